This design comes from an exercise in tuning for small area and few clock cycles on the open sky130 flow, not from production work. Only simulation tests tie the RTL to the original design; equivalence was not proved. The runs stand in the order in which they began. Some may have run side by side, so a run need not build on the results above it, and the first need not be the original design. The series may have gaps, and a smaller design here may also do less where the tests do not look. Power and IR drop assume default switching activity.

`flow/config.mk`:
```
export PLATFORM = sky130hd
export DESIGN_NAME = apb_register_top
export DESIGN_NICKNAME = apb_register_top
export VERILOG_FILES = /design/flow/design.v
export SDC_FILE = /design/flow/constraint.sdc
export NUM_CORES = 4
export LEC_CHECK = 0
export CAP_MARGIN = 20
export CORE_MARGIN = 2
export CORE_UTILIZATION = 40
export PLACE_DENSITY = 0.6
export SLEW_MARGIN = 20
```
`flow/constraint.sdc`:
```
create_clock -name core_clock -period 5.0 [get_ports {clk}]
set_input_delay 1.0000 -clock core_clock [delete_from_list [all_inputs] [get_ports {clk}]]
set_output_delay 1.0000 -clock core_clock [all_outputs]
set_load 0.01 [all_outputs]
```
`flow/design.v`:
```
module apb_slave (
    input               psel,
    input               pwrite,
    input  logic [31:0] paddr,
    output logic [31:0] prdata,
    output logic        pready,
    output logic        pslverr,
    output logic        wr_tx,
    output logic        wr_cfg,
    output logic        wr_ctrl,
    output logic [2:0]  rsel,
    input  logic [31:0] rdata
);
    logic       aligned;
    logic [2:0] a;
    assign aligned = ~|paddr[31:5] & ~|paddr[1:0];
    assign a       = paddr[4:2];
    logic wvalid, rvalid;
    assign wvalid = aligned & ~a[2] & (a[1] | ~a[0]);
    assign rvalid = aligned & (~a[2] | (a[1:0] == 2'b00));
    assign pready  = 1'b1;
    assign pslverr = pwrite ? ~wvalid : ~rvalid;
    assign wr_tx   = psel & pwrite & aligned & (a == 3'd0);
    assign wr_cfg  = psel & pwrite & aligned & (a == 3'd2);
    assign wr_ctrl = psel & pwrite & aligned & (a == 3'd3);
    assign rsel   = a;
    assign prdata = rdata;
endmodule
module register_block (
    input               clk,
    input               reset,
    input  logic [31:0] wdata,
    input  logic        wr_tx,
    input  logic        wr_cfg,
    input  logic        wr_ctrl,
    input  logic [2:0]  rsel,
    output logic [31:0] rdata,
    output logic [31:0] tx_data,
    output logic        ctrl_cpol,
    output logic        ctrl_cpha,
    output logic        ctrl_order,
    output logic [3:0]  ctrl_slave_en,
    output logic        ctrl_rd,
    output logic [1:0]  ctrl_scks,
    output logic        start_op,
    input  logic [31:0] rx_data,
    input               busy
);
    logic [9:0] cfg_data;
    logic       ctrl_data;
    assign ctrl_cpol     = cfg_data[0];
    assign ctrl_cpha     = cfg_data[1];
    assign ctrl_order    = cfg_data[2];
    assign ctrl_slave_en = cfg_data[6:3];
    assign ctrl_rd       = cfg_data[7];
    assign ctrl_scks     = cfg_data[9:8];
    assign start_op      = ctrl_data;
    always_ff @(posedge clk or negedge reset) begin
        if (!reset) begin
            tx_data   <= 32'd0;
            cfg_data  <= 10'd0;
            ctrl_data <= 1'b0;
        end else begin
            if (wr_tx)   tx_data   <= wdata;
            if (wr_cfg)  cfg_data  <= wdata[9:0];
            if (wr_ctrl) ctrl_data <= wdata[0];
        end
    end
    logic sel_tx, sel_rx, sel_cfg, sel_ctrl, sel_stt;
    assign sel_tx   = ~rsel[2] & ~rsel[1] & ~rsel[0];
    assign sel_rx   = ~rsel[2] & ~rsel[1] &  rsel[0];
    assign sel_cfg  = ~rsel[2] &  rsel[1] & ~rsel[0];
    assign sel_ctrl = ~rsel[2] &  rsel[1] &  rsel[0];
    assign sel_stt  =  rsel[2];
    assign rdata = ({32{sel_tx}}   & tx_data)
                 | ({32{sel_rx}}   & rx_data)
                 | ({32{sel_cfg}}  & {22'd0, cfg_data})
                 | ({32{sel_ctrl}} & {31'd0, ctrl_data})
                 | ({32{sel_stt}}  & {31'd0, busy});
endmodule
module apb_register_top (
    input          clk,           
    input          rst,           
    input          psel,          
    input          penable,       
    input          pwrite,        
    input  logic [31:0] paddr,    
    input  logic [31:0] pwdata,   
    output logic [31:0] prdata,   
    output logic        pready,    
    output logic        pslverr,   
    output logic [31:0] tx_data,           
    output logic        ctrl_cpol,         
    output logic        ctrl_cpha,         
    output logic        ctrl_order,        
    output logic [3:0]  ctrl_slave_en,     
    output logic        ctrl_rd,           
    output logic [1:0]  ctrl_scks,         
    output logic        start_op,          
    input  logic [31:0] rx_data,           
    input  logic        busy               
);
    logic [31:0] rdata;
    logic [2:0]  rsel;
    logic        wr_tx, wr_cfg, wr_ctrl;
    apb_slave u_apb_slave (
        .psel, .pwrite, .paddr,
        .prdata, .pready, .pslverr,
        .wr_tx, .wr_cfg, .wr_ctrl, .rsel, .rdata
    );
    register_block u_register_block (
        .clk, .reset(rst), .wdata(pwdata),
        .wr_tx, .wr_cfg, .wr_ctrl, .rsel, .rdata,
        .tx_data, .ctrl_cpol, .ctrl_cpha, .ctrl_order,
        .ctrl_slave_en, .ctrl_rd, .ctrl_scks, .start_op,
        .rx_data, .busy
    );
endmodule
```
`flow/run.sh`:
```
#!/bin/bash
# synth_recipe.tcl (not shown) runs the flow's synth.tcl, then flattens the netlist and writes it again
# the make line also repeats each setting of config.mk as NAME=value (left out here)
make -C /OpenROAD-flow-scripts/flow DESIGN_CONFIG=/design/flow/config.mk WORK_HOME=/design/flow/orfs CLKGATE_MAP_FILE= SYNTH_SCRIPT=/design/flow/synth_recipe.tcl finish
```
==> results of run 1 <==
cell usage after synthesis, drive strengths merged:
| cell | n | share of area |
|---|---|---|
| or3 | 1 | 0.0033 |
| a31oi | 1 | 0.0028 |
| a22o | 22 | 0.086 |
| o21ai | 1 | 0.0022 |
| mux2i | 9 | 0.040 |
| nand2 | 2 | 0.0033 |
| nand4 | 3 | 0.0083 |
| nand3 | 1 | 0.0022 |
| nor4bb | 1 | 0.0044 |
| a221o | 1 | 0.0044 |
| conb | 1 | 0.0017 |
| inv | 3 | 0.0050 |
| a21oi | 11 | 0.024 |
| buf | 5 | 0.018 |
| dfrtp | 43 | 0.48 |
| nor4 | 9 | 0.038 |
| nor3 | 3 | 0.0089 |
| mux2 | 44 | 0.22 |
| clkbuf | 7 | 0.012 |
| or2b | 1 | 0.0033 |
| nor2 | 20 | 0.033 |
registers in the layout (all words and copies together) (netlist names):
name,count
u_register_block.cfg_data,10
u_register_block.ctrl_data,1
u_register_block.tx_data,32
placed cells by master (no fill, tap or decap), types with 5 or more instances in the layout:
| cell | instances |
|---|---|
| a21oi_1 | 11 |
| a22o_1 | 22 |
| buf_4 | 5 |
| clkbuf_8 | 5 |
| clkdlybuf4s50_1 | 175 |
| dfrtp_1 | 43 |
| mux2_2 | 43 |
| mux2i_1 | 9 |
| nor2_1 | 20 |
| nor4_1 | 7 |
power by group through the flow:
stage | logic [uW] | clock network (uW) | registers (uW)
after floorplan | 29.4 | 0 | 354
after global placement | 134 | 0 | 354
after detailed placement | 137 | 0 | 354
after CTS | 137 | 224 | 347
after global routing | 146 | 239 | 347
final | 136 | 218 | 347
layer usage:
metal,share of wire,track usage
met5,0,0
met4,0.0083,0.0534
met3,0.089,0.0773
met2,0.53,0.439
met1,0.37,0.252
cell type report:
cell class	instances	area, um^2
timing repair buffer	181	1790
fill	436	1310
multi-input combinational	131	1110
sequential	43	1080
tap	72	90.1
clock buffer	5	68.8
clock inverter	3	20.0
inverter	3	11.3
final timing paths:
check / endpoint / start / depth (start not counted)
max in group asynchronous: u_register_block.tx_data[24] / rst / 1
worst min-delay path: u_register_block.tx_data[28] / u_register_block.tx_data[28] / 1
worst min register to register: u_register_block.tx_data[28] / u_register_block.tx_data[28] / 1
min in group asynchronous: u_register_block.tx_data[9] / rst / 1
worst max-delay path: prdata[4] / paddr[3] / 6
worst max register to register: u_register_block.tx_data[22] / u_register_block.tx_data[22] / 1
kinds of logic after synthesis:
logic type / Yosys count / synth area share
AO/OA/AOI/OAI: 36 / 0.120
other: 1 / 0.00167
buffers and inverters: 15 / 0.0350
flip-flops: 43 / 0.478
multiplexers: 53 / 0.260
AND/OR/NAND/NOR: 41 / 0.106
worst max-delay path: cells and delay by family:
family                 cells  cell delay (ns)
AO/OA/AOI/OAI              1             0.13
buffers and inverters      3             1.65
AND/OR/NAND/NOR            2             0.51
metrics by stage:
stage               hold WS (ns)  total power (uW)  area [um^2]  utilization  setup slack, ns
floorplan                  0.549               384         2250            -             1.97
global placement           0.507               489         4080        0.745            0.704
detailed placement         0.510               491         4080        0.745            0.690
CTS                        0.529               708         4170        0.762            0.697
global route               0.553               733         4170        0.762            0.508
finish                     0.527               701         4170        0.762            0.703
==> impl_metrics.ini, run 1 <==
[worst_setup_path]
crit_fanout = 12
cp_data_required_time_ns = 4.00
worstPathCellList = clkdlybuf4s50_1, buf_4, nor2_1, a21oi_1, nor2_1, clkdlybuf4s50_1
slowest_delay_ns = 0.73
startpoint_type = primary input
cp.arrival_ns = 3.30
slowest_stage = clkdlybuf4s50_1
worst-r2r-setup-slack_ns = 4.20
cp-end-kind = output port
path_class = in2out

[power]
p_comb_frac = 0.193
p_seq_frac = 0.495
p_leak_uw = 0.00178
p_int_uw = 536
p_sw_uw = 166
p_sw_frac = 0.236
max-vdd-ir-drop_uv = 156
cellPowerDensity_nw_per_um2 = 168
clkPwrFrac = 0.311

[clock_network]
path_clk_slew_ns = 0.08
cts_hold_buf = 0
cts_buffers = 5
cts_tree = yes
ctsRootBufferMaster = clkbuf_8
cts_setup_buffers = 0
post_cts_resized = 0
clock_sinks = 43
clkLatencyLatePin_ns = 0.30
clock_path_buffers = 2
h-tree-depth = 2

[synth]
postSynthCellCount = 189
netlist_area_um2 = 2250
synth_seq_cells = 43
yosysSeqAreaShare = 0.478
yosysWarnings = 1
ys_types = 25
syn-mean-instance-area_um2 = 11.9

[layout]
nets = 467
drive_gt1_frac = 0.169
area_delta_synth_final_pct = 85.2
stdcell_count = 438
diodes = 0

[timing]
finalSetupViolCount = 0
slew_violations = 0
skew_ns = 0
slew_headroom = 0.373
rsz0062_at_grt = no
fin_crit_sh = 0.859
totalNegativeSetupSlack_ns = 0
max_freq_ghz = 0.233
tightest_slew_ns = 0.940
fin_crit_ns = 4.30
hold_viol = 0

[floorplan]
fp.dieH_um = 79.0
core_um2 = 5470
die_area_um2 = 6240
num_rows = 27
pin_count = 179
start_util = 0.411
die_w_um = 79.0

[detailed_routing]
drt-initial-drc-count = 60
drtPass1Iterations = 4
vias = 2267
via_per_inst = 5.18
antenna_left = 0
wire_per_inst_um = 16.8
routed_wl_um = 7340
remaining_drc_errors = 0

[grt]
antenna_found_initial = 0
grt_remaining_overflow = 0
grt_pass1_wl_um = 11400
grt_pass1_vias = 2321
grt_usage = 0.234
grt_max_degree = 44

[place]
hpwl_um = 5650
portBuffers = 176
dp_cells = 430
place_congestion = 0.765

[outcome]
status = no timing/DRC/antenna violations

[worst_hold_path]
min_path_type = reg2reg

[flow_run]
drv_cap = 0
Testbench counts, summed over its fixed seeds: cycles 48,000.
==> inputs of run 2 (changes only) <==
--- a/flow/config.mk
+++ b/flow/config.mk
@@ -6,4 +6,5 @@
 export NUM_CORES = 4
 export LEC_CHECK = 0
+export ABC_AREA = 1
 export CAP_MARGIN = 20
 export CORE_MARGIN = 2
==> impl_metrics.ini, run 2 <==
[clock_network]
cts_tree = yes
h-tree-depth = 2
path_clk_slew_ns = 0.08
cts_setup_buffers = 0
clkLatencyLatePin_ns = 0.30
post_cts_resized = 0
ctsRootBufferMaster = clkbuf_8
cts_buffers = 5
clock_sinks = 43
cts_hold_buf = 0
clock_path_buffers = 2

[floorplan]
num_rows = 28
fp.dieH_um = 81.4
die_area_um2 = 6630
pin_count = 179
start_util = 0.410
core_um2 = 5850
die_w_um = 81.4

[layout]
area_delta_synth_final_pct = 78.3
final_area_um2 = 4280
drive_gt1_frac = 0.0462
top_register = u_register_block.tx_data
final_common_cell = clkdlybuf4s50_1
nets = 577
largest_register_ffs = 32
fill_cells = 484
multiInputGateArea_um2 = 1150
regArea_um2 = 1080
diodes = 0
most-common-layout-cells = clkdlybuf4s50_1, nand2_1, nand4_1, dfrtp_1, a22o_1
top_regs = u_register_block.tx_data (32), u_register_block.cfg_data (10), u_register_block.ctrl_data (1)

[synth]
ys.flop_type = dfrtp_1
synth_commonest_cells = nand2_1, dfrtp_1, nand4_1
synth_compound_area_frac = 0.0877
synth.top_cell.area_share = 0.449
synthArstFlopShare = 1.00
synth_top_family_by_area = simple AND/OR/NAND/NOR gates
synth-adder-area-share = 0
ys_types = 21
synth.area.mux_share = 0
postSynthCellCount = 309
yosys.area_share.xor_xnor = 0
synth.area.top_cells = dfrtp_1, nand2_1, nand4_1
synth_seq_cells = 43
yosysSeqAreaShare = 0.449
synth-edff-count = 0
yosysWarnings = 1
netlist_area_um2 = 2400
yosys.area.top_type = dfrtp_1
synth_most_common_cell = nand2_1
syn-mean-instance-area_um2 = 7.76
yosys.area_share.simple = 0.390

[timing]
hold_viol = 0
slew_headroom = 0.376
max_freq_ghz = 0.240
rsz0062_at_grt = no
finalSetupViolCount = 0
skew_ns = 0
tightest_slew_ns = 0.937
whs_ns = 0.505
fin_crit_ns = 4.17
totalNegativeSetupSlack_ns = 0
slew_violations = 0
setup_ws_ns = 0.826
fin_crit_sh = 0.835

[worst_setup_path]
cp_top_family = buffers and inverters
worstPathCellList = clkdlybuf4s50_1, nor2_1, nand2_1, inv_1, buf_4, nand2_1, nand3_1, clkdlybuf4s50_1
rr_endpoint = u_register_block.tx_data[19]
cp_data_required_time_ns = 4.00
cp.arrival_ns = 3.17
cp_num_buf_inv = 4
r2r-start = u_register_block.tx_data[19]
slowest_delay_ns = 0.56
cp-end-kind = output port
path_class = in2out
r2r_cells = 2
startpoint_type = primary input
worst-r2r-setup-slack_ns = 4.34
crit_fanout = 20
slowest_stage = clkdlybuf4s50_1

[grt]
grt_max_degree = 47
grt_pass1_wl_um = 13200
grt_pass1_vias = 2623
grt_remaining_overflow = 0
grt_usage = 0.257
antenna_found_initial = 0

[power]
p_seq_frac = 0.457
max-vdd-ir-drop_uv = 157
p_comb_frac = 0.183
p_leak_uw = 0.00195
cellPowerDensity_nw_per_um2 = 178
clkPwrFrac = 0.361
p_int_uw = 585
p_sw_frac = 0.231
p_sw_uw = 175

[detailed_routing]
drt-initial-drc-count = 93
wire_per_inst_um = 15.0
antenna_left = 0
drtPass1Iterations = 4
via_per_inst = 5.04
remaining_drc_errors = 0
vias = 2775
routed_wl_um = 8280

[place]
hpwl_um = 6160
preCtsSetupSlack_ns = 0.829
portBuffers = 176
place_congestion = 0.795
post_dp_cell_area_um2 = 4160

[worst_hold_path]
holdPathEnd = u_register_block.tx_data[16]
hp-start = u_register_block.tx_data[16]
min_delay_path_depth = 2
min_path_type = reg2reg

[outcome]
status = no timing/DRC/antenna violations

[flow_run]
drv_cap = 0
## run 2: logic make-up (layout without fill, tap and decap cells)
logic type | count (synthesis) | after routing
buffers and inverters | 31 | 198
other | 1 | 1
DFF | 43 | 43
and+or+nand+nor | 209 | 209
AOI/OAI and AO/OA | 25 | 25
## run 2: worst max path at each step
stage	from	to	slack [ns]	cells after the start
finish	paddr[4]	prdata[8]	0.83	8
floorplan	paddr[7]	pslverr	2.12	7
CTS	paddr[4]	prdata[17]	0.82	7
detailed placement	paddr[4]	prdata[17]	0.83	7
global placement	paddr[4]	prdata[17]	0.85	7
global route	paddr[4]	prdata[17]	0.65	7
## run 2: worst register-to-register path, cell delays in order (launching register included)
cell and delay, ns:
dfrtp_1 0.40, nand2_1 0.09, nand2_1 0.06
## run 2: area by class of cell
type | instances | share of cell area
timing repair buffer | 184 | 0.425
tap | 75 | 0.0219
sequential | 43 | 0.252
clock inverter | 3 | 0.0102
inverter | 6 | 0.00527
clock buffer | 5 | 0.0161
multi-input combinational | 235 | 0.270
## run 2: through the flow
| step | utilization | total power [uW] | std cells |
|---|---|---|---|
| 5_1_grt | 0.731 | 790 | 551 |
| 3_5_place_dp | 0.712 | 494 | 543 |
| 4_1_cts | 0.731 | 765 | 551 |
| 3_3_place_gp | 0.712 | 492 | 543 |
| 2_1_floorplan | - | 387 | 309 |
| 6_report | 0.731 | 761 | 551 |
## run 2: routing by layer
layer / part of all wire / global-route usage
met1: 0.41 / 0.332
met3: 0.074 / 0.0571
met4: 0.022 / 0.0746
met5: 0 / 0
met2: 0.50 / 0.433
## run 2: power groups by stage
stage	Combinational (uW)	Clock, uW	Sequential, uW
6_report	139	274	347
5_1_grt	150	292	347
4_1_cts	140	278	347
3_5_place_dp	139	0	354
3_3_place_gp	138	0	354
2_1_floorplan	33.0	0	354
==> inputs of run 3 (changes only) <==
==> flow/flow/run.sh (new file) <==
#!/bin/bash
# Standard layout, but with the smallest buffer on every input and output port.
set -euo pipefail
cd "$(dirname "$0")/.."
bash standard.sh "BUFFER_PORTS_ARGS=-buffer_cell sky130_fd_sc_hd__buf_1" finish > make_finish.log 2>&1
==> flow/standard.sh (new file) <==
#!/bin/bash
# synth_recipe.tcl (not shown) runs the flow's synth.tcl, then flattens the netlist and writes it again
# the make line also repeats each setting of config.mk as NAME=value (left out here)
make -C /OpenROAD-flow-scripts/flow DESIGN_CONFIG=/design/flow/config.mk WORK_HOME=/design/flow/orfs CLKGATE_MAP_FILE= SYNTH_SCRIPT=/design/flow/synth_recipe.tcl "${@:-finish}"
--- a/flow/config.mk
+++ b/flow/config.mk
@@ -6,5 +6,4 @@
 export NUM_CORES = 4
 export LEC_CHECK = 0
-export ABC_AREA = 1
 export CAP_MARGIN = 20
 export CORE_MARGIN = 2
removed: flow/run.sh
==> impl_metrics.ini, run 3 <==
[outcome]
status = no timing/DRC/antenna violations

[worst_setup_path]
worst-r2r-setup-slack_ns = 4.20
cp-end-kind = output port
startpoint_type = primary input
r2r_cells = 1
worstPathCellList = buf_1, inv_1, nor2_1, a21oi_1, nor2_1, buf_1
cp.arrival_ns = 2.83
crit_fanout = 14
path_class = in2out
rr_endpoint = u_register_block.tx_data[10]
slowest_delay_ns = 0.60
cp_data_required_time_ns = 4.00
cp-endpoint = prdata[2]
cp-startpoint = paddr[2]
slowest_stage = buf_1
r2r-start = u_register_block.tx_data[10]

[worst_hold_path]
min_path_type = reg2reg
min_delay_path_depth = 1

[synth]
netlist_area_um2 = 2250
ys.flop_type = dfrtp_1
synthArstFlopShare = 1.00
synth.top_cell.area_share = 0.478
yosys.area.top_type = dfrtp_1
synth-edff-count = 0
synth.area.top_cells = dfrtp_1, mux2_2, a22o_1
ys_types = 25
synth_seq_cells = 43
synth_commonest_cells = dfrtp_1, mux2_2, a22o_1
syn-mean-instance-area_um2 = 11.9
yosysWarnings = 1
postSynthCellCount = 189
yosysSeqAreaShare = 0.478

[power]
cellPowerDensity_nw_per_um2 = 203
finalPower_uw = 621
p_leak_uw = 0.00134
max-vdd-ir-drop_uv = 163

[timing]
tightest_slew_ns = 0.946
skew_ns = 0
max_freq_ghz = 0.261
slew_headroom = 0.369
whs_ns = 0.527
hold_viol = 0
totalNegativeSetupSlack_ns = 0
finalSetupViolCount = 0
fin_crit_sh = 0.765
fin_crit_ns = 3.83
rsz0062_at_grt = no
slew_violations = 0

[place]
place_congestion = 0.709
portBuffers = 176
hpwl_um = 4810
post_dp_cell_area_um2 = 2980

[layout]
drive_gt1_frac = 0.162
final_area_um2 = 3060
diodes = 0
final_common_cell = buf_1
area_delta_synth_final_pct = 35.8
nets = 467
top_register = u_register_block.tx_data
largest_register_ffs = 32
top_regs = u_register_block.tx_data (32), u_register_block.cfg_data (10), u_register_block.ctrl_data (1)
most-common-layout-cells = buf_1, mux2_2, dfrtp_1, a22o_1, nor2_1

[detailed_routing]
remaining_drc_errors = 0
wire_per_inst_um = 14.7
drtPass1Iterations = 4
via_per_inst = 5.09
drt-initial-drc-count = 70
routed_wl_um = 6430
vias = 2219
antenna_left = 0

[clock_network]
cts_buffers = 5
clock_sinks = 43
clock_path_buffers = 2
cts_tree = yes
ctsRootBufferMaster = clkbuf_8
post_cts_resized = 0
cts_setup_buffers = 0
path_clk_slew_ns = 0.07
h-tree-depth = 2
cts_hold_buf = 0
clkLatencyLatePin_ns = 0.28

[grt]
antenna_found_initial = 0
grt_pass1_vias = 2074
grt_usage = 0.202
grt_remaining_overflow = 0
grt_pass1_wl_um = 9750
grt_max_degree = 44

[floorplan]
die_area_um2 = 6240
num_rows = 27
fp.dieH_um = 79.0
die_w_um = 79.0
pin_count = 179
start_util = 0.411
core_um2 = 5470

[flow_run]
drv_cap = 0
==> run 3: cell count changes after synthesis, sizes merged, moves of 3 or more <==
cell   previous run  this run
a21oi             1        11
buf              18         5
inv               6         3
mux2              0        44
mux2i             0         9
nand2           130         2
nand3            14         1
nand4            43         3
nor4              0         9
==> run 3: area by class of cell <==
type / instances / area [um^2]
fill: 519 / 2420
multi-input combinational: 131 / 1110
sequential: 43 / 1080
timing repair buffer: 181 / 699
tap: 72 / 90.1
clock buffer: 6 / 72.6
inverter: 3 / 11.3
==> run 3: per-layer routing <==
layer,GRT usage,share of wire,vias up
met5,0,0,-
met4,0.0552,0.0064,0
met3,0.0489,0.075,2
met2,0.345,0.50,93
met1,0.255,0.42,1068
li1,-,-,1056
==> run 3: worst min path at each step <==
stage	from	end	slack (ns)
4_1_cts	u_register_block.tx_data[28]	u_register_block.tx_data[28]	0.53
5_1_grt	u_register_block.tx_data[28]	u_register_block.tx_data[28]	0.56
3_3_place_gp	u_register_block.tx_data[28]	u_register_block.tx_data[28]	0.51
6_report	u_register_block.tx_data[28]	u_register_block.tx_data[28]	0.53
3_5_place_dp	u_register_block.tx_data[28]	u_register_block.tx_data[28]	0.51
2_1_floorplan	u_register_block.tx_data[28]	u_register_block.tx_data[28]	0.55
==> run 3: cell families (layout without fill, tap and decap cells) <==
group / Yosys count / in the layout / synth area share
buf+inv: 15 / 190 / 0.0350
compound gates: 36 / 36 / 0.120
other cells: 1 / 1 / 0.00167
flops: 43 / 43 / 0.478
mux: 53 / 53 / 0.260
simple gates: 41 / 41 / 0.106
==> run 3: worst max-delay path: cells and delay by family <==
| family | cells | cell delay [ns] |
|---|---|---|
| buffers and inverters | 3 | 1.04 |
| and+or+nand+nor | 2 | 0.63 |
| AOI/OAI and AO/OA | 1 | 0.15 |
==> run 3: metrics by stage <==
step	setup slack [ns]	util	std cells
6_report	1.17	0.559	436
5_1_grt	0.966	0.559	436
3_3_place_gp	1.18	0.545	430
2_1_floorplan	1.97	-	189
3_5_place_dp	1.14	0.545	430
4_1_cts	1.14	0.559	436
==> run 3: power breakdown <==
group | switching, uW | total [uW] | leakage [uW] | internal, uW
Clock | 104 | 197 | 0.0000371 | 93.1
Combinational | 44.3 | 76.4 | 0.000703 | 32.0
Sequential | 0.00000123 | 348 | 0.000601 | 348
==> inputs of run 4 (changes only) <==
--- a/flow/config.mk
+++ b/flow/config.mk
@@ -9,4 +9,7 @@
 export CORE_MARGIN = 2
 export CORE_UTILIZATION = 40
+export CTS_BUF_LIST = sky130_fd_sc_hd__clkbuf_4
+export CTS_CLUSTER_DIAMETER = 200
+export CTS_CLUSTER_SIZE = 50
 export PLACE_DENSITY = 0.6
 export SLEW_MARGIN = 20
==> impl_metrics.ini, run 4 <==
[clock_network]
clock_sinks = 43
post_cts_resized = 0
cts_setup_buffers = 0
cts_buffers = 5
h-tree-depth = 2
path_clk_slew_ns = 0.11
clkLatencyLatePin_ns = 0.33
clock_path_buffers = 2
ctsRootBufferMaster = clkbuf_4
cts_tree = yes
cts_hold_buf = 0

[detailed_routing]
drt-initial-drc-count = 69
wl_met1_um = 2620
wl_met2_um = 3230
routed_wl_um = 6380
antenna_left = 0
remaining_drc_errors = 0
met3_length_um = 465
drtPass1Iterations = 4
vias = 2216
top_layer_used = met4
via_per_inst = 5.08
wire_per_inst_um = 14.6

[grt]
grt_max_degree = 44
grt_pass1_wl_um = 9700
grt_remaining_overflow = 0
grt_pass1_vias = 2088
antenna_found_initial = 0
grt_usage = 0.200

[layout]
stdcell_count = 436
fill_cells = 527
final_common_cell = buf_1
drive_gt1_frac = 0.165
most-common-layout-cells = buf_1, mux2_2, dfrtp_1, a22o_1, nor2_1
top_register = u_register_block.tx_data
top_regs = u_register_block.tx_data (32), u_register_block.cfg_data (10), u_register_block.ctrl_data (1)
nets = 467
final_area_um2 = 3030
diodes = 0
area_delta_synth_final_pct = 34.6
largest_register_ffs = 32

[timing]
setup_ws_ns = 1.17
totalNegativeSetupSlack_ns = 0
fin_crit_ns = 3.83
tightest_slew_ns = 0.937
skew_ns = 0
rsz0062_at_grt = no
fin_crit_sh = 0.766
whs_ns = 0.537
slew_violations = 0
hold_viol = 0
max_freq_ghz = 0.261
slew_headroom = 0.376
finalSetupViolCount = 0

[synth]
yosys.area_share.xor_xnor = 0
synth-adder-area-share = 0
ys_types = 25
yosys.area_share.simple = 0.106
synth.area.top_cells = dfrtp_1, mux2_2, a22o_1
synth.top_cell.area_share = 0.478
synth-edff-count = 0
synth.area.mux_share = 0.260
ys.flop_type = dfrtp_1
yosysSeqAreaShare = 0.478
synth_top_family_by_area = multiplexers
yosysWarnings = 1
postSynthCellCount = 189
yosys.area.top_type = dfrtp_1
netlist_area_um2 = 2250
synthArstFlopShare = 1.00
synth_commonest_cells = dfrtp_1, mux2_2, a22o_1
synth_compound_area_frac = 0.120
syn-mean-instance-area_um2 = 11.9
synth_seq_cells = 43

[worst_setup_path]
slowest_delay_ns = 0.60
cp.arrival_ns = 2.83
cp_top_family = buffers and inverters
slowest_stage = buf_1
critical_path_depth = 6
path_class = in2out
cp_num_buf_inv = 3
r2r_cells = 1
cp-end-kind = output port
startpoint_type = primary input
cp_data_required_time_ns = 4.00
crit_fanout = 14
worstPathCellList = buf_1, inv_1, nor2_1, a21oi_1, nor2_1, buf_1

[power]
cellPowerDensity_nw_per_um2 = 191
max-vdd-ir-drop_uv = 112
p_leak_uw = 0.00133

[floorplan]
start_util = 0.411
pin_count = 179
die_area_um2 = 6240
die_w_um = 79.0
num_rows = 27
fp.dieH_um = 79.0
core_um2 = 5470

[place]
preCtsSetupSlack_ns = 1.14
portBuffers = 176
place_congestion = 0.709
dp_cells = 430
post_dp_cell_area_um2 = 2980
hpwl_um = 4810

[outcome]
status = no timing/DRC/antenna violations

[flow_run]
drv_cap = 0

[worst_hold_path]
min_path_type = reg2reg
min_delay_path_depth = 1
## run 4: final timing paths
| path | from | to | slack (ns) |
|---|---|---|---|
| min in group asynchronous | rst | u_register_block.tx_data[9] | 0.79 |
| worst max register to register | u_register_block.tx_data[10] | u_register_block.tx_data[10] | 4.20 |
| max in group asynchronous | rst | u_register_block.tx_data[0] | 3.63 |
| worst min-delay path | u_register_block.tx_data[28] | u_register_block.tx_data[28] | 0.54 |
| worst max-delay path | paddr[2] | prdata[2] | 1.17 |
| worst min register to register | u_register_block.tx_data[28] | u_register_block.tx_data[28] | 0.54 |
## run 4: cells by family (layout without fill, tap and decap cells)
group	after synthesis	in the layout
AO/OA/AOI/OAI	36	36
buffers and inverters	15	190
flip-flops	43	43
multiplexers	53	53
other	1	1
AND/OR/NAND/NOR	41	41
## run 4: where the power goes
part           internal (uW)  total [uW]  switching, uW
clock                   55.6         156            101
sequential               348         348     0.00000122
combinational           32.0        76.2           44.2
total                    435         580            145
## run 4: routing by layer
metal  global-route usage  vias up
li1                     -     1056
met1                0.245     1063
met2                0.350       93
met3               0.0455        4
met4               0.0603        0
met5                    0        -
## run 4: final cells by class
type	count	area, um^2	area share
Sequential cell	43	1080	0.355
Inverter	3	11.3	0.00372
Tap cell	72	90.1	0.0297
Multi-Input combinational cell	131	1110	0.366
Timing Repair Buffer	181	699	0.231
Clock buffer	6	45.0	0.0149
## run 4: stage by stage
step | utilization | power [uW]
2_1_floorplan | - | 384
3_3_place_gp | 0.545 | 430
3_5_place_dp | 0.545 | 431
4_1_cts | 0.553 | 589
5_1_grt | 0.553 | 614
6_report | 0.553 | 580
==> inputs of run 5 (changes only) <==
--- a/flow/design.v
+++ b/flow/design.v
@@ -69,7 +69,7 @@
     logic sel_tx, sel_rx, sel_cfg, sel_ctrl, sel_stt;
     assign sel_tx   = ~rsel[2] & ~rsel[1] & ~rsel[0];
-    assign sel_rx   = ~rsel[2] & ~rsel[1] &  rsel[0];
-    assign sel_cfg  = ~rsel[2] &  rsel[1] & ~rsel[0];
-    assign sel_ctrl = ~rsel[2] &  rsel[1] &  rsel[0];
+    assign sel_rx   = ~rsel[1] &  rsel[0];
+    assign sel_cfg  =  rsel[1] & ~rsel[0];
+    assign sel_ctrl =  rsel[1] &  rsel[0];
     assign sel_stt  =  rsel[2];
     assign rdata = ({32{sel_tx}}   & tx_data)
==> flow/flow/run.sh (replaced) <==
#!/bin/bash
# Standard layout, with these changes:
#  - synthesis maps the combinational logic with an area-oriented ABC script
#    (flow/abc_map.script); everything else in synthesis is the standard flow's own script;
#  - the smallest buffer on every input and output port;
#  - clock tree built from small buffers, without dummy loads.
set -euo pipefail
cd "$(dirname "$0")/.."
export MY_ABC_SCRIPT="$PWD/flow/abc_map.script"
bash standard.sh "SYNTH_SCRIPT=$PWD/flow/synth.tcl" \
  "BUFFER_PORTS_ARGS=-buffer_cell sky130_fd_sc_hd__buf_1" \
  "CTS_ARGS=-sink_clustering_enable -repair_clock_nets -buf_list sky130_fd_sc_hd__clkbuf_4 -dont_use_dummy_load" \
  finish > make_finish.log 2>&1
==> flow/flow/abc_map.script (new file) <==
&get -n
&st
&dch
&nf -R 1000
&put
==> flow/flow/synth.tcl (new file) <==
proc synth {args} { yosys synth -nofsm -noshare {*}$args }
# Map the combinational logic with the flow's own ABC script replaced by
# abc_map.script, kept beside this file.
proc abc {args} {
  set i [lsearch -exact $args -script]
  if {$i >= 0 && [info exists ::env(MY_ABC_SCRIPT)]} {
    lset args [expr {$i + 1}] $::env(MY_ABC_SCRIPT)
  }
  yosys abc {*}$args
}
source $::env(SCRIPTS_DIR)/synth.tcl
# left out here: clear keep_hierarchy, flatten, clean up, hide names made inside functions, write 1_2_yosys.v
--- a/flow/config.mk
+++ b/flow/config.mk
@@ -8,8 +8,5 @@
 export CAP_MARGIN = 20
 export CORE_MARGIN = 2
-export CORE_UTILIZATION = 40
-export CTS_BUF_LIST = sky130_fd_sc_hd__clkbuf_4
-export CTS_CLUSTER_DIAMETER = 200
-export CTS_CLUSTER_SIZE = 50
-export PLACE_DENSITY = 0.6
+export CORE_UTILIZATION = 70
+export PLACE_DENSITY = 0.8
 export SLEW_MARGIN = 20
==> impl_metrics.ini, run 5 <==
[synth]
postSynthCellCount = 162
synth_commonest_cells = dfrtp_1, mux2_1, a22o_1
synth.area.top_cells = dfrtp_1, mux2_1, a22o_1
yosys.area.top_type = dfrtp_1
syn-mean-instance-area_um2 = 12.6
synth.top_cell.area_share = 0.527
netlist_area_um2 = 2040
synthArstFlopShare = 1.00
yosysSeqAreaShare = 0.527
yosysWarnings = 1
synth_seq_cells = 43
synth-edff-count = 0
ys.flop_type = dfrtp_1
ys_types = 15

[outcome]
lastStage = 3_3_place_gp
status = stopped before the end
firstError = [ERROR GPL-0301] Utilization 102.048 % exceeds 100%.

[floorplan]
die_w_um = 58.0
start_util = 0.741
pin_count = 179
num_rows = 19
fp.dieH_um = 58.0

[place]
portBuffers = 176
## run 5: kinds of logic after synthesis
family | Yosys count | share of synthesized area
DFF | 43 | 0.527
and+or+nand+nor | 40 | 0.0937
AOI/OAI and AO/OA | 34 | 0.137
other | 1 | 0.00184
muxes | 43 | 0.237
buffers and inverters | 1 | 0.00368
Testbench counts for the RTL of run 5, summed over its fixed seeds: cycles 48,000.
==> inputs of run 6 (changes only) <==
--- a/flow/config.mk
+++ b/flow/config.mk
@@ -6,7 +6,7 @@
 export NUM_CORES = 4
 export LEC_CHECK = 0
-export CAP_MARGIN = 20
+export CAP_MARGIN = 0
 export CORE_MARGIN = 2
-export CORE_UTILIZATION = 70
-export PLACE_DENSITY = 0.8
-export SLEW_MARGIN = 20
+export CORE_UTILIZATION = 40
+export PLACE_DENSITY = 0.6
+export SLEW_MARGIN = 0
==> impl_metrics.ini, run 6 <==
[synth]
yosysSeqAreaShare = 0.527
synthArstFlopShare = 1.00
ys_types = 15
yosys.area.top_type = dfrtp_1
syn-mean-instance-area_um2 = 12.6
postSynthCellCount = 162
synth-adder-area-share = 0
yosysWarnings = 1
synth.area.top_cells = dfrtp_1, mux2_1, a22o_1
yosys.area_share.simple = 0.0937
ys.flop_type = dfrtp_1
synth.area.mux_share = 0.237
netlist_area_um2 = 2040
synth_top_family_by_area = multiplexers
synth_seq_cells = 43
yosys.area_share.xor_xnor = 0
synth.top_cell.area_share = 0.527
synth-edff-count = 0
synth_commonest_cells = dfrtp_1, mux2_1, a22o_1
synth_compound_area_frac = 0.137

[layout]
top_regs = u_register_block.tx_data (32), u_register_block.cfg_data (10), u_register_block.ctrl_data (1)
drive_gt1_frac = 0.0377
fill_cells = 464
nets = 449
final_common_cell = buf_1
most-common-layout-cells = buf_1, mux2_1, dfrtp_1, a22o_1, nand2_1
area_delta_synth_final_pct = 40.6
diodes = 0
top_register = u_register_block.tx_data
largest_register_ffs = 32

[timing]
totalNegativeSetupSlack_ns = 0
finalSetupViolCount = 0
skew_ns = 0
fin_crit_sh = 0.734
whs_ns = 0.524
tightest_slew_ns = 1.05
slew_headroom = 0.297
max_freq_ghz = 0.273
slew_violations = 0
rsz0062_at_grt = no
hold_viol = 0
fin_crit_ns = 3.67

[worst_setup_path]
r2r-start = u_register_block.tx_data[10]
worst-r2r-setup-slack_ns = 4.17
cp.arrival_ns = 2.67
crit_fanout = 20
path_class = in2out
cp-endpoint = prdata[11]
cp-end-kind = output port
cp-startpoint = paddr[3]
cp_data_required_time_ns = 4.00
startpoint_type = primary input
rr_endpoint = u_register_block.tx_data[10]
r2r_cells = 1

[clock_network]
ctsRootBufferMaster = clkbuf_4
cts_hold_buf = 0
cts_setup_buffers = 0
clock_path_buffers = 2
post_cts_resized = 0
cts_buffers = 5
path_clk_slew_ns = 0.10
clkLatencyLatePin_ns = 0.32
clock_sinks = 43
h-tree-depth = 2
cts_tree = yes

[grt]
grt_pass1_vias = 1811
antenna_found_initial = 0
grt_remaining_overflow = 0
grt_max_degree = 44
grt_pass1_wl_um = 8610
grt_usage = 0.203

[power]
p_leak_uw = 0.00131
cellPowerDensity_nw_per_um2 = 198
max-vdd-ir-drop_uv = 120

[floorplan]
fp.dieH_um = 75.5
num_rows = 26
pin_count = 179
start_util = 0.408
die_area_um2 = 5700
core_um2 = 5010
die_w_um = 75.5

[worst_hold_path]
min_path_type = reg2reg

[detailed_routing]
via_per_inst = 5.06
antenna_left = 0
routed_wl_um = 5870
vias = 2101
remaining_drc_errors = 0
drt-initial-drc-count = 107
drtPass1Iterations = 4
wire_per_inst_um = 14.1

[place]
hpwl_um = 4530
portBuffers = 176
place_congestion = 0.789

[outcome]
status = no timing/DRC/antenna violations

[flow_run]
drv_cap = 0
run 6: cell counts after synthesis:
No cell type changed its count.
run 6: report_power, final:
| group | internal, uW | total [uW] | leakage [uW] | switching, uW |
|---|---|---|---|---|
| Clock | 47.2 | 144 | 0.0000230 | 97.2 |
| Combinational | 33.0 | 76.5 | 0.000686 | 43.5 |
| Sequential | 348 | 348 | 0.000601 | 0.00000108 |
| Total | 428 | 569 | 0.00131 | 141 |
run 6: how the worst min path moves through the flow:
stage | from | to | slack, ns | cells after the start
after floorplan | u_register_block.tx_data[1] | u_register_block.tx_data[1] | 0.55 | 1
after global placement | u_register_block.tx_data[0] | u_register_block.tx_data[0] | 0.50 | 1
after detailed placement | u_register_block.cfg_data[0] | u_register_block.cfg_data[0] | 0.50 | 1
after CTS | u_register_block.cfg_data[0] | u_register_block.cfg_data[0] | 0.52 | 1
after global routing | u_register_block.tx_data[4] | u_register_block.tx_data[4] | 0.54 | 1
final | u_register_block.cfg_data[0] | u_register_block.cfg_data[0] | 0.52 | 1
run 6: logic make-up (layout without fill, tap and decap cells):
family,Yosys count,in the layout
AOI/OAI and AO/OA,34,34
buffers and inverters,1,184
DFF,43,43
muxes,43,43
other,1,1
and+or+nand+nor,40,40
run 6: through the flow:
step | power [uW] | worst slack (ns) | std cells | util | area, um^2
floorplan | 381 | 0.838 | 162 | - | 2050
global placement | 431 | 1.30 | 410 | 0.566 | 2840
detailed placement | 432 | 1.28 | 410 | 0.566 | 2840
CTS | 581 | 1.28 | 415 | 0.573 | 2870
global route | 604 | 1.17 | 415 | 0.573 | 2870
finish | 569 | 1.33 | 415 | 0.573 | 2870
run 6: area by class of cell:
class                           instances  area [um^2]  area share
Sequential cell                        43         1080       0.375
Timing Repair Buffer                  179          684       0.238
Multi-Input combinational cell        118          987       0.344
Tap cell                               70         87.6      0.0305
Clock buffer                            5         37.5      0.0131
run 6: critical path, stage by stage:
cell,delay [ns]
buf_1,0.19
nor3_2,0.76
buf_4,0.38
a22o_1,0.18
buf_1,0.15
run 6: layer usage:
layer	GRT usage	vias to the layer above	routed length [um]
met5	0	-	0
met4	0.0468	0	24
met3	0.0595	2	544
met2	0.329	120	2750
met1	0.272	981	2540
li1	-	998	-
==> inputs of run 7 (changes only) <==
--- a/flow/config.mk
+++ b/flow/config.mk
@@ -6,7 +6,7 @@
 export NUM_CORES = 4
 export LEC_CHECK = 0
-export CAP_MARGIN = 0
+export CAP_MARGIN = 20
 export CORE_MARGIN = 2
-export CORE_UTILIZATION = 40
-export PLACE_DENSITY = 0.6
-export SLEW_MARGIN = 0
+export CORE_UTILIZATION = 55
+export PLACE_DENSITY = 0.8
+export SLEW_MARGIN = 20
==> impl_metrics.ini, run 7 <==
[floorplan]
die_w_um = 65.0
num_rows = 22
start_util = 0.567
fp.dieH_um = 65.0
pin_count = 179
die_area_um2 = 4220
core_um2 = 3610

[layout]
multiInputGateArea_um2 = 982
largest_register_ffs = 32
most-common-layout-cells = buf_1, mux2_1, dfrtp_1, a22o_1, nand2_1
nets = 450
top_regs = u_register_block.tx_data (32), u_register_block.cfg_data (10), u_register_block.ctrl_data (1)
final_common_cell = buf_1
drive_gt1_frac = 0.0376
diodes = 0
fill_cells = 264
top_register = u_register_block.tx_data
regArea_um2 = 1080
area_delta_synth_final_pct = 39.4

[synth]
synth.top_cell.area_share = 0.527
yosysSeqAreaShare = 0.527
syn-mean-instance-area_um2 = 12.6
synth_commonest_cells = dfrtp_1, mux2_1, a22o_1
synthArstFlopShare = 1.00
yosys.area.top_type = dfrtp_1
ys_types = 15
synth_seq_cells = 43
yosysWarnings = 1
synth-edff-count = 0
netlist_area_um2 = 2040
ys.flop_type = dfrtp_1
synth.area.top_cells = dfrtp_1, mux2_1, a22o_1
postSynthCellCount = 162

[outcome]
status = no timing/DRC/antenna violations

[clock_network]
cts_hold_buf = 0
clock_path_buffers = 2
ctsRootBufferMaster = clkbuf_4
clkLatencyLatePin_ns = 0.34
cts_tree = yes
cts_buffers = 5
clock_sinks = 43
path_clk_slew_ns = 0.13
cts_setup_buffers = 0
h-tree-depth = 2
post_cts_resized = 0

[place]
hpwl_um = 4710
portBuffers = 176
preCtsSetupSlack_ns = 1.30
place_congestion = 0.758

[worst_setup_path]
worst-r2r-setup-slack_ns = 4.16
r2r_cells = 1
cp-end-kind = output port
startpoint_type = primary input
cp.arrival_ns = 2.71
crit_fanout = 19
path_class = in2out
cp_data_required_time_ns = 4.00

[timing]
rsz0062_at_grt = no
tightest_slew_ns = 0.908
max_freq_ghz = 0.269
slew_headroom = 0.395
fin_crit_sh = 0.742
fin_crit_ns = 3.71
setup_ws_ns = 1.29
totalNegativeSetupSlack_ns = 0
skew_ns = 0
whs_ns = 0.527
hold_viol = 0
slew_violations = 0
finalSetupViolCount = 0

[detailed_routing]
routed_wl_um = 6030
via_per_inst = 5.38
drtPass1Iterations = 4
drt-initial-drc-count = 145
antenna_left = 0
remaining_drc_errors = 0
wire_per_inst_um = 15.3
vias = 2120

[grt]
grt_max_degree = 44
antenna_found_initial = 0
grt_remaining_overflow = 0
grt_pass1_vias = 1932
grt_usage = 0.291
grt_pass1_wl_um = 9280

[flow_run]
drv_cap = 0

[power]
cellPowerDensity_nw_per_um2 = 199
max-vdd-ir-drop_uv = 176
p_leak_uw = 0.00131
finalPower_uw = 568

[worst_hold_path]
min_delay_path_depth = 1
min_path_type = reg2reg
run 7: cell count changes in the layout (fill, tap and decap cells not counted):
cell,before,now
buf_2,0,1
buf_4,3,4
clkbuf_2,1,0
nor3b_1,0,1
nor3b_2,1,0
run 7: final timing paths:
path | startpoint | endpoint
worst max-delay path | paddr[3] | prdata[25]
worst min-delay path | u_register_block.tx_data[1] | u_register_block.tx_data[1]
worst max register to register | u_register_block.tx_data[16] | u_register_block.tx_data[16]
worst min register to register | u_register_block.tx_data[1] | u_register_block.tx_data[1]
max in group asynchronous | rst | u_register_block.tx_data[11]
min in group asynchronous | rst | u_register_block.tx_data[5]
run 7: final cells by class:
cell class,instances,area share
Sequential cell,43,0.378
Timing Repair Buffer,180,0.243
Tap cell,48,0.0211
Clock buffer,5,0.0132
Multi-Input combinational cell,118,0.345
run 7: logic make-up (layout without fill, tap and decap cells):
family | Yosys count | in the layout | synth area share
buffers and inverters | 1 | 185 | 0.00368
AOI/OAI and AO/OA | 34 | 34 | 0.137
DFF | 43 | 43 | 0.527
and+or+nand+nor | 40 | 40 | 0.0937
muxes | 43 | 43 | 0.237
other | 1 | 1 | 0.00184
run 7: per-stage QoR:
| step | utilization | std cells | cell area [um^2] |
|---|---|---|---|
| floorplan | - | 162 | 2050 |
| global placement | 0.779 | 389 | 2810 |
| detailed placement | 0.779 | 389 | 2810 |
| CTS | 0.790 | 394 | 2850 |
| global route | 0.790 | 394 | 2850 |
| finish | 0.790 | 394 | 2850 |
run 7: report_power, final:
group / internal (uW) / switching (uW) / leakage (uW)
Sequential: 348 / 0.00000115 / 0.000601
Clock: 47.1 / 96.3 / 0.0000230
Combinational: 33.0 / 44.0 / 0.000691
Total: 428 / 140 / 0.00131
run 7: routing by layer:
metal,share of wire,up-vias,track usage
li1,-,997,-
met1,0.41,1016,0.366
met2,0.50,100,0.490
met3,0.083,7,0.0851
met4,0.010,0,0.0798
met5,0,-,0
run 7: worst max-delay path, stage by stage:
cell and delay [ns]:
buf_1 0.19, nor3_2 0.78, buf_4 0.38, a22o_1 0.17, buf_1 0.19
==> inputs of run 8 (changes only) <==
--- a/flow/config.mk
+++ b/flow/config.mk
@@ -8,5 +8,5 @@
 export CAP_MARGIN = 20
 export CORE_MARGIN = 2
-export CORE_UTILIZATION = 55
-export PLACE_DENSITY = 0.8
+export CORE_UTILIZATION = 40
+export PLACE_DENSITY = 0.6
 export SLEW_MARGIN = 20
==> impl_metrics.ini, run 8 <==
[outcome]
status = no timing/DRC/antenna violations

[place]
portBuffers = 176
hpwl_um = 4530
post_dp_cell_area_um2 = 2840
place_congestion = 0.789
dp_cells = 410

[grt]
grt_pass1_vias = 1811
antenna_found_initial = 0
grt_remaining_overflow = 0
grt_usage = 0.203
grtUsageMet2 = 0.329
grt.busiest_layer = met2
use_met3 = 0.0595
grt.met1_usage = 0.272
grt_max_degree = 44
grt_pass1_wl_um = 8610

[floorplan]
die_w_um = 75.5
num_rows = 26
pin_count = 179
fp.dieH_um = 75.5
die_area_um2 = 5700
start_util = 0.408
core_um2 = 5010

[clock_network]
cts_setup_buffers = 0
cts_tree = yes
ctsRootBufferMaster = clkbuf_4
clock_sinks = 43
cts_buffers = 5
cts_hold_buf = 0
post_cts_resized = 0
clock_path_buffers = 2
path_clk_slew_ns = 0.10
h-tree-depth = 2
clkLatencyLatePin_ns = 0.32

[synth]
ys_types = 15
yosys.area.top_type = dfrtp_1
ys.flop_type = dfrtp_1
synth-edff-count = 0
syn-mean-instance-area_um2 = 12.6
synth_seq_cells = 43
netlist_area_um2 = 2040
yosysSeqAreaShare = 0.527
synth_commonest_cells = dfrtp_1, mux2_1, a22o_1
yosysWarnings = 1
postSynthCellCount = 162
synth.top_cell.area_share = 0.527
synth.area.top_cells = dfrtp_1, mux2_1, a22o_1
synthArstFlopShare = 1.00

[layout]
diodes = 0
stdcell_count = 415
nets = 449
final_common_cell = buf_1
utilization = 0.573
most-common-layout-cells = buf_1, mux2_1, dfrtp_1, a22o_1, nand2_1
area_delta_synth_final_pct = 40.6
final_area_um2 = 2870
drive_gt1_frac = 0.0377
fill_cells = 464
top_register = u_register_block.tx_data
largest_register_ffs = 32
top_regs = u_register_block.tx_data (32), u_register_block.cfg_data (10), u_register_block.ctrl_data (1)

[worst_hold_path]
min_path_type = reg2reg

[power]
finalPower_uw = 569
p_int_uw = 428
p_leak_uw = 0.00131
p_sw_frac = 0.248
cellPowerDensity_nw_per_um2 = 198
max-vdd-ir-drop_uv = 120
clkPwrFrac = 0.254
p_seq_frac = 0.611
p_comb_frac = 0.135
p_sw_uw = 141

[timing]
hold_viol = 0
tightest_slew_ns = 0.947
skew_ns = 0
fin_crit_ns = 3.67
finalSetupViolCount = 0
slew_violations = 0
max_freq_ghz = 0.273
totalNegativeSetupSlack_ns = 0
slew_headroom = 0.369
fin_crit_sh = 0.734
rsz0062_at_grt = no

[detailed_routing]
vias = 2101
remaining_drc_errors = 0
via_per_inst = 5.06
antenna_left = 0
drt-initial-drc-count = 107
drtPass1Iterations = 4
routed_wl_um = 5870
wire_per_inst_um = 14.1

[worst_setup_path]
path_class = in2out
startpoint_type = primary input
worst-r2r-setup-slack_ns = 4.17
cp-end-kind = output port
crit_fanout = 20
cp_data_required_time_ns = 4.00
cp.arrival_ns = 2.67

[flow_run]
drv_cap = 0
run 8: layout make-up:
cell class,instances,area (um^2),area share
Tap cell,70,87.6,0.0305
Sequential cell,43,1080,0.375
Timing Repair Buffer,179,684,0.238
Multi-Input combinational cell,118,987,0.344
Clock buffer,5,37.5,0.0131
run 8: power by group through the flow:
| stage | sequential (uW) | combinational, uW | clock [uW] |
|---|---|---|---|
| 3_5_place_dp | 354 | 77.2 | 0 |
| 5_1_grt | 348 | 86.3 | 170 |
| 2_1_floorplan | 354 | 26.6 | 0 |
| 6_report | 348 | 76.6 | 144 |
| 4_1_cts | 348 | 77.6 | 155 |
| 3_3_place_gp | 354 | 76.5 | 0 |
run 8: stage by stage:
step / setup WS, ns / hold WS [ns]
2_1_floorplan: 0.838 / 0.548
3_3_place_gp: 1.30 / 0.496
3_5_place_dp: 1.28 / 0.501
4_1_cts: 1.28 / 0.524
5_1_grt: 1.17 / 0.544
6_report: 1.33 / 0.524
run 8: cell families (layout without fill, tap and decap cells):
logic type	count (synthesis)	in the layout	share of synthesized area
AND/OR/NAND/NOR	40	40	0.0937
AO/OA/AOI/OAI	34	34	0.137
flip-flops	43	43	0.527
buffers and inverters	1	184	0.00368
multiplexers	43	43	0.237
other	1	1	0.00184
run 8: routing by layer:
metal | share of wire | vias up
met5 | 0 | -
met4 | 0.0041 | 0
met3 | 0.093 | 2
met2 | 0.47 | 120
met1 | 0.43 | 981
li1 | - | 998
run 8: worst max-delay path: stages:
cell and delay [ns]:
buf_1 0.19, nor3_2 0.76, buf_4 0.38, a22o_1 0.18, buf_1 0.15
run 8: path summary, 6_finish.rpt:
check,startpoint,end,cells past startpoint
hold reg to reg,u_register_block.cfg_data[0],u_register_block.cfg_data[0],1
setup reg to reg,u_register_block.tx_data[10],u_register_block.tx_data[10],1
min in group asynchronous,rst,u_register_block.tx_data[7],1
setup / recovery,paddr[3],prdata[11],5
max in group asynchronous,rst,u_register_block.tx_data[8],1
hold / removal,u_register_block.cfg_data[0],u_register_block.cfg_data[0],1
==> inputs of run 9 (changes only) <==
--- a/flow/config.mk
+++ b/flow/config.mk
@@ -8,5 +8,5 @@
 export CAP_MARGIN = 20
 export CORE_MARGIN = 2
-export CORE_UTILIZATION = 40
-export PLACE_DENSITY = 0.6
+export CORE_UTILIZATION = 30
+export PLACE_DENSITY = 0.5
 export SLEW_MARGIN = 20
==> impl_metrics.ini, run 9 <==
[detailed_routing]
wire_per_inst_um = 14.6
antenna_left = 0
drt-initial-drc-count = 53
drtPass1Iterations = 4
routed_wl_um = 6220
remaining_drc_errors = 0
via_per_inst = 4.94
vias = 2104

[timing]
slew_headroom = 0.413
hold_viol = 0
fin_crit_ns = 3.71
slew_violations = 0
totalNegativeSetupSlack_ns = 0
finalSetupViolCount = 0
rsz0062_at_grt = no
tightest_slew_ns = 0.879
max_freq_ghz = 0.270
fin_crit_sh = 0.742
skew_ns = 0

[power]
cellPowerDensity_nw_per_um2 = 197
p_comb_frac = 0.138
p_int_uw = 428
p_leak_uw = 0.00131
clkPwrFrac = 0.253
max-vdd-ir-drop_uv = 116
p_sw_uw = 142
p_sw_frac = 0.249
p_seq_frac = 0.610

[layout]
fill_cells = 668
drive_gt1_frac = 0.0405
diodes = 0
area_delta_synth_final_pct = 41.6
largest_register_ffs = 32
final_common_cell = buf_1
top_regs = u_register_block.tx_data (32), u_register_block.cfg_data (10), u_register_block.ctrl_data (1)
most-common-layout-cells = buf_1, mux2_1, dfrtp_1, a22o_1, nand2_1
nets = 450
final_area_um2 = 2890
top_register = u_register_block.tx_data

[synth]
synthArstFlopShare = 1.00
yosys.area.top_type = dfrtp_1
synth_commonest_cells = dfrtp_1, mux2_1, a22o_1
ys.flop_type = dfrtp_1
syn-mean-instance-area_um2 = 12.6
synth_seq_cells = 43
synth.top_cell.area_share = 0.527
postSynthCellCount = 162
yosysSeqAreaShare = 0.527
netlist_area_um2 = 2040
synth.area.top_cells = dfrtp_1, mux2_1, a22o_1
ys_types = 15
synth-edff-count = 0
yosysWarnings = 1

[floorplan]
die_w_um = 86.5
num_rows = 30
pin_count = 179
start_util = 0.306
fp.dieH_um = 86.5
core_um2 = 6680
die_area_um2 = 7490

[worst_hold_path]
hp-start = u_register_block.tx_data[10]
min_path_type = reg2reg

[worst_setup_path]
worstPathCellList = buf_1, nor3_2, buf_4, a22o_1, buf_1
cp-end-kind = output port
r2r_cells = 1
cp-startpoint = paddr[3]
path_class = in2out
cp.arrival_ns = 2.71
slowest_delay_ns = 0.77
r2r-start = u_register_block.tx_data[22]
cp_num_buf_inv = 3
worst-r2r-setup-slack_ns = 4.18
startpoint_type = primary input
crit_fanout = 20
worst_path_most_repeated_cell = buf_1
slowest_stage = nor3_2
cp_top_family = simple AND/OR/NAND/NOR gates
cp-endpoint = prdata[14]
cp_data_required_time_ns = 4.00
critical_path_depth = 5
rr_endpoint = u_register_block.tx_data[22]

[clock_network]
cts_buffers = 5
clock_path_buffers = 2
cts_setup_buffers = 0
h-tree-depth = 2
cts_tree = yes
path_clk_slew_ns = 0.11
cts_hold_buf = 0
clock_sinks = 43
clkLatencyLatePin_ns = 0.32
post_cts_resized = 0
ctsRootBufferMaster = clkbuf_4

[grt]
antenna_found_initial = 0
grt_pass1_wl_um = 9160
grt_max_degree = 44
grt_pass1_vias = 1874
grt_remaining_overflow = 0
grt_usage = 0.159

[place]
hpwl_um = 4740
portBuffers = 176
post_dp_cell_area_um2 = 2860
place_congestion = 0.704

[flow_run]
drv_cap = 0

[outcome]
status = no timing/DRC/antenna violations
run 9: cell families (layout without fill, tap and decap cells):
kind of cell / count (synthesis) / in the layout / share of synthesized area
compound gates: 34 / 34 / 0.137
flops: 43 / 43 / 0.527
mux: 43 / 43 / 0.237
other cells: 1 / 1 / 0.00184
simple gates: 40 / 40 / 0.0937
buf+inv: 1 / 185 / 0.00368
run 9: routing by layer:
layer / vias up / track usage / wire [um]
li1: 993 / - / -
met1: 977 / 0.184 / 2560
met2: 132 / 0.293 / 3040
met3: 2 / 0.0419 / 582
met4: 0 / 0.0384 / 34
met5: - / 0 / 0
run 9: area by class of cell:
class,count,area [um^2],share of cell area
multi-input cells,118,987,0.341
repair buffers,180,692,0.239
clock buffers,5,37.5,0.0130
well taps,80,100,0.0346
flip-flops and latches,43,1080,0.372
run 9: power by group through the flow:
| stage | sequential [uW] | clock, uW | combinational, uW |
|---|---|---|---|
| global route | 348 | 170 | 87.5 |
| finish | 348 | 144 | 78.4 |
| floorplan | 354 | 0 | 26.6 |
| detailed placement | 354 | 0 | 79.6 |
| CTS | 348 | 157 | 79.9 |
| global placement | 354 | 0 | 78.7 |
run 9: worst min path at each step:
stage	endpoint	cells after the start
final	u_register_block.tx_data[10]	1
after CTS	u_register_block.cfg_data[9]	1
after detailed placement	u_register_block.cfg_data[9]	1
after global routing	u_register_block.tx_data[16]	1
after global placement	u_register_block.tx_data[10]	1
after floorplan	u_register_block.tx_data[1]	1
run 9: through the flow:
| step | hold slack (ns) | util | instances | power [uW] | setup slack [ns] |
|---|---|---|---|---|---|
| floorplan | 0.548 | - | 162 | 381 | 0.838 |
| global placement | 0.495 | 0.427 | 421 | 433 | 1.22 |
| detailed placement | 0.503 | 0.427 | 421 | 434 | 1.24 |
| CTS | 0.527 | 0.433 | 426 | 585 | 1.23 |
| global route | 0.553 | 0.433 | 426 | 605 | 1.10 |
| finish | 0.528 | 0.433 | 426 | 570 | 1.29 |
==> inputs of run 10 (changes only) <==
==> flow/flow/abc_map.script (replaced) <==
&get -n
&st
&dch
&nf -R 1000 -C 32 -F 10
&put
--- a/flow/config.mk
+++ b/flow/config.mk
@@ -8,5 +8,5 @@
 export CAP_MARGIN = 20
 export CORE_MARGIN = 2
-export CORE_UTILIZATION = 30
-export PLACE_DENSITY = 0.5
+export CORE_UTILIZATION = 40
+export PLACE_DENSITY = 0.6
 export SLEW_MARGIN = 20
==> impl_metrics.ini, run 10 <==
[outcome]
status = no timing/DRC/antenna violations

[timing]
rsz0062_at_grt = no
skew_ns = 0
slew_headroom = 0.375
totalNegativeSetupSlack_ns = 0
fin_crit_sh = 0.732
max_freq_ghz = 0.273
finalSetupViolCount = 0
tightest_slew_ns = 0.937
whs_ns = 0.519
slew_violations = 0
hold_viol = 0
fin_crit_ns = 3.66

[detailed_routing]
wire_per_inst_um = 14.2
antenna_left = 0
drt-initial-drc-count = 65
vias = 2044
remaining_drc_errors = 0
routed_wl_um = 5740
via_per_inst = 5.06
drtPass1Iterations = 4

[clock_network]
cts_setup_buffers = 0
ctsRootBufferMaster = clkbuf_4
post_cts_resized = 0
clock_path_buffers = 2
clkLatencyLatePin_ns = 0.32
cts_hold_buf = 0
clock_sinks = 43
cts_tree = yes
cts_buffers = 5
path_clk_slew_ns = 0.09
h-tree-depth = 2

[layout]
top_register = u_register_block.tx_data
most-common-layout-cells = buf_1, mux2_1, dfrtp_1, a22o_1, a222oi_1
final_common_cell = buf_1
area_delta_synth_final_pct = 41.0
top_regs = u_register_block.tx_data (32), u_register_block.cfg_data (10), u_register_block.ctrl_data (1)
fill_cells = 457
diodes = 0
drive_gt1_frac = 0.0415
nets = 441
largest_register_ffs = 32

[flow_run]
drv_cap = 0

[synth]
synthArstFlopShare = 1.00
netlist_area_um2 = 2030
yosysWarnings = 1
ys.flop_type = dfrtp_1
synth_seq_cells = 43
synth-edff-count = 0
yosysSeqAreaShare = 0.530
postSynthCellCount = 153
ys_types = 15
synth.area.top_cells = dfrtp_1, mux2_1, a22o_1
yosys.area.top_type = dfrtp_1
synth_commonest_cells = dfrtp_1, mux2_1, a22o_1
synth.top_cell.area_share = 0.530
syn-mean-instance-area_um2 = 13.3

[place]
hpwl_um = 4370
portBuffers = 176
place_congestion = 0.791

[worst_setup_path]
cp_data_required_time_ns = 4.00
path_class = in2out
cp-end-kind = output port
cp.arrival_ns = 2.66
crit_fanout = 20
startpoint_type = primary input

[power]
p_sw_frac = 0.243
p_int_uw = 429
p_seq_frac = 0.614
max-vdd-ir-drop_uv = 106
finalPower_uw = 566
p_leak_uw = 0.00128
p_sw_uw = 138
p_comb_frac = 0.135
cellPowerDensity_nw_per_um2 = 198
clkPwrFrac = 0.251

[grt]
antenna_found_initial = 0
grt_pass1_wl_um = 8230
grt_usage = 0.194
grt_pass1_vias = 1744
grt_max_degree = 44
grt_remaining_overflow = 0

[floorplan]
pin_count = 179
die_w_um = 75.3
fp.dieH_um = 75.3
die_area_um2 = 5670
core_um2 = 4820
num_rows = 25
start_util = 0.422

[worst_hold_path]
min_path_type = reg2reg
## run 10: changes by cell type after synthesis, sizes merged
cell,change
a22oi,-9
a222oi,+9
nand2,-18
clkinv,+9
## run 10: worst max-delay path, stage by stage
cell      delay (ns)
buf_1           0.31
nor2b_2         0.61
buf_4           0.36
a222oi_1        0.15
clkinv_1        0.08
buf_1           0.15
## run 10: layout make-up
| type | instances | area [um^2] | area share |
|---|---|---|---|
| tap | 67 | 83.8 | 0.0293 |
| multi-input combinational | 100 | 942 | 0.329 |
| inverter | 9 | 33.8 | 0.0118 |
| timing repair buffer | 180 | 692 | 0.241 |
| sequential | 43 | 1080 | 0.376 |
| clock buffer | 5 | 37.5 | 0.0131 |
## run 10: power groups by stage
stage,clock [uW],combinational (uW),sequential (uW)
3_3_place_gp,0,76.3,354
2_1_floorplan,0,27.2,354
6_report,142,76.7,348
4_1_cts,151,77.8,348
3_5_place_dp,0,77.4,354
5_1_grt,167,86.4,348
## run 10: worst paths after layout
check | slack (ns) | start | to | depth (start not counted)
worst min register to register | 0.52 | u_register_block.tx_data[23] | u_register_block.tx_data[23] | 1
min in group asynchronous | 0.79 | rst | u_register_block.tx_data[28] | 1
worst max-delay path | 1.34 | paddr[2] | prdata[1] | 6
worst min-delay path | 0.52 | u_register_block.tx_data[23] | u_register_block.tx_data[23] | 1
max in group asynchronous | 3.61 | rst | u_register_block.cfg_data[1] | 1
worst max register to register | 4.18 | u_register_block.tx_data[13] | u_register_block.tx_data[13] | 1
## run 10: through the flow
stage	area (um^2)	worst slack (ns)	instances	utilization
final	2870	1.34	404	0.595
after global routing	2870	1.22	404	0.595
after CTS	2870	1.34	404	0.595
after detailed placement	2830	1.34	399	0.587
after global placement	2830	1.36	399	0.587
after floorplan	2040	0.838	153	-
## run 10: per-layer routing
layer | GRT usage | part of all wire | vias to the layer above
met4 | 0.0409 | 0.0073 | 0
met2 | 0.312 | 0.47 | 113
met1 | 0.247 | 0.41 | 946
met3 | 0.0803 | 0.11 | 5
li1 | - | - | 980
met5 | 0 | 0 | -
## run 10: cell families after synthesis
| group | after synthesis | share of synthesized area |
|---|---|---|
| AOI/OAI and AO/OA | 34 | 0.149 |
| DFF | 43 | 0.530 |
| other | 1 | 0.00185 |
| muxes | 43 | 0.238 |
| buffers and inverters | 10 | 0.0203 |
| and+or+nand+nor | 22 | 0.0610 |
==> inputs of run 11 (changes only) <==
--- a/flow/config.mk
+++ b/flow/config.mk
@@ -9,4 +9,5 @@
 export CORE_MARGIN = 2
 export CORE_UTILIZATION = 40
+export GPL_TIMING_DRIVEN = 0
 export PLACE_DENSITY = 0.6
 export SLEW_MARGIN = 20
==> impl_metrics.ini, run 11 <==
[outcome]
status = no timing/DRC/antenna violations

[worst_setup_path]
slowest_stage = nor2b_4
r2r-start = u_register_block.tx_data[28]
startpoint_type = primary input
cp.arrival_ns = 2.52
cp-startpoint = paddr[2]
worst-r2r-setup-slack_ns = 4.18
crit_fanout = 33
worst_path_most_repeated_cell = buf_1
rr_endpoint = u_register_block.tx_data[28]
worstPathCellList = buf_1, nor2b_4, a222oi_1, nand3_1, buf_1
cp_data_required_time_ns = 4.00
path_class = in2out
r2r_cells = 1
cp-end-kind = output port
slowest_delay_ns = 0.71
cp-endpoint = prdata[0]

[power]
p_sw_frac = 0.244
p_leak_uw = 0.00131
p_seq_frac = 0.610
clkPwrFrac = 0.251
cellPowerDensity_nw_per_um2 = 194
p_sw_uw = 139
p_comb_frac = 0.138
max-vdd-ir-drop_uv = 117
p_int_uw = 431

[synth]
postSynthCellCount = 153
synth.top_cell.area_share = 0.530
syn-mean-instance-area_um2 = 13.3
yosys.area.top_type = dfrtp_1
ys_types = 15
synth.area.top_cells = dfrtp_1, mux2_1, a22o_1
synth-edff-count = 0
synth_commonest_cells = dfrtp_1, mux2_1, a22o_1
ys.flop_type = dfrtp_1
netlist_area_um2 = 2030
yosysSeqAreaShare = 0.530
yosysWarnings = 1
synth_seq_cells = 43
synthArstFlopShare = 1.00

[layout]
multiInputGateArea_um2 = 947
regArea_um2 = 1080
largest_register_ffs = 32
final_area_um2 = 2930
nets = 445
top_regs = u_register_block.tx_data (32), u_register_block.cfg_data (10), u_register_block.ctrl_data (1)
drive_gt1_frac = 0.0528
area_delta_synth_final_pct = 44.1
diodes = 0
final_common_cell = buf_1
fill_cells = 455
most-common-layout-cells = buf_1, mux2_1, dfrtp_1, a22o_1, a222oi_1
top_register = u_register_block.tx_data

[detailed_routing]
remaining_drc_errors = 0
routed_wl_um = 5820
vias = 2091
wire_per_inst_um = 14.3
antenna_left = 0
via_per_inst = 5.13
drtPass1Iterations = 5
drt-initial-drc-count = 61

[timing]
max_freq_ghz = 0.284
slew_violations = 0
slew_headroom = 0.493
hold_viol = 0
finalSetupViolCount = 0
tightest_slew_ns = 0.760
fin_crit_sh = 0.704
totalNegativeSetupSlack_ns = 0
fin_crit_ns = 3.52
skew_ns = 0
rsz0062_at_grt = no

[clock_network]
cts_tree = yes
clkLatencyLatePin_ns = 0.31
cts_hold_buf = 0
post_cts_resized = 0
clock_sinks = 43
clock_path_buffers = 2
cts_buffers = 5
path_clk_slew_ns = 0.12
cts_setup_buffers = 0
ctsRootBufferMaster = clkbuf_4
h-tree-depth = 2

[worst_hold_path]
min_path_type = in2async

[floorplan]
start_util = 0.422
die_w_um = 75.3
die_area_um2 = 5670
num_rows = 25
core_um2 = 4820
fp.dieH_um = 75.3
pin_count = 179

[flow_run]
drv_cap = 0

[grt]
grt_pass1_vias = 1727
antenna_found_initial = 0
grt_usage = 0.197
grt_pass1_wl_um = 8360
grt_remaining_overflow = 0
grt_max_degree = 34

[place]
portBuffers = 176
hpwl_um = 4670
place_congestion = 0.808
post_dp_cell_area_um2 = 2890
run 11: cell counts after synthesis:
Identical to the previous run, type by type.
run 11: power groups by stage:
stage	sequential [uW]	combinational, uW	clock, uW
CTS	348	80.2	152
detailed placement	354	79.7	0
finish	348	78.9	143
floorplan	354	27.2	0
global placement	354	74.4	0
global route	348	88.6	169
run 11: stage by stage:
step	hold WS (ns)	power [uW]	cells	setup WS, ns	utilization
6_report	0.520	569	408	1.48	0.608
5_1_grt	0.505	605	408	1.33	0.608
4_1_cts	0.505	580	408	1.43	0.608
3_5_place_dp	0.501	434	403	1.44	0.600
3_3_place_gp	0.493	429	396	-0.502	0.578
2_1_floorplan	0.549	382	153	0.838	-
run 11: cell families after synthesis:
kind of cell | share of synthesized area
buf+inv | 0.0203
mux | 0.238
other cells | 0.00185
flops | 0.530
simple gates | 0.0610
compound gates | 0.149
run 11: final cells by class:
cell class	count	area share
Buffer	1	0.00256
Clock buffer	5	0.0128
Inverter	9	0.0115
Multi-Input combinational cell	100	0.324
Sequential cell	43	0.368
Tap cell	67	0.0286
Timing Repair Buffer	183	0.253
run 11: worst min-delay path by stage:
stage | slack, ns | cells past startpoint | to
6_report | 0.52 | 1 | u_register_block.tx_data[6]
5_1_grt | 0.50 | 1 | u_register_block.cfg_data[7]
4_1_cts | 0.51 | 1 | u_register_block.tx_data[6]
3_5_place_dp | 0.50 | 1 | u_register_block.tx_data[25]
3_3_place_gp | 0.49 | 1 | u_register_block.tx_data[15]
2_1_floorplan | 0.55 | 1 | u_register_block.cfg_data[0]
run 11: per-layer routing:
layer,GRT usage,share of wire
met2,0.318,0.46
met3,0.0643,0.10
met5,0,0
met4,0.0585,0.0089
met1,0.253,0.43
run 11: critical path, delay by kind of cell:
kind / cells / cell delay, ns
compound gates: 1 / 0.24
simple gates: 2 / 0.85
buf+inv: 2 / 0.43
==> inputs of run 12 (changes only) <==
--- a/flow/flow/run.sh
+++ b/flow/flow/run.sh
@@ -4,5 +4,6 @@
 #    (flow/abc_map.script); everything else in synthesis is the standard flow's own script;
 #  - the smallest buffer on every input and output port;
-#  - clock tree built from small buffers, without dummy loads.
+#  - clock tree built from small buffers, without dummy loads;
+#  - no timing repair before placement, where it only sees wire-load estimates.
 set -euo pipefail
 cd "$(dirname "$0")/.."
@@ -11,3 +12,4 @@
   "BUFFER_PORTS_ARGS=-buffer_cell sky130_fd_sc_hd__buf_1" \
   "CTS_ARGS=-sink_clustering_enable -repair_clock_nets -buf_list sky130_fd_sc_hd__clkbuf_4 -dont_use_dummy_load" \
+  REMOVE_ABC_BUFFERS=1 \
   finish > make_finish.log 2>&1
--- a/flow/config.mk
+++ b/flow/config.mk
@@ -9,5 +9,4 @@
 export CORE_MARGIN = 2
 export CORE_UTILIZATION = 40
-export GPL_TIMING_DRIVEN = 0
 export PLACE_DENSITY = 0.6
 export SLEW_MARGIN = 20
==> impl_metrics.ini, run 12 <==
[detailed_routing]
wire_per_inst_um = 14.9
met3_length_um = 543
routed_wl_um = 6030
drt-initial-drc-count = 87
vias = 2084
via_per_inst = 5.16
drtPass1Iterations = 6
wl_met2_um = 3020
remaining_drc_errors = 0
top_layer_used = met4
antenna_left = 0
wl_met1_um = 2370

[clock_network]
cts_hold_buf = 0
h-tree-depth = 2
clkLatencyLatePin_ns = 0.33
path_clk_slew_ns = 0.10
ctsRootBufferMaster = clkbuf_4
cts_tree = yes
clock_sinks = 43
cts_buffers = 5
post_cts_resized = 0
cts_setup_buffers = 0
clock_path_buffers = 2

[timing]
max_freq_ghz = 0.263
tightest_slew_ns = 1.06
fin_crit_ns = 3.80
slew_violations = 0
slew_headroom = 0.292
finalSetupViolCount = 0
hold_viol = 0
rsz0062_at_grt = no
skew_ns = 0
fin_crit_sh = 0.761

[synth]
netlist_area_um2 = 2030
syn-mean-instance-area_um2 = 13.3
synth_compound_area_frac = 0.149
synth.top_cell.area_share = 0.530
synth_commonest_cells = dfrtp_1, mux2_1, a22o_1
synthArstFlopShare = 1.00
ys_types = 15
synth.area.mux_share = 0.238
yosys.area.top_type = dfrtp_1
yosys.area_share.xor_xnor = 0
yosys.area_share.simple = 0.0610
postSynthCellCount = 153
synth_top_family_by_area = multiplexers
yosysSeqAreaShare = 0.530
synth_seq_cells = 43
synth-adder-area-share = 0
yosysWarnings = 1
ys.flop_type = dfrtp_1
synth.area.top_cells = dfrtp_1, mux2_1, a22o_1
synth-edff-count = 0

[layout]
top_register = u_register_block.tx_data
drive_gt1_frac = 0.0415
top_regs = u_register_block.tx_data (32), u_register_block.cfg_data (10), u_register_block.ctrl_data (1)
fill_cells = 445
final_common_cell = buf_1
stdcell_count = 404
most-common-layout-cells = buf_1, mux2_1, dfrtp_1, a22o_1, a222oi_1
area_delta_synth_final_pct = 40.6
nets = 441
largest_register_ffs = 32
diodes = 0
final_area_um2 = 2860

[place]
dp_cells = 399
place_congestion = 0.750
portBuffers = 176
post_dp_cell_area_um2 = 2820
hpwl_um = 4560

[worst_hold_path]
min_path_type = reg2reg

[floorplan]
core_um2 = 4820
die_area_um2 = 5670
start_util = 0.422
pin_count = 179
fp.dieH_um = 75.3
num_rows = 25
die_w_um = 75.3

[grt]
grt_pass1_vias = 1797
grt_pass1_wl_um = 8450
grt_remaining_overflow = 0
grt_usage = 0.201
grt_max_degree = 44
antenna_found_initial = 0

[power]
p_sw_uw = 143
max-vdd-ir-drop_uv = 112
p_int_uw = 428
p_leak_uw = 0.00127
clkPwrFrac = 0.257
p_seq_frac = 0.608
p_sw_frac = 0.251
cellPowerDensity_nw_per_um2 = 200
p_comb_frac = 0.135

[outcome]
status = no timing/DRC/antenna violations

[worst_setup_path]
path_class = in2out
cp.arrival_ns = 2.80
startpoint_type = primary input
crit_fanout = 24
cp-end-kind = output port
cp_data_required_time_ns = 4.00

[flow_run]
drv_cap = 0
==> run 12: power groups by stage <==
stage / logic [uW] / registers (uW) / clock network (uW)
after floorplan: 26.6 / 354 / 0
after global placement: 76.8 / 354 / 0
after detailed placement: 78.1 / 354 / 0
after CTS: 78.4 / 348 / 156
after global routing: 87.4 / 348 / 169
final: 77.2 / 348 / 147
==> run 12: area by class of cell <==
type / count / area (um^2) / area share
sequential: 43 / 1080 / 0.377
tap: 67 / 83.8 / 0.0293
clock buffer: 5 / 37.5 / 0.0131
inverter: 9 / 33.8 / 0.0118
timing repair buffer: 180 / 692 / 0.242
multi-input combinational: 100 / 933 / 0.327
==> run 12: through the flow <==
| step | worst slack, ns | util | hold slack, ns | TNS (ns) | power, uW |
|---|---|---|---|---|---|
| 2_1_floorplan | -0.510 | - | 0.549 | -16.32 | 381 |
| 3_5_place_dp | 1.18 | 0.585 | 0.500 | 0 | 432 |
| 4_1_cts | 1.17 | 0.593 | 0.528 | 0 | 582 |
| 3_3_place_gp | 1.19 | 0.585 | 0.492 | 0 | 431 |
| 5_1_grt | 1.02 | 0.593 | 0.546 | 0 | 604 |
| 6_report | 1.20 | 0.593 | 0.525 | 0 | 571 |
==> run 12: worst max-delay path: stages <==
cell	delay, ns
buf_1	0.24
nor2b_2	0.91
buf_4	0.33
a22o_1	0.15
buf_1	0.16
==> run 12: logic make-up (layout without fill, tap and decap cells) <==
family | Yosys count | count (layout)
other | 1 | 1
buffers and inverters | 10 | 194
AO/OA/AOI/OAI | 34 | 34
flip-flops | 43 | 43
AND/OR/NAND/NOR | 22 | 22
multiplexers | 43 | 43
==> run 12: layer usage <==
metal  vias up  GRT usage
li1        985          -
met1       972      0.235
met2       118      0.349
met3         9     0.0509
met4         0     0.0877
met5         -          0
==> run 12: final timing paths <==
path | cells after the start | start | to | slack [ns]
max | 5 | paddr[2] | prdata[31] | 1.20
min | 1 | u_register_block.cfg_data[1] | u_register_block.cfg_data[1] | 0.52
max reg2reg | 1 | u_register_block.cfg_data[4] | u_register_block.cfg_data[4] | 4.18
min reg2reg | 1 | u_register_block.cfg_data[1] | u_register_block.cfg_data[1] | 0.52
max in group asynchronous | 1 | rst | u_register_block.tx_data[0] | 3.60
min in group asynchronous | 1 | rst | u_register_block.tx_data[25] | 0.78

-- re-timing with driven ports --
No port has a modelled driver above. Below, the same layouts with a new extraction and two added sets of constraints. Step 1: set_driving_cell puts a clkbuf_16 on clk and a buf_2 on each other input, an assumption about the parent block. Step 2 also shifts input and output timing later by t, the mid clock arrival at the registers, as if the neighbouring blocks saw the same clock. a / b / c = ideal / step 1 / step 2; a / b = the first two.
run	t (ns)	setup WS [ns]	worst setup path after step 2	pins driven straight from the clock port
run 1	0.319	0.703 / 0.673 / 0.673	input to output	1
run 2	0.328	0.826 / 0.783 / 0.783	input to output	1
run 3	0.312	1.174 / 1.141 / 1.141	input to output	1
run 4	0.359	1.170 / 1.137 / 1.137	input to output	1
run 6	0.353	1.332 / 1.307 / 1.307	input to output	1
run 7	0.366	1.289 / 1.265 / 1.265	input to output	1
run 8	0.353	1.332 / 1.307 / 1.307	input to output	1
run 9	0.349	1.292 / 1.266 / 1.266	input to output	1
run 10	0.355	1.338 / 1.313 / 1.313	input to output	1
run 11	0.350	1.478 / 1.453 / 1.453	input to output	1
run 12	0.367	1.196 / 1.167 / 1.167	input to output	1
After both steps setup and hold are still met in every run listed. For run 2, which loses most, drivers alone change the setup slack by -0.043 ns; drivers and shift together by -0.043 ns.
